This design comes from an exercise in tuning for small area on the open sky130 flow, not from production work. The RTL was checked by simulation tests, not by an equivalence proof against the original design. The runs stand in the order in which they began. Some may have run side by side, so a run need not build on the results above it, and the first need not be the original design. Not every run is shown, and edits may drop behaviour that the tests do not exercise. The clock cells of runs 8 to 12, 14, 15 and 17 to 20 come from the design's own scripts or RTL, not from TritonCTS. The clock input has no modelled driver; a real chip could not lean on it and would need a root buffer or a full tree. No activity file was given, so power comes from the tool's default toggle rates.

==> flow/design.v <==
module counter_peripheral (
    input  logic        clk,
    input  logic        rst_n,
    input  logic        awvalid,
    output logic        awready,
    input  logic [31:0] awaddr,
    input  logic        wvalid,
    output logic        wready,
    input  logic [31:0] wdata,
    input  logic [3:0]  wstrb,
    output logic        bvalid,
    input  logic        bready,
    output logic [1:0]  bresp,   
    input  logic        arvalid,
    output logic        arready,
    input  logic [31:0] araddr,
    output logic        rvalid,
    input  logic        rready,
    output logic [31:0] rdata,
    output logic [1:0]  rresp    
);
    logic [31:0] ctrl;
    logic [31:0] count;
    logic [31:0] init_val;
    logic        counting;
    logic        ctrl_prev;   
    typedef enum logic [1:0] {
        W_IDLE,
        W_WAIT_DATA,
        W_RESPONSE
    } write_state_t;
    write_state_t wr_state;
    logic [31:0] wr_addr_reg;
    typedef enum logic [1:0] {
        R_IDLE,
        R_RESPONSE
    } read_state_t;
    read_state_t rd_state;
    logic [31:0] rd_addr_reg;
    always_ff @(posedge clk or negedge rst_n) begin
        if (!rst_n) begin
            ctrl <= 32'd0;
            init_val <= 32'd0;
            wr_state <= W_IDLE;
            wr_addr_reg <= 32'd0;
            awready <= 1'b0;
            wready <= 1'b0;
            bvalid <= 1'b0;
            bresp <= 2'b00;
        end else begin
            case (wr_state)
                W_IDLE: begin
                    awready <= 1'b1;
                    wready <= 1'b1;
                    bvalid <= 1'b0;
                    if (awvalid && awready) begin
                        wr_addr_reg <= awaddr;
                        awready <= 1'b0;
                        if (wvalid && wready) begin
                            case (awaddr)
                                32'h00: ctrl <= wdata;
                                32'h08: init_val <= wdata;
                                default: ;
                            endcase
                            wr_state <= W_RESPONSE;
                            wready <= 1'b0;
                            bvalid <= 1'b1;
                            bresp <= 2'b00;  
                        end else begin
                            wr_state <= W_WAIT_DATA;
                        end
                    end else if (wvalid && wready) begin
                        wready <= 1'b0;
                        wr_state <= W_WAIT_DATA;  
                    end
                end
                W_WAIT_DATA: begin
                    if (wvalid && !wready) begin
                        wready <= 1'b1;
                        case (wr_addr_reg)
                            32'h00: ctrl <= wdata;
                            32'h08: init_val <= wdata;
                            default: ;
                        endcase
                        wr_state <= W_RESPONSE;
                        wready <= 1'b0;
                        bvalid <= 1'b1;
                        bresp <= 2'b00;
                    end else if (awvalid && !awready) begin
                        awready <= 1'b1;
                        wr_addr_reg <= awaddr;
                        case (awaddr)
                            32'h00: ctrl <= wdata;
                            32'h08: init_val <= wdata;
                            default: ;
                        endcase
                        wr_state <= W_RESPONSE;
                        awready <= 1'b0;
                        bvalid <= 1'b1;
                        bresp <= 2'b00;
                    end
                end
                W_RESPONSE: begin
                    if (bvalid && bready) begin
                        bvalid <= 1'b0;
                        wr_state <= W_IDLE;
                    end
                end
            endcase
        end
    end
    always_ff @(posedge clk or negedge rst_n) begin
        if (!rst_n) begin
            count <= 32'd0;
            counting <= 1'b0;
            ctrl_prev <= 1'b0;
        end else begin
            ctrl_prev <= ctrl[0];
            if (!ctrl_prev && ctrl[0]) begin
                count <= init_val;
                counting <= 1'b1;
            end else if (ctrl[0] && counting) begin
                count <= count + 1;
            end else if (!ctrl[0]) begin
                counting <= 1'b0;
            end
        end
    end
    always_ff @(posedge clk or negedge rst_n) begin
        if (!rst_n) begin
            rd_state <= R_IDLE;
            rd_addr_reg <= 32'd0;
            arready <= 1'b0;
            rvalid <= 1'b0;
            rdata <= 32'd0;
            rresp <= 2'b00;
        end else begin
            case (rd_state)
                R_IDLE: begin
                    arready <= 1'b1;
                    rvalid <= 1'b0;
                    if (arvalid && arready) begin
                        rd_addr_reg <= araddr;
                        arready <= 1'b0;
                        rvalid <= 1'b1;
                        rresp <= 2'b00;  
                        case (araddr)
                            32'h00: rdata <= ctrl;
                            32'h04: rdata <= count;
                            32'h08: rdata <= init_val;
                            default: begin
                                rdata <= 32'd0;
                                rresp <= 2'b10;  
                            end
                        endcase
                        rd_state <= R_RESPONSE;
                    end
                end
                R_RESPONSE: begin
                    if (rvalid && rready) begin
                        rvalid <= 1'b0;
                        rd_state <= R_IDLE;
                    end
                end
            endcase
        end
    end
endmodule
==> flow/run.sh <==
#!/bin/bash
# synth_recipe.tcl (not shown) runs the flow's synth.tcl, then flattens the netlist and writes it again
# the make line also repeats each setting of config.mk as NAME=value (left out here)
make -C /OpenROAD-flow-scripts/flow DESIGN_CONFIG=/design/flow/config.mk WORK_HOME=/design/flow/orfs CLKGATE_MAP_FILE= SYNTH_SCRIPT=/design/flow/synth_recipe.tcl finish
==> flow/config.mk <==
export PLATFORM = sky130hd
export DESIGN_NAME = counter_peripheral
export DESIGN_NICKNAME = counter_peripheral
export VERILOG_FILES = /design/flow/design.v
export SDC_FILE = /design/flow/constraint.sdc
export NUM_CORES = 4
export LEC_CHECK = 0
export CAP_MARGIN = 20
export CORE_MARGIN = 2
export CORE_UTILIZATION = 40
export SLEW_MARGIN = 20
==> flow/constraint.sdc <==
create_clock -name core_clock -period 4.0 [get_ports {clk}]
set_input_delay 0.8000 -clock core_clock [delete_from_list [all_inputs] [get_ports {clk}]]
set_output_delay 0.8000 -clock core_clock [all_outputs]
set_load 0.01 [all_outputs]
==> results of run 1 <==
worst max-delay path, stage by stage:
cell and delay [ns]:
clkdlybuf4s50_1 0.42, or4_4 0.55, nor4_4 0.41, a32oi_4 0.16
buf_4 0.35, mux2_4 0.38
final cells by class:
class	instances	share of cell area
Sequential cell	171	0.401
Multi-Input combinational cell	522	0.363
Timing Repair Buffer	156	0.143
Clock buffer	17	0.0399
Tap cell	275	0.0323
Clock inverter	15	0.0157
Inverter	11	0.00387
Antenna cell	1	0.000235
cell usage in the layout, fill, tap and decap left out, types with 4 or more instances in the layout:
cell type,instances
clkdlybuf4s50_1,138
mux2_4,60
xor2_1,11
nand2_1,74
a2bb2oi_1,6
nor3_1,8
o21ai_0,53
inv_1,10
nand4_1,17
a31oi_1,4
mux2_2,38
mux2i_1,37
clkbuf_16,17
dfrtp_1,171
a22oi_1,8
a21oi_1,45
nor4_1,24
nand2b_1,5
and2_1,5
o22ai_1,5
or2_2,5
and3_1,7
nor2_1,46
nand3_1,25
inv_6,7
a221o_1,4
buf_4,15
ha_1,4
path summary, 6_finish.rpt:
path                              from            to  slack [ns]  depth (start not counted)
setup / recovery             awaddr[6]  init_val[13]        1.22                          6
max in group asynchronous        rst_n   init_val[6]        2.73                          2
setup reg to reg           wr_state[1]   init_val[0]        1.52                          8
min in group core_clock       rdata[0]      rdata[0]        0.48                          2
hold reg to reg               rdata[0]      rdata[0]        0.48                          2
hold / removal                   rst_n     rdata[14]        0.40                          1
cells by family after synthesis:
group           Yosys count  synth area share
simple gates            229             0.137
flops                   171             0.509
compound gates          138            0.0977
mux                     135             0.202
buf+inv                  59            0.0341
xor+xnor                 13            0.0136
fa+ha+maj                 4           0.00596
other cells               1          0.000446
power by group through the flow:
| stage | Clock (mW) | Sequential [mW] | Combinational [mW] |
|---|---|---|---|
| 2_1_floorplan | 0 | 1.79 | 0.0738 |
| 3_3_place_gp | 0 | 1.79 | 0.269 |
| 3_5_place_dp | 0 | 1.79 | 0.272 |
| 4_1_cts | 1.70 | 1.75 | 0.272 |
| 5_1_grt | 1.78 | 1.75 | 0.292 |
| 6_report | 1.66 | 1.75 | 0.264 |
routing by layer:
layer | GRT usage | up-vias
met5 | 0 | -
met4 | 0.0576 | 0
met3 | 0.0398 | 18
met2 | 0.301 | 160
met1 | 0.268 | 3008
li1 | - | 2965
==> flow_summary.yaml, run 1 <==
timing:
  slew_violations: 0
  setup-tns-final_ns: 0
  setup_violations: 0
  hold_slack_ns: 0.400
  skew_ns: 0.0110
  rsz0062_at_grt: "no"
  tightest_slew_ns: 0.906
  post-route-period-util: 0.695
  worst_slack_ns: 1.22
  finalCriticalPeriod_ns: 2.78
  slew_headroom: 0.390
  max_freq_mhz: 360
  final_hold_viol_count: 0
cells_and_area:
  instances_no_fill: 1168
  regArea_um2: 4280
  fillerInstances: 1878
  postLayoutCellArea_um2: 10700
  layout-drive-gt1-share: 0.182
  final_net_count: 990
  multiInputGateArea_um2: 3870
  final_util: 0.512
  syn_to_final_growth_pct: 26.9
global_routing:
  grt_overflow: 0
  grt_max_degree: 76
  grt_pass1_vias: 6249
  grt_pass1_wl_mm: 33.2
  antenna_found_initial: 1
  grt_usage: 0.192
cts:
  cts_resized: 0
  cts.sinks: 171
  post-cts-setup-buffer-count: 0
  cts.path.max_buffers: 2
  numCtsBuffers: 17
  cts_tree: "yes"
  htree_num_levels: 4
  clock_latency_ns: 0.43
  clk_pin_slew_ns: 0.07
  cts_hold_buffers: 0
  root_buffer: "clkbuf_16"
placed_design:
  gp_congestion: 0.798
  hpwl_mm: 14.1
  post_dp_cell_area_um2: 10100
  dp_cells: 1135
  dpl_worst_slack_ns: 0.755
  portBuffers: 140
yosys:
  synth_area_um2: 8400
  avgSynthCellArea_um2: 11.2
  synthTopCellsByCount: "dfrtp_1 (171), nand2_1 (74), mux2_4 (60), o21ai_0 (53), nor2_1 (47)"
  netlist.area_leader.share: 0.509
  synth_cells: 750
  synth_area_leaders: "dfrtp_1 (51%), mux2_4 (11%), mux2_2 (5.1%)"
  ys_seq_area_frac: 0.509
  ys_seq_elements: 171
  synth_top_area_cell: "dfrtp_1"
  yosysWarningCount: 1
  yosysMostFrequentCell: "dfrtp_1"
  synth_edf_count: 0
  ys.flop_type: "dfrtp_1"
  async_flop_share: 1.00
  synth_cell_types: 53
die:
  dieWidth_um: 149
  num_io_pins: 148
  die-area_um2: 22200
  start_util: 0.403
  die_h_um: 149
  core-area_um2: 20800
  rows: 53
critical_path:
  path_class: "in2reg"
  startpoint_type: "input port"
  crit_required_ns: 4.31
  path_max_fanout: 32
  end_kind: "flop"
  arrival_ns: 3.09
drt:
  drcViolationCount: 0
  dr.pass1.iters: 5
  top_layer: "met4"
  wl_mm: 20.2
  drtAntennaViolNets: 0
  wl_met1_mm: 9.62
  wire_per_inst_um: 17.3
  routed_via_density: 5.27
  met3_length_mm: 1.16
  first_iter_violations: 366
  dr_wl_met2_mm: 9.14
  vias: 6151
power_and_ir_drop:
  clkPwrFrac: 0.452
  max-vdd-ir-drop_mv: 0.292
  p_total_mw: 3.68
  internal-power_mw: 2.76
  power.leakage_nw: 4.97
  seq_power_share: 0.476
  power_density_nw_per_um2: 345
  power_frac_comb: 0.072
  p_switching_uw: 917
  p_sw_frac: 0.249
worst_hold_path:
  min_path_type: "in2async"
status:
  status: "timing/DRC/antenna clean"
flow_run:
  maxCapViolations: 0
==> run 2: changes to the inputs <==
==> flow/design.v (replaced) <==
module counter_peripheral (
    input  logic        clk,
    input  logic        rst_n,
    input  logic        awvalid,
    output logic        awready,
    input  logic [31:0] awaddr,
    input  logic        wvalid,
    output logic        wready,
    input  logic [31:0] wdata,
    input  logic [3:0]  wstrb,
    output logic        bvalid,
    input  logic        bready,
    output logic [1:0]  bresp,
    input  logic        arvalid,
    output logic        arready,
    input  logic [31:0] araddr,
    output logic        rvalid,
    input  logic        rready,
    output logic [31:0] rdata,
    output logic [1:0]  rresp
);
    logic [31:1] ctrl_hi;      
    logic        ctrl0;        
    logic        ctrl_v;       
    logic [31:0] init_val;
    logic        init_v;       
    logic [31:0] count;
    logic        count_v;      
    logic        ctrl_prev;    
    logic        wait_st;
    logic        wa_ctrl, wa_init;    
    logic        rerr;
    wire aw_hi0 = (awaddr[31:4] == 28'd0) && (awaddr[1:0] == 2'd0);
    wire aw_c   = aw_hi0 && (awaddr[3:2] == 2'b00);
    wire aw_i   = aw_hi0 && (awaddr[3:2] == 2'b10);
    wire ar_hi0 = (araddr[31:4] == 28'd0) && (araddr[1:0] == 2'd0);
    wire ar_c   = ar_hi0 && (araddr[3:2] == 2'b00);
    wire ar_n   = ar_hi0 && (araddr[3:2] == 2'b01);
    wire ar_i   = ar_hi0 && (araddr[3:2] == 2'b10);
    wire idle    = !bvalid && !wait_st;
    wire aw_hs   = idle && awvalid && awready;
    wire w_hs    = idle && wvalid && wready;
    wire wr_aw   = wait_st && !awready && awvalid;    
    wire wr_w    = wait_st && !wready && wvalid;      
    wire wr_now  = (aw_hs && w_hs) || wr_aw;          
    wire we_ctrl = (wr_now && aw_c) || (wr_w && wa_ctrl);
    wire we_init = (wr_now && aw_i) || (wr_w && wa_init);
    wire aw_take = aw_hs || wr_aw;
    assign bresp = 2'b00;
    assign rresp = {rerr, 1'b0};
    always_ff @(posedge clk or negedge rst_n) begin
        if (!rst_n) begin
            awready <= 1'b0;
            wready  <= 1'b0;
            bvalid  <= 1'b0;
            wait_st <= 1'b0;
            wa_ctrl <= 1'b1;
            wa_init <= 1'b0;
        end else begin
            if (aw_take) begin
                wa_ctrl <= aw_c;
                wa_init <= aw_i;
            end
            if (bvalid) begin
                if (bready) bvalid <= 1'b0;
            end else if (!wait_st) begin
                if (aw_hs) begin
                    awready <= 1'b0;
                    if (w_hs) begin
                        wready <= 1'b0;
                        bvalid <= 1'b1;
                    end else begin
                        wready  <= 1'b1;
                        wait_st <= 1'b1;
                    end
                end else if (w_hs) begin
                    awready <= 1'b1;
                    wready  <= 1'b0;
                    wait_st <= 1'b1;
                end else begin
                    awready <= 1'b1;
                    wready  <= 1'b1;
                end
            end else if (wr_w) begin
                wready  <= 1'b0;
                bvalid  <= 1'b1;
                wait_st <= 1'b0;
            end else if (wr_aw) begin
                awready <= 1'b0;
                bvalid  <= 1'b1;
                wait_st <= 1'b0;
            end
        end
    end
    always_ff @(posedge clk or negedge rst_n) begin
        if (!rst_n) begin
            ctrl0     <= 1'b0;
            ctrl_v    <= 1'b0;
            init_v    <= 1'b0;
            count_v   <= 1'b0;
            ctrl_prev <= 1'b0;
        end else begin
            ctrl_prev <= ctrl0;
            if (we_ctrl) begin
                ctrl0  <= wdata[0];
                ctrl_v <= 1'b1;
            end
            if (we_init) init_v <= 1'b1;
            if (ctrl0 && !ctrl_prev) count_v <= 1'b1;
        end
    end
    always_ff @(posedge clk) begin
        if (we_ctrl) ctrl_hi <= wdata[31:1];
        if (we_init) init_val <= wdata;
        if (ctrl0) begin
            if (!ctrl_prev) count <= init_v ? init_val : 32'd0;
            else            count <= count + 32'd1;
        end
    end
    always_ff @(posedge clk or negedge rst_n) begin
        if (!rst_n) begin
            arready <= 1'b0;
            rvalid  <= 1'b0;
        end else if (rvalid) begin
            if (rready) rvalid <= 1'b0;
        end else begin
            arready <= 1'b1;
            if (arvalid && arready) begin
                arready <= 1'b0;
                rvalid  <= 1'b1;
            end
        end
    end
    always_ff @(posedge clk) begin
        if (!rvalid) begin
            rerr  <= !(ar_c || ar_n || ar_i);
            rdata <= ({32{ar_c}} & {ctrl_v ? ctrl_hi : 31'd0, ctrl0})
                   | ({32{ar_n && count_v}} & count)
                   | ({32{ar_i && init_v}} & init_val);
        end
    end
endmodule
==> flow_summary.yaml, run 2 <==
power_and_ir_drop:
  power_density_nw_per_um2: 470
  p_total_mw: 3.91
  power.leakage_nw: 2.87
  max-vdd-ir-drop_mv: 0.450
timing:
  final_hold_viol_count: 0
  max_freq_mhz: 381
  setup-tns-final_ns: 0
  skew_ns: 0.00760
  tightest_slew_ns: 1.00
  slew_headroom: 0.330
  slew_violations: 0
  finalCriticalPeriod_ns: 2.62
  rsz0062_at_grt: "no"
  setup_violations: 0
  post-route-period-util: 0.656
  worst_slack_ns: 1.38
  hold_slack_ns: 0.458
yosys:
  yosysWarningCount: 1
  netlist.area_leader.share: 0.631
  ys.flop_type: "edfxtp_1"
  synthTopCellsByCount: "edfxtp_1 (128), nand2_1 (49), nor2_1 (43), a222oi_1 (31), o21ai_0 (28)"
  synth_area_um2: 6090
  synth_cell_types: 40
  synth_area_leaders: "edfxtp_1 (63%), a222oi_1 (5.1%), dfrtp_1 (4.9%)"
  avgSynthCellArea_um2: 13.4
  async_flop_share: 0.0922
  synth_top_area_cell: "edfxtp_1"
  synth_cells: 453
  yosysMostFrequentCell: "edfxtp_1"
  ys_seq_elements: 141
  synth_edf_count: 128
  ys_seq_area_frac: 0.685
cells_and_area:
  antennaDiodeCount: 0
  layout-drive-gt1-share: 0.0911
  syn_to_final_growth_pct: 36.7
  final_util: 0.553
  final_cell_mix: "clkdlybuf4s50_1 (140), edfxtp_1 (128), nand2_1 (49)"
  postLayoutCellArea_um2: 8320
  instances_no_fill: 803
  final_net_count: 711
  reg.largest.list: "count (32), init_val (32), rdata (32)"
  layout_commonest_cell: "clkdlybuf4s50_1"
die:
  core-area_um2: 15000
  num_io_pins: 148
  die-area_um2: 16200
  rows: 45
  start_util: 0.405
  die_h_um: 127
  dieWidth_um: 127
drt:
  first_iter_violations: 516
  drtAntennaViolNets: 0
  drcViolationCount: 0
  routed_via_density: 5.51
  wl_mm: 14.8
  vias: 4423
  wire_per_inst_um: 18.5
  dr.pass1.iters: 9
cts:
  post-cts-setup-buffer-count: 0
  clk_pin_slew_ns: 0.06
  cts_hold_buffers: 0
  htree_num_levels: 4
  cts.path.max_buffers: 2
  cts.sinks: 141
  numCtsBuffers: 17
  cts_tree: "yes"
  cts_resized: 0
  root_buffer: "clkbuf_16"
  clock_latency_ns: 0.43
global_routing:
  grt_pass1_vias: 4507
  grt_pass1_wl_mm: 23.4
  grt_overflow: 0
  antenna_found_initial: 0
  grt_max_degree: 35
  grt_usage: 0.190
flow_run:
  maxCapViolations: 0
status:
  status: "timing/DRC/antenna clean"
critical_path:
  end_kind: "flop"
  crit_required_ns: 4.06
  path_class: "in2reg"
  startpoint_type: "input port"
  path_max_fanout: 32
  arrival_ns: 2.69
placed_design:
  portBuffers: 140
  post_dp_cell_area_um2: 7720
  dp_cells: 771
  hpwl_mm: 9.74
  dpl_worst_slack_ns: 0.955
  gp_congestion: 0.836
worst_hold_path:
  min_path_type: "reg2reg"
==> run 2: changes by cell type in the layout (fill, tap and decap cells not counted), moves of 31 or more <==
cell,change
edfxtp_1,+128
mux2i_1,-35
a21oi_1,-40
mux2_2,-37
mux2_4,-59
a222oi_1,+31
dfrtp_1,-159
==> run 2: final timing paths <==
kind / startpoint / to / slack, ns / depth (start not counted)
max reg2reg: wait_st / init_val[18] / 1.75 / 7
min reg2reg: ctrl_v / ctrl_v / 0.46 / 1
min in group asynchronous: rst_n / arready / 0.75 / 1
max in group asynchronous: rst_n / ctrl_v / 2.88 / 1
min: ctrl_v / ctrl_v / 0.46 / 1
max: awaddr[13] / init_val[18] / 1.38 / 7
==> run 2: final cells by class <==
cell class,count,area (um2)
Fill cell,1281,6710
Tap cell,188,235
Sequential cell,141,4170
Timing Repair Buffer,152,1490
Multi-Input combinational cell,286,1810
Clock buffer,17,425
Clock inverter,15,173
Inverter,4,15.0
==> run 2: worst max-delay path: stages <==
cell             delay [ns]
clkdlybuf4s50_1        0.41
nor4_1                 0.29
nand2_1                0.14
nor4_4                 0.38
nand3_1                0.15
nand2_1                0.08
buf_4                  0.42
==> run 2: cells by family (layout without fill, tap and decap cells) <==
logic type | Yosys count | in the layout | share of synthesized area
and+or+nand+nor | 171 | 171 | 0.145
other | 1 | 3 | 0.000616
adders and majority gates | 2 | 2 | 0.00411
xor gates and xnor gates | 30 | 30 | 0.0432
muxes | 4 | 4 | 0.00760
DFF | 141 | 141 | 0.685
buffers and inverters | 28 | 188 | 0.0208
AOI/OAI and AO/OA | 76 | 76 | 0.0933
==> run 2: per-layer routing <==
| metal | GRT usage | vias up | wire (um) |
|---|---|---|---|
| met1 | 0.244 | 2164 | 6450 |
| met3 | 0.0452 | 27 | 814 |
| met2 | 0.314 | 158 | 7290 |
| li1 | - | 2074 | - |
| met5 | 0 | - | 0 |
| met4 | 0.0750 | 0 | 269 |
==> run 2: where the power goes <==
part | total [mW] | leakage, nW | switching (mW) | internal (mW)
Clock | 1.58 | 0.290 | 0.605 | 0.977
Sequential | 1.79 | 1.30 | 0.0494 | 1.74
Combinational | 0.534 | 1.28 | 0.225 | 0.308
Total | 3.91 | 2.87 | 0.879 | 3.03
==> run 3: changes to the inputs <==
==> flow/flow/run.sh (new file) <==
#!/bin/bash
# Standard layout, but ports are buffered with the smallest buffer (buf_1).
set -euo pipefail
export BUFFER_PORTS_ARGS="-buffer_cell sky130_fd_sc_hd__buf_1"
bash standard.sh > standard_flow.log 2>&1
==> flow/standard.sh (new file) <==
#!/bin/bash
# synth_recipe.tcl (not shown) runs the flow's synth.tcl, then flattens the netlist and writes it again
# the make line also repeats each setting of config.mk as NAME=value (left out here)
make -C /OpenROAD-flow-scripts/flow DESIGN_CONFIG=/design/flow/config.mk WORK_HOME=/design/flow/orfs CLKGATE_MAP_FILE= SYNTH_SCRIPT=/design/flow/synth_recipe.tcl "${@:-finish}"
--- a/flow/config.mk
+++ b/flow/config.mk
@@ -8,4 +8,5 @@
 export CAP_MARGIN = 20
 export CORE_MARGIN = 2
 export CORE_UTILIZATION = 40
+export CTS_BUF_LIST = sky130_fd_sc_hd__clkbuf_2 sky130_fd_sc_hd__clkbuf_4
 export SLEW_MARGIN = 20
removed: flow/run.sh
==> flow_summary.yaml, run 3 <==
placed_design:
  dp_cells: 768
  gp_congestion: 0.819
  hpwl_mm: 9.25
  portBuffers: 140
  post_dp_cell_area_um2: 6840
drt:
  first_iter_violations: 411
  drtAntennaViolNets: 0
  wire_per_inst_um: 17.6
  wl_mm: 14.1
  routed_via_density: 5.39
  dr.pass1.iters: 8
  drcViolationCount: 0
  vias: 4309
timing:
  tightest_slew_ns: 0.818
  setup_violations: 0
  rsz0062_at_grt: "no"
  skew_ns: 0.0161
  slew_headroom: 0.454
  setup-tns-final_ns: 0
  post-route-period-util: 0.603
  finalCriticalPeriod_ns: 2.41
  slew_violations: 0
  final_hold_viol_count: 0
  max_freq_mhz: 415
power_and_ir_drop:
  internal-power_mw: 2.41
  p_total_mw: 3.18
  p_switching_uw: 773
  power_density_nw_per_um2: 443
  max-vdd-ir-drop_mv: 0.255
  p_sw_frac: 0.243
  power_frac_comb: 0.103
  clkPwrFrac: 0.334
  seq_power_share: 0.563
  power.leakage_nw: 2.36
cts:
  clk_pin_slew_ns: 0.12
  cts_tree: "yes"
  numCtsBuffers: 17
  root_buffer: "clkbuf_4"
  cts_hold_buffers: 0
  clock_latency_ns: 0.53
  cts.path.max_buffers: 2
  cts.sinks: 141
  htree_num_levels: 4
  post-cts-setup-buffer-count: 0
  cts_resized: 0
critical_path:
  r2r_start: "wait_st"
  crit_slowest_cell: "dfrtp_1"
  arrival_ns: 2.65
  cp_top_family: "buffers and inverters"
  startpoint_type: "flop"
  cp_cell_sequence: "nor2_1, and3_1, ha_1, a21o_1, a31oi_2, inv_1, buf_12"
  r2r_end: "ctrl_hi[4]"
  rr_worst_depth: 7
  path_buf_inv: 2
  path_max_fanout: 21
  cpPeakStageDelay_ns: 0.45
  crit_required_ns: 4.24
  end_kind: "flop"
  path_class: "reg2reg"
  ff2ff_setup_slack_ns: 1.59
status:
  status: "timing/DRC/antenna clean"
global_routing:
  grt_pass1_vias: 4394
  grt_pass1_wl_mm: 22.6
  grt_max_degree: 34
  grt_usage: 0.182
  antenna_found_initial: 1
  grt_overflow: 0
yosys:
  synth_area_um2: 6090
  ys_seq_elements: 141
  ys.flop_type: "edfxtp_1"
  synth_cell_types: 40
  netlist.area_leader.share: 0.631
  async_flop_share: 0.0922
  synth_area_leaders: "edfxtp_1 (63%), a222oi_1 (5.1%), dfrtp_1 (4.9%)"
  yosysWarningCount: 1
  synth_top_area_cell: "edfxtp_1"
  synthTopCellsByCount: "edfxtp_1 (128), nand2_1 (49), nor2_1 (43), a222oi_1 (31), o21ai_0 (28)"
  yosysMostFrequentCell: "edfxtp_1"
  avgSynthCellArea_um2: 13.4
  synth_cells: 453
  ys_seq_area_frac: 0.685
  synth_edf_count: 128
die:
  start_util: 0.405
  dieWidth_um: 127
  die-area_um2: 16200
  num_io_pins: 148
  core-area_um2: 15000
  die_h_um: 127
  rows: 45
cells_and_area:
  reg.largest.list: "count (32), init_val (32), rdata (32)"
  postLayoutCellArea_um2: 7170
  instances_no_fill: 800
  layout-drive-gt1-share: 0.0833
  final_cell_mix: "buf_1 (140), edfxtp_1 (128), nand2_1 (49)"
  final_net_count: 708
  syn_to_final_growth_pct: 17.8
  layout_commonest_cell: "buf_1"
  antennaDiodeCount: 0
worst_hold_path:
  min_path_type: "in2async"
flow_run:
  maxCapViolations: 0
[run 3: kinds of logic (layout without fill, tap and decap cells)]
kind of cell    after synthesis  in the layout  share of synthesized area
mux                           4              4                    0.00760
compound gates               76             76                     0.0933
other cells                   1              3                   0.000616
simple gates                171            171                      0.145
fa+ha+maj                     2              2                    0.00411
buf+inv                      28            185                     0.0208
xor+xnor                     30             30                     0.0432
flops                       141            141                      0.685
[run 3: power groups by stage]
stage / Clock [mW] / Sequential (mW) / Combinational (mW)
after floorplan: 0 / 1.88 / 0.114
after global placement: 0 / 1.82 / 0.326
after detailed placement: 0 / 1.82 / 0.337
after CTS: 1.09 / 1.79 / 0.338
after global routing: 1.15 / 1.80 / 0.365
final: 1.06 / 1.79 / 0.329
[run 3: routing by layer]
metal | global-route usage | wire, um | vias to the layer above
li1 | - | - | 2051
met1 | 0.238 | 6230 | 2099
met2 | 0.295 | 6810 | 140
met3 | 0.0448 | 794 | 17
met4 | 0.0672 | 208 | 2
met5 | 0 | 11 | -
[run 3: worst max path at each step]
stage / from / to / slack (ns) / cells past startpoint
2_1_floorplan: awaddr[14] / init_val[0] / 1.25 / 5
3_3_place_gp: awaddr[14] / ctrl_hi[16] / 1.15 / 7
3_5_place_dp: awaddr[13] / ctrl_hi[15] / 1.07 / 7
4_1_cts: wait_st / ctrl_hi[15] / 1.55 / 7
5_1_grt: wait_st / ctrl_hi[5] / 1.41 / 7
6_report: wait_st / ctrl_hi[4] / 1.59 / 7
[run 3: stage by stage]
step	utilization	hold slack [ns]	setup slack, ns
6_report	0.477	0.277	1.59
5_1_grt	0.477	0.290	1.41
4_1_cts	0.477	0.239	1.55
3_5_place_dp	0.455	0.453	1.07
3_3_place_gp	0.455	0.442	1.15
2_1_floorplan	-	0.425	1.25
[run 3: cell type report]
class	count	area [um2]
Fill cell	1364	7860
Clock buffer	18	135
Tap cell	188	235
Sequential cell	141	4170
Multi-Input combinational cell	286	1810
Timing Repair Buffer	149	606
Inverter	4	15.0
Clock inverter	14	199
==> run 4: changes to the inputs <==
==> flow/flow/run.sh (replaced) <==
#!/bin/bash
# Standard layout with the smallest port buffers (buf_1) and a clock tree without dummy loads.
set -euo pipefail
export BUFFER_PORTS_ARGS="-buffer_cell sky130_fd_sc_hd__buf_1"
export CTS_ARGS='-sink_clustering_enable -repair_clock_nets -dont_use_dummy_load -buf_list "sky130_fd_sc_hd__clkbuf_4 sky130_fd_sc_hd__clkbuf_8"'
bash standard.sh > standard_flow.log 2>&1
--- a/flow/config.mk
+++ b/flow/config.mk
@@ -8,5 +8,4 @@
 export CAP_MARGIN = 20
 export CORE_MARGIN = 2
 export CORE_UTILIZATION = 40
-export CTS_BUF_LIST = sky130_fd_sc_hd__clkbuf_2 sky130_fd_sc_hd__clkbuf_4
 export SLEW_MARGIN = 20
==> flow_summary.yaml, run 4 <==
placed_design:
  portBuffers: 140
  gp_congestion: 0.819
  hpwl_mm: 9.25
worst_hold_path:
  min_path_type: "in2async"
yosys:
  synth_edf_count: 128
  synthTopCellsByCount: "edfxtp_1 (128), nand2_1 (49), nor2_1 (43), a222oi_1 (31), o21ai_0 (28)"
  synth_compound_area_frac: 0.0933
  synthAdderAreaFrac: 0.00411
  synth_cells: 453
  synth_cell_types: 40
  async_flop_share: 0.0922
  synthMuxAreaShare: 0.00761
  ys.flop_type: "edfxtp_1"
  synth_top_family_by_area: "simple AND/OR/NAND/NOR gates"
  netlist.area_leader.share: 0.631
  synth_xor_area_frac: 0.0432
  avgSynthCellArea_um2: 13.4
  ys_seq_elements: 141
  synth_area_um2: 6090
  yosysMostFrequentCell: "edfxtp_1"
  yosysWarningCount: 1
  ys_seq_area_frac: 0.685
  synth_area_leaders: "edfxtp_1 (63%), a222oi_1 (5.1%), dfrtp_1 (4.9%)"
  synth_top_area_cell: "edfxtp_1"
  synth-simple-area-share: 0.145
cells_and_area:
  antennaDiodeCount: 0
  layout-drive-gt1-share: 0.0653
  fillerInstances: 1372
  final_net_count: 708
  layout_commonest_cell: "buf_1"
  syn_to_final_growth_pct: 16.2
  final_util: 0.470
  reg.largest.list: "count (32), init_val (32), rdata (32)"
  final_cell_mix: "buf_1 (140), edfxtp_1 (128), nand2_1 (49)"
flow_run:
  maxCapViolations: 0
timing:
  slew_violations: 0
  post-route-period-util: 0.616
  finalCriticalPeriod_ns: 2.46
  rsz0062_at_grt: "no"
  tightest_slew_ns: 0.825
  final_hold_viol_count: 0
  setup_violations: 0
  skew_ns: 0.0188
  max_freq_mhz: 406
  slew_headroom: 0.449
  setup-tns-final_ns: 0
cts:
  root_buffer: "clkbuf_8"
  cts_tree: "yes"
  post-cts-setup-buffer-count: 0
  cts_hold_buffers: 0
  numCtsBuffers: 17
  htree_num_levels: 4
  cts.path.max_buffers: 2
  clk_pin_slew_ns: 0.07
  clock_latency_ns: 0.45
  cts_resized: 0
  cts.sinks: 141
die:
  start_util: 0.405
  die_h_um: 127
  dieWidth_um: 127
  die-area_um2: 16200
  rows: 45
  core-area_um2: 15000
  num_io_pins: 148
critical_path:
  startpoint_type: "input port"
  cp_cell_sequence: "buf_1, nor4_1, nand2_1, nor4_4, a31oi_2, inv_1, buf_12"
  crit_slowest_cell: "inv_1"
  end_kind: "flop"
  crit_required_ns: 4.13
  arrival_ns: 2.60
  cpPeakStageDelay_ns: 0.43
  path_max_fanout: 21
  path_class: "in2reg"
drt:
  routed_via_density: 5.47
  vias: 4292
  first_iter_violations: 490
  dr.pass1.iters: 9
  drtAntennaViolNets: 0
  drcViolationCount: 0
  wire_per_inst_um: 17.7
  wl_mm: 13.9
power_and_ir_drop:
  power_density_nw_per_um2: 417
  max-vdd-ir-drop_mv: 0.290
  power.leakage_nw: 2.31
global_routing:
  grt_pass1_vias: 4356
  grt_overflow: 0
  antenna_found_initial: 1
  grt_pass1_wl_mm: 22.5
  grt_max_degree: 34
  grt_usage: 0.181
status:
  status: "timing/DRC/antenna clean"
==> run 4: cell counts after synthesis <==
Identical to the previous run, type by type.
==> run 4: worst paths after layout <==
check / startpoint / endpoint / slack (ns) / cells after the start
setup / recovery: awaddr[13] / ctrl_hi[4] / 1.54 / 7
hold / removal: rst_n / init_v / 0.38 / 1
setup reg to reg: wait_st / ctrl_hi[4] / 1.60 / 7
hold reg to reg: ctrl_v / ctrl_v / 0.47 / 1
max in group asynchronous: rst_n / arready / 3.16 / 1
min in group core_clock: ctrl_v / ctrl_v / 0.47 / 1
==> run 4: stage by stage <==
stage | worst slack [ns] | power (mW) | hold slack (ns) | instances | area (um2)
2_1_floorplan | 1.25 | 2.00 | 0.425 | 455 | 6090
3_3_place_gp | 1.15 | 2.14 | 0.442 | 768 | 6840
3_5_place_dp | 1.07 | 2.16 | 0.453 | 768 | 6840
4_1_cts | 1.54 | 2.99 | 0.375 | 785 | 7070
5_1_grt | 1.32 | 3.08 | 0.425 | 785 | 7070
6_report | 1.54 | 2.95 | 0.384 | 785 | 7070
==> run 4: kinds of logic (layout without fill, tap and decap cells) <==
logic type | Yosys count | in the layout
multiplexers | 4 | 4
AO/OA/AOI/OAI | 76 | 76
AND/OR/NAND/NOR | 171 | 171
buffers and inverters | 28 | 170
XOR/XNOR | 30 | 30
flip-flops | 141 | 141
other | 1 | 3
adder cells (fa/ha/maj) | 2 | 2
==> run 4: power breakdown <==
group / internal, mW / switching, mW
clock: 0.374 / 0.453
sequential: 1.74 / 0.0490
combinational: 0.110 / 0.219
==> run 4: cell type report <==
| type | count | area [um2] | share of cell area |
|---|---|---|---|
| flip-flops and latches | 141 | 4170 | 0.590 |
| multi-input cells | 286 | 1810 | 0.256 |
| repair buffers | 149 | 606 | 0.0856 |
| well taps | 188 | 235 | 0.0333 |
| clock buffers | 17 | 234 | 0.0331 |
| inverters | 4 | 15.0 | 0.00212 |
==> run 4: routing by layer <==
metal  global-route usage  share of wire  up-vias
met1                0.237           0.44     2073
met4               0.0621          0.019        2
met2                0.293           0.48      160
met5                    0        0.00079        -
met3               0.0486          0.065       21
li1                     -              -     2036
==> run 4: worst max-delay path: cells and delay by family <==
family	cells	cell delay [ns]
compound gates	1	0.18
buf+inv	3	0.76
simple gates	3	0.84
==> run 5: changes to the inputs <==
--- a/flow/design.v
+++ b/flow/design.v
@@ -92,6 +92,8 @@
             end
         end
     end
+    wire load = ctrl0 && !ctrl_prev;    
+    wire inc  = ctrl0 && ctrl_prev;     
     always_ff @(posedge clk or negedge rst_n) begin
         if (!rst_n) begin
             ctrl0     <= 1'b0;
@@ -106,16 +108,14 @@
                 ctrl_v <= 1'b1;
             end
             if (we_init) init_v <= 1'b1;
-            if (ctrl0 && !ctrl_prev) count_v <= 1'b1;
+            if (load) count_v <= 1'b1;
         end
     end
+    wire [31:0] cnt_inc = count + {31'd0, inc};    
     always_ff @(posedge clk) begin
-        if (we_ctrl) ctrl_hi <= wdata[31:1];
-        if (we_init) init_val <= wdata;
-        if (ctrl0) begin
-            if (!ctrl_prev) count <= init_v ? init_val : 32'd0;
-            else            count <= count + 32'd1;
-        end
+        ctrl_hi  <= ({31{we_ctrl}} & wdata[31:1]) | ({31{!we_ctrl}} & ctrl_hi);
+        init_val <= ({32{we_init}} & wdata) | ({32{!we_init}} & init_val);
+        count    <= ({32{load && init_v}} & init_val) | ({32{!load}} & cnt_inc);
     end
     always_ff @(posedge clk or negedge rst_n) begin
         if (!rst_n) begin
@@ -132,11 +132,10 @@
         end
     end
     always_ff @(posedge clk) begin
-        if (!rvalid) begin
-            rerr  <= !(ar_c || ar_n || ar_i);
-            rdata <= ({32{ar_c}} & {ctrl_v ? ctrl_hi : 31'd0, ctrl0})
-                   | ({32{ar_n && count_v}} & count)
-                   | ({32{ar_i && init_v}} & init_val);
-        end
+        rerr  <= (rvalid && rerr) || (!rvalid && !(ar_c || ar_n || ar_i));
+        rdata <= ({32{rvalid}} & rdata)
+               | ({32{!rvalid && ar_c}} & {ctrl_v ? ctrl_hi : 31'd0, ctrl0})
+               | ({32{!rvalid && ar_n && count_v}} & count)
+               | ({32{!rvalid && ar_i && init_v}} & init_val);
     end
 endmodule
==> flow/flow/run.sh (replaced) <==
#!/bin/bash
# Standard layout with the smallest port buffers (buf_1) and a clock tree without dummy loads.
set -euo pipefail
export BUFFER_PORTS_ARGS="-buffer_cell sky130_fd_sc_hd__buf_1"
export CTS_ARGS='-sink_clustering_enable -repair_clock_nets -dont_use_dummy_load -buf_list "sky130_fd_sc_hd__clkbuf_2 sky130_fd_sc_hd__clkbuf_4" -sink_clustering_size 20'
bash standard.sh > standard_flow.log 2>&1
==> flow_summary.yaml, run 5 <==
cts:
  cts.path.max_buffers: 2
  root_buffer: "clkbuf_4"
  clk_pin_slew_ns: 0.10
  post-cts-setup-buffer-count: 0
  cts_tree: "yes"
  cts_hold_buffers: 0
  clock_latency_ns: 0.55
  numCtsBuffers: 17
  htree_num_levels: 4
  cts_resized: 0
  cts.sinks: 141
critical_path:
  arrival_ns: 2.84
  end_kind: "flop"
  path_max_fanout: 10
  crit_required_ns: 4.41
  cp_cell_sequence: "and2_1, ha_1, ha_1, nand4_1, nor2_1, nand3_1, xor2_1, a21oi_1"
  startpoint_type: "flop"
  cpPeakStageDelay_ns: 0.51
  rr_worst_depth: 8
  cp_common_cell: "ha_1"
  crit_slowest_cell: "nor2_1"
  path_class: "reg2reg"
drt:
  first_iter_violations: 247
  drtAntennaViolNets: 0
  dr.pass1.iters: 5
  wire_per_inst_um: 16.9
  wl_mm: 13.8
  vias: 4447
  drcViolationCount: 0
  routed_via_density: 5.42
yosys:
  synthAdderAreaFrac: 0.00649
  synthTopCellsByCount: "dfxtp_1 (64), edfxtp_1 (64), a21oi_1 (61), nor2_1 (45)"
  ys.flop_type: "edfxtp_1"
  synth_edf_count: 64
  synth_compound_area_frac: 0.162
  synth_cell_types: 46
  synth_cells: 503
  synth_top_family_by_area: "compound AO/OA/AOI/OAI gates"
  synth_top_area_cell: "edfxtp_1"
  ys_seq_area_frac: 0.610
  synth_area_leaders: "edfxtp_1 (33%), dfxtp_1 (22%), a221o_1 (5.4%)"
  async_flop_share: 0.0922
  avgSynthCellArea_um2: 11.5
  synth-simple-area-share: 0.135
  synth_xor_area_frac: 0.0454
  netlist.area_leader.share: 0.332
  yosysWarningCount: 1
  ys_seq_elements: 141
  synth_area_um2: 5790
  synthMuxAreaShare: 0.00757
timing:
  rsz0062_at_grt: "no"
  max_freq_mhz: 411
  post-route-period-util: 0.608
  setup_violations: 0
  final_hold_viol_count: 0
  tightest_slew_ns: 0.741
  finalCriticalPeriod_ns: 2.43
  skew_ns: 0.0436
  slew_violations: 0
  slew_headroom: 0.506
  hold_slack_ns: 0.292
  setup-tns-final_ns: 0
die:
  start_util: 0.414
  num_io_pins: 148
  core-area_um2: 14000
  dieWidth_um: 124
  die-area_um2: 15400
  rows: 43
  die_h_um: 124
cells_and_area:
  layout-drive-gt1-share: 0.0642
  postLayoutCellArea_um2: 6600
  final_cell_mix: "buf_1 (140), edfxtp_1 (64), dfxtp_1 (64)"
  fillerInstances: 1313
  final_net_count: 751
  syn_to_final_growth_pct: 14.1
  regArea_um2: 3530
  layout_commonest_cell: "buf_1"
  multiInputGateArea_um2: 2090
global_routing:
  grt_overflow: 0
  grt_pass1_vias: 4504
  grt_pass1_wl_mm: 22.8
  antenna_found_initial: 1
  grt_max_degree: 47
  grt_usage: 0.185
power_and_ir_drop:
  seq_power_share: 0.662
  max-vdd-ir-drop_mv: 0.138
  p_switching_uw: 587
  power.leakage_nw: 2.17
  clkPwrFrac: 0.252
  p_sw_frac: 0.245
  power_frac_comb: 0.086
  internal-power_mw: 1.81
  power_density_nw_per_um2: 363
flow_run:
  maxCapViolations: 0
placed_design:
  portBuffers: 140
  gp_congestion: 0.798
  hpwl_mm: 9.00
  post_dp_cell_area_um2: 6470
status:
  status: "timing/DRC/antenna clean"
worst_hold_path:
  min_path_type: "in2async"
-- run 5: cell count changes in the layout (fill, tap and decap cells not counted), sizes merged, moves of 6 or more --
cell and change:
dfxtp +64, edfxtp -64, a21oi +56, a221o +31
a222oi -31, a22oi +31, o21ai -25, nand2 -19
xnor2 +11, xor2 -11, nor4 +6
-- run 5: metal layers --
layer / routed length (um) / GRT usage / up-vias
li1: - / - / 2166
met1: 6070 / 0.232 / 2124
met2: 6720 / 0.308 / 140
met3: 814 / 0.0490 / 17
met4: 222 / 0.0668 / 0
met5: 0 / 0 / -
-- run 5: layout make-up --
type / count / area share
multi-input cells: 323 / 0.316
clock buffers: 17 / 0.0193
flip-flops and latches: 141 / 0.535
diodes: 1 / 0.000379
repair buffers: 150 / 0.0910
well taps: 180 / 0.0341
inverters: 8 / 0.00455
-- run 5: worst paths after layout --
path                            from   endpoint  slack, ns
hold reg to reg               ctrl_v     ctrl_v       0.47
max in group asynchronous      rst_n     ctrl_v       3.22
hold / removal                 rst_n     init_v       0.29
min in group core_clock    wdata[11]       flop       0.44
setup / recovery               ctrl0  count[14]       1.57
setup reg to reg               ctrl0  count[14]       1.57
-- run 5: cells by family after synthesis --
kind of cell,Yosys count
AO/OA/AOI/OAI,136
XOR/XNOR,30
adder cells (fa/ha/maj),3
buffers and inverters,41
flip-flops,141
multiplexers,4
other,1
AND/OR/NAND/NOR,147
-- run 5: through the flow --
step           cells  setup WS [ns]  power, mW  utilization
2_1_floorplan    505           1.14       1.72            -
3_3_place_gp     802           1.16       1.82        0.463
3_5_place_dp     802           1.14       1.83        0.463
4_1_cts          819           1.55       2.43        0.472
5_1_grt          820           1.28       2.52        0.472
6_report         820           1.57       2.39        0.472
-- run 5: power by group through the flow --
stage                     Combinational, mW  Clock (mW)  Sequential [mW]
after floorplan                       0.124           0             1.60
after global placement                0.200           0             1.62
after detailed placement              0.208           0             1.62
after CTS                             0.209       0.631             1.59
after global routing                  0.233       0.692             1.59
final                                 0.207       0.603             1.58
-- run 5: critical path, delay by kind of cell, from the launching register on --
kind	cells	cell delay, ns
adders and majority gates	2	0.36
and+or+nand+nor	4	1.30
AOI/OAI and AO/OA	1	0.08
DFF	1	0.42
xor gates and xnor gates	1	0.15
==> run 6: changes to the inputs <==
==> flow/flow/run.sh (replaced) <==
#!/bin/bash
# The standard layout with three changes that only affect area:
#  - after the standard synthesis, its combinational cells are re-mapped by ABC
#    with an area-oriented script (registers are left exactly as synthesized);
#  - ports are buffered with the smallest buffer, buf_1;
#  - the clock tree uses small clock buffers and no dummy loads.
set -euo pipefail
HERE=$(pwd)
RES=$HERE/orfs/results/$FLOW_PLATFORM/counter_peripheral/base
export BUFFER_PORTS_ARGS="-buffer_cell sky130_fd_sc_hd__buf_1"
export CTS_ARGS='-sink_clustering_enable -repair_clock_nets -dont_use_dummy_load -buf_list "sky130_fd_sc_hd__clkbuf_4 sky130_fd_sc_hd__clkbuf_8"'

bash standard.sh synth > standard_synth.log 2>&1

# Re-map the logic of the standard netlist.
cp $RES/1_2_yosys.v $HERE/standard_netlist.v
printf 'set_driving_cell sky130_fd_sc_hd__buf_1\nset_load 5\n' > $HERE/abc.constr
YOSYS=$FLOW_HOME/../tools/install/yosys/bin/yosys
[[ -x $YOSYS ]] || YOSYS=yosys
LIB=$FLOW_HOME/platforms/$FLOW_PLATFORM/lib/sky130_fd_sc_hd__tt_025C_1v80.lib \
NETLIST_IN=$HERE/standard_netlist.v NETLIST_OUT=$HERE/remapped_netlist.v \
ABC_SCRIPT=$HERE/flow/area.abc ABC_CONSTR=$HERE/abc.constr \
  $YOSYS -c $HERE/flow/remap.ys > remap_yosys.log 2>&1
cp $HERE/remapped_netlist.v $RES/1_2_yosys.v
rm -f $RES/1_synth.odb $RES/1_synth.sdc

bash standard.sh > standard_flow.log 2>&1
==> flow/flow/area.abc (new file) <==
strash
ifraig
scorr
dc2
strash
&get -n
&dch -f
&nf -R 1000
&put
stime -c
==> flow/flow/remap.ys (new file) <==
# Re-map the combinational cells of the standard synthesis netlist for area.
# Flip-flops (and tie cells) are kept as black boxes, so the registers keep
# their instance names, cell types and output nets.
yosys read_liberty -ignore_miss_func $::env(LIB)
yosys read_verilog $::env(NETLIST_IN)
yosys hierarchy -top $::env(FLOW_TOP)
yosys blackbox sky130_fd_sc_hd__df* sky130_fd_sc_hd__edf* sky130_fd_sc_hd__sdf* sky130_fd_sc_hd__conb_1
yosys flatten
yosys rename -hide w:*.*
yosys opt_clean
yosys stat -liberty $::env(LIB)
yosys abc -script $::env(ABC_SCRIPT) -liberty $::env(LIB) -dont_use sky130_fd_sc_hd__lpflow_bleeder_1 -dont_use sky130_fd_sc_hd__lpflow_clkbufkapwr_1 -dont_use sky130_fd_sc_hd__lpflow_clkbufkapwr_16 -dont_use sky130_fd_sc_hd__lpflow_clkbufkapwr_2 -dont_use sky130_fd_sc_hd__lpflow_clkbufkapwr_4 -dont_use sky130_fd_sc_hd__lpflow_clkbufkapwr_8 -dont_use sky130_fd_sc_hd__lpflow_clkinvkapwr_1 -dont_use sky130_fd_sc_hd__lpflow_clkinvkapwr_16 -dont_use sky130_fd_sc_hd__lpflow_clkinvkapwr_2 -dont_use sky130_fd_sc_hd__lpflow_clkinvkapwr_4 -dont_use sky130_fd_sc_hd__lpflow_clkinvkapwr_8 -dont_use sky130_fd_sc_hd__lpflow_decapkapwr_12 -dont_use sky130_fd_sc_hd__lpflow_decapkapwr_3 -dont_use sky130_fd_sc_hd__lpflow_decapkapwr_4 -dont_use sky130_fd_sc_hd__lpflow_decapkapwr_6 -dont_use sky130_fd_sc_hd__lpflow_decapkapwr_8 -dont_use sky130_fd_sc_hd__lpflow_inputiso0n_1 -dont_use sky130_fd_sc_hd__lpflow_inputiso0p_1 -dont_use sky130_fd_sc_hd__lpflow_inputiso1n_1 -dont_use sky130_fd_sc_hd__lpflow_inputiso1p_1 -dont_use sky130_fd_sc_hd__lpflow_inputisolatch_1 -dont_use sky130_fd_sc_hd__lpflow_isobufsrc_1 -dont_use sky130_fd_sc_hd__lpflow_isobufsrc_16 -dont_use sky130_fd_sc_hd__lpflow_isobufsrc_2 -dont_use sky130_fd_sc_hd__lpflow_isobufsrc_4 -dont_use sky130_fd_sc_hd__lpflow_isobufsrc_8 -dont_use sky130_fd_sc_hd__lpflow_isobufsrckapwr_16 -dont_use sky130_fd_sc_hd__lpflow_lsbuf_lh_hl_isowell_tap_1 -dont_use sky130_fd_sc_hd__lpflow_lsbuf_lh_hl_isowell_tap_2 -dont_use sky130_fd_sc_hd__lpflow_lsbuf_lh_hl_isowell_tap_4 -dont_use sky130_fd_sc_hd__lpflow_lsbuf_lh_isowell_4 -dont_use sky130_fd_sc_hd__lpflow_lsbuf_lh_isowell_tap_1 -dont_use sky130_fd_sc_hd__lpflow_lsbuf_lh_isowell_tap_2 -dont_use sky130_fd_sc_hd__lpflow_lsbuf_lh_isowell_tap_4 -dont_use sky130_fd_sc_hd__probe_p_8 -dont_use sky130_fd_sc_hd__probec_p_8  -constr $::env(ABC_CONSTR) -D 4000
yosys opt_clean -purge
yosys stat -liberty $::env(LIB)
yosys write_verilog -noattr -nohex -nodec $::env(NETLIST_OUT)
==> flow_summary.yaml, run 6 <==
cts:
  cts.sinks: 141
  htree_num_levels: 4
  post-cts-setup-buffer-count: 0
  cts.path.max_buffers: 2
  clock_latency_ns: 0.43
  clk_pin_slew_ns: 0.07
  cts_tree: "yes"
  numCtsBuffers: 17
  root_buffer: "clkbuf_8"
die:
  rows: 41
  num_io_pins: 148
  start_util: 0.414
  core-area_um2: 12800
  die_h_um: 119
  dieWidth_um: 119
  die-area_um2: 14100
power_and_ir_drop:
  max-vdd-ir-drop_mv: 0.266
  p_switching_uw: 604
  power_density_nw_per_um2: 405
  p_total_mw: 2.59
  internal-power_mw: 1.99
  power_frac_comb: 0.085
  p_sw_frac: 0.233
  power.leakage_nw: 2.06
  clkPwrFrac: 0.313
  seq_power_share: 0.602
cells_and_area:
  final_util: 0.501
  fillerInstances: 1174
  syn_to_final_growth_pct: 21.0
  postLayoutCellArea_um2: 6390
  final_net_count: 714
  antennaDiodeCount: 0
  final_cell_mix: "buf_1 (140), edfxtp_1 (64), dfxtp_1 (64)"
  instances_no_fill: 777
  layout-drive-gt1-share: 0.0595
  layout_commonest_cell: "buf_1"
critical_path:
  path_class: "reg2reg"
  crit_slowest_cell: "dfrtp_1"
  path_buf_inv: 1
  cp_cell_sequence: "nand4_1, nor2_2, nand3_1, nor2_1, and3_1, and2_0, nand3_1, nor4_1, buf_4, and2_0, and3_1, nand3_1, o21ai_1, o21ai_0"
  rr_worst_depth: 14
  cp_top_family: "simple AND/OR/NAND/NOR gates"
  end_kind: "flop"
  startpoint_type: "flop"
  cp_num_cells: 14
  arrival_ns: 3.86
  crit_required_ns: 4.31
  cpPeakStageDelay_ns: 0.48
  cp_common_cell: "nand3_1"
  path_max_fanout: 8
global_routing:
  grt_max_degree: 34
  grt_overflow: 0
  grt_pass1_vias: 4261
  grt_pass1_wl_mm: 21.0
  antenna_found_initial: 0
  grt_usage: 0.192
timing:
  max_freq_mhz: 281
  hold_slack_ns: 0.387
  tightest_slew_ns: 0.746
  slew_headroom: 0.503
  post-route-period-util: 0.890
  worst_slack_ns: 0.441
  setup_violations: 0
  slew_violations: 0
  final_hold_viol_count: 0
  finalCriticalPeriod_ns: 3.56
  rsz0062_at_grt: "no"
  skew_ns: 0.0174
  setup-tns-final_ns: 0
yosys:
  synth_cells: 433
  synth_area_um2: 5280
  yosysWarningCount: 1
  avgSynthCellArea_um2: 12.2
drt:
  wl_mm: 13.2
  wire_per_inst_um: 16.9
  drtAntennaViolNets: 0
  vias: 4186
  dr.pass1.iters: 5
  first_iter_violations: 282
  routed_via_density: 5.39
  drcViolationCount: 0
placed_design:
  hpwl_mm: 8.73
  post_dp_cell_area_um2: 6160
  dp_cells: 760
  dpl_worst_slack_ns: 0.315
  portBuffers: 140
  gp_congestion: 0.777
status:
  status: "timing/DRC/antenna clean"
worst_hold_path:
  min_path_type: "in2async"
flow_run:
  maxCapViolations: 0
run 6: path summary, 6_finish.rpt:
kind	start	slack, ns	to
hold / removal	rst_n	0.39	rvalid
min in group core_clock	flop	0.47	count[18]
hold reg to reg	flop	0.47	count[18]
max in group asynchronous	rst_n	3.17	init_v
setup / recovery	ctrl0	0.44	count[29]
setup reg to reg	ctrl0	0.44	count[29]
run 6: timing repair:
action                                  4_1_cts  5_1_grt
hold buffers                                  0        0
resized for setup                             0        2
endpoints found under the setup margin        0        2
run 6: worst register-to-register path, cell delays in order, from the launching register on:
cell and delay [ns]:
dfrtp_1 0.48, nand4_1 0.23, nor2_2 0.25, nand3_1 0.17, nor2_1 0.22, and3_1 0.23, and2_0 0.26, nand3_1 0.19
nor4_1 0.34, buf_4 0.18, and2_0 0.23, and3_1 0.21, nand3_1 0.15, o21ai_1 0.21, o21ai_0 0.10
run 6: layer usage:
layer / up-vias / share of wire / track usage
met5: - / 0 / 0
met4: 0 / 0.0043 / 0.0677
met3: 4 / 0.083 / 0.0589
met2: 153 / 0.49 / 0.315
met1: 2000 / 0.42 / 0.241
li1: 2029 / - / -
run 6: cell type report:
cell class                 instances  area, um2  share of cell area
clock buffer                      17        234              0.0366
inverter                           7       26.3             0.00411
multi-input combinational        287       1750               0.274
sequential                       141       3530               0.552
tap                              172        215              0.0337
timing repair buffer             153        636              0.0994
run 6: power by group through the flow:
stage / Combinational [mW] / Sequential, mW / Clock (mW)
5_1_grt: 0.245 / 1.56 / 0.896
3_3_place_gp: 0.213 / 1.59 / 0
3_5_place_dp: 0.221 / 1.59 / 0
2_1_floorplan: 0.0718 / 1.62 / 0
4_1_cts: 0.221 / 1.56 / 0.840
6_report: 0.219 / 1.56 / 0.811
==> run 7: changes to the inputs <==
--- a/flow/flow/run.sh
+++ b/flow/flow/run.sh
@@ -8,7 +8,7 @@
 HERE=$(pwd)
 RES=$HERE/orfs/results/$FLOW_PLATFORM/counter_peripheral/base
 export BUFFER_PORTS_ARGS="-buffer_cell sky130_fd_sc_hd__buf_1"
-export CTS_ARGS='-sink_clustering_enable -repair_clock_nets -dont_use_dummy_load -buf_list "sky130_fd_sc_hd__clkbuf_4 sky130_fd_sc_hd__clkbuf_8"'
+export CTS_ARGS='-sink_clustering_enable -repair_clock_nets -dont_use_dummy_load -buf_list "sky130_fd_sc_hd__clkbuf_4"'
 
 bash standard.sh synth > standard_synth.log 2>&1
 
--- a/flow/config.mk
+++ b/flow/config.mk
@@ -7,5 +7,5 @@
 export LEC_CHECK = 0
 export CAP_MARGIN = 20
 export CORE_MARGIN = 2
-export CORE_UTILIZATION = 40
+export CORE_UTILIZATION = 60
 export SLEW_MARGIN = 20
==> flow_summary.yaml, run 7 <==
status:
  status: "timing/DRC/antenna clean"
placed_design:
  hpwl_mm: 8.14
  portBuffers: 140
  dp_cells: 694
  gp_congestion: 0.854
timing:
  rsz0062_at_grt: "no"
  hold_slack_ns: 0.301
  max_freq_mhz: 281
  skew_ns: 0.0437
  post-route-period-util: 0.891
  final_hold_viol_count: 0
  setup_violations: 0
  slew_violations: 0
  tightest_slew_ns: 0.862
  setup-tns-final_ns: 0
  finalCriticalPeriod_ns: 3.56
  slew_headroom: 0.425
global_routing:
  grt_overflow: 0
  antenna_found_initial: 0
  grt_max_degree: 34
  grt_pass1_vias: 4218
  grt_pass1_wl_mm: 19.7
  grt_usage: 0.263
cts:
  clk_pin_slew_ns: 0.10
  cts.sinks: 141
  cts.path.max_buffers: 2
  post-cts-setup-buffer-count: 0
  cts_hold_buffers: 0
  cts_tree: "yes"
  numCtsBuffers: 17
  cts_resized: 0
  clock_latency_ns: 0.51
  htree_num_levels: 4
  root_buffer: "clkbuf_4"
critical_path:
  crit_required_ns: 4.38
  arrival_ns: 3.95
  startpoint_type: "flop"
  end_kind: "flop"
  path_max_fanout: 8
  rr_worst_depth: 13
  r2r_end: "count[29]"
  path_class: "reg2reg"
  ff2ff_setup_slack_ns: 0.44
  r2r_start: "ctrl0"
die:
  num_io_pins: 148
  dieWidth_um: 97.8
  rows: 34
  die-area_um2: 9570
  die_h_um: 97.8
  core-area_um2: 8640
  start_util: 0.612
drt:
  wl_mm: 12.4
  vias: 4248
  dr.pass1.iters: 6
  drcViolationCount: 0
  wire_per_inst_um: 17.5
  first_iter_violations: 205
  routed_via_density: 5.97
  drtAntennaViolNets: 0
cells_and_area:
  fillerInstances: 667
  layout_commonest_cell: "buf_1"
  final_cell_mix: "buf_1 (140), edfxtp_1 (64), dfxtp_1 (64)"
  final_net_count: 712
  instances_no_fill: 711
  antennaDiodeCount: 0
  syn_to_final_growth_pct: 17.5
  layout-drive-gt1-share: 0.0564
power_and_ir_drop:
  p_total_mw: 2.37
  power_density_nw_per_um2: 382
  power.leakage_nw: 2.02
  max-vdd-ir-drop_mv: 0.307
yosys:
  yosysWarningCount: 1
  avgSynthCellArea_um2: 12.2
  synth_area_um2: 5280
  synth_cells: 433
worst_hold_path:
  min_path_type: "in2async"
flow_run:
  maxCapViolations: 0
## run 7: report_power, final
part	switching (mW)	internal [mW]	total [mW]	leakage (nW)
clock network	0.403	0.195	0.598	0.0782
logic	0.115	0.0742	0.189	0.694
registers	0.0541	1.53	1.59	1.25
total	0.572	1.80	2.37	2.02
## run 7: worst max-delay path, cell delays in order (launching register included)
cell	delay (ns)
dfrtp_1	0.47
nand4_1	0.20
nor2_1	0.24
nand3_1	0.19
nor2_1	0.22
and3_1	0.23
and2_0	0.27
nand3_1	0.24
nor4_4	0.41
and2_1	0.25
and3_1	0.30
nand3_1	0.16
o21ai_1	0.18
o21ai_0	0.09
## run 7: layout make-up
type / instances / area (um2) / area share
timing repair buffer: 151 / 621 / 0.100
multi-input combinational: 287 / 1770 / 0.285
tap: 108 / 135 / 0.0218
inverter: 7 / 26.3 / 0.00423
clock buffer: 17 / 128 / 0.0206
sequential: 141 / 3530 / 0.569
## run 7: worst max-delay path by stage
stage	startpoint	slack [ns]	end	cells past startpoint
global placement	ctrl0	0.41	count[30]	14
finish	ctrl0	0.44	count[29]	13
CTS	ctrl0	0.20	count[29]	13
floorplan	rvalid	0.04	rdata[11]	4
detailed placement	ctrl0	0.26	count[29]	13
global route	ctrl0	0.04	count[29]	13
## run 7: through the flow
step / instance area, um2 / utilization / worst slack, ns
after floorplan: 5290 / - / 0.0419
after global placement: 6060 / 0.702 / 0.414
after detailed placement: 6060 / 0.702 / 0.258
after CTS: 6190 / 0.717 / 0.197
after global routing: 6210 / 0.719 / 0.0387
final: 6210 / 0.719 / 0.438
## run 7: metal layers
metal / up-vias / global-route usage / routed length [um] / share of wire
met5: - / 0 / 0 / 0
met4: 0 / 0.0694 / 49 / 0.0039
met3: 9 / 0.0823 / 966 / 0.078
met2: 185 / 0.457 / 6430 / 0.52
met1: 2025 / 0.319 / 4990 / 0.40
li1: 2029 / - / - / -
==> run 8: changes to the inputs <==
--- a/flow/design.v
+++ b/flow/design.v
@@ -111,7 +111,12 @@
             if (load) count_v <= 1'b1;
         end
     end
-    wire [31:0] cnt_inc = count + {31'd0, inc};    
+    logic [31:0] ones;                              
+    assign ones[0] = 1'b1;
+    for (genvar i = 1; i < 32; i++) begin : g_ones
+        assign ones[i] = ones[i-1] & count[i-1];
+    end
+    wire [31:0] cnt_inc = count ^ ({32{inc}} & ones);    
     always_ff @(posedge clk) begin
         ctrl_hi  <= ({31{we_ctrl}} & wdata[31:1]) | ({31{!we_ctrl}} & ctrl_hi);
         init_val <= ({32{we_init}} & wdata) | ({32{!we_init}} & init_val);
--- a/flow/flow/run.sh
+++ b/flow/flow/run.sh
@@ -1,14 +1,20 @@
 #!/bin/bash
-# The standard layout with three changes that only affect area:
+# The standard layout with changes that only affect area:
 #  - after the standard synthesis, its combinational cells are re-mapped by ABC
 #    with an area-oriented script (registers are left exactly as synthesized);
 #  - ports are buffered with the smallest buffer, buf_1;
-#  - the clock tree uses small clock buffers and no dummy loads.
+#  - the clock tree is a small balanced two-level tree (flow/manual_cts.tcl):
+#    clock port -> one root buffer -> a few leaf buffers -> the flip-flops.
 set -euo pipefail
 HERE=$(pwd)
 RES=$HERE/orfs/results/$FLOW_PLATFORM/counter_peripheral/base
 export BUFFER_PORTS_ARGS="-buffer_cell sky130_fd_sc_hd__buf_1"
-export CTS_ARGS='-sink_clustering_enable -repair_clock_nets -dont_use_dummy_load -buf_list "sky130_fd_sc_hd__clkbuf_4"'
+export PRE_CTS_TCL=$HERE/flow/pre_cts.tcl
+export MCTS_DIR=$HERE/flow
+export MCTS_CLOCK_PORT=clk
+export MCTS_LEAF=sky130_fd_sc_hd__buf_12
+export MCTS_ROOT=sky130_fd_sc_hd__buf_8
+export MCTS_MAX_SINKS=24
 
 bash standard.sh synth > standard_synth.log 2>&1
 
==> flow/flow/manual_cts.tcl (new file) <==
# A small balanced clock tree: the clock port drives one root buffer, which
# drives a few leaf buffers; each leaf buffer drives one cluster of the
# clock sinks (clusters of nearly equal size, found by k-means on the sink
# locations). Every sink is two buffers from the port.
proc manual_cts_build { leaf_master root_master max_sinks } {
  set db [ord::get_db]
  set block [ord::get_db_block]
  set clk_net [$block findNet $::env(MCTS_CLOCK_PORT)]
  set sinks {}
  foreach it [$clk_net getITerms] {
    set inst [$it getInst]
    lappend sinks [list $it {*}[$inst getLocation]]
  }
  set n [llength $sinks]
  set k [expr {int(ceil(double($n) / $max_sinks))}]
  if { $k < 1 } { set k 1 }
  # k-means with capacity: seed centres along the x-sorted list
  set sorted [lsort -real -index 1 $sinks]
  set centres {}
  for {set c 0} {$c < $k} {incr c} {
    set lo [expr {$c * $n / $k}]
    set hi [expr {($c + 1) * $n / $k - 1}]
    set tx 0.0; set ty 0.0
    for {set i $lo} {$i <= $hi} {incr i} {
      set s [lindex $sorted $i]
      set tx [expr {$tx + [lindex $s 1]}]; set ty [expr {$ty + [lindex $s 2]}]
    }
    set m [expr {$hi - $lo + 1}]
    lappend centres [list [expr {$tx / $m}] [expr {$ty / $m}]]
  }
  set cap [expr {int(ceil(double($n) / $k))}]
  for {set iter 0} {$iter < 30} {incr iter} {
    # all (sink, centre) distances, assign greedily by distance with capacity
    set pairs {}
    set i 0
    foreach s $sinks {
      set c 0
      foreach ctr $centres {
        set d [expr {abs([lindex $s 1] - [lindex $ctr 0]) + abs([lindex $s 2] - [lindex $ctr 1])}]
        lappend pairs [list $d $i $c]
        incr c
      }
      incr i
    }
    set pairs [lsort -real -index 0 $pairs]
    array unset assign
    array unset count
    for {set c 0} {$c < $k} {incr c} { set count($c) 0 }
    foreach p $pairs {
      lassign $p d i c
      if { [info exists assign($i)] } { continue }
      if { $count($c) >= $cap } { continue }
      set assign($i) $c
      incr count($c)
    }
    set new {}
    array unset sx
    array unset sy
    for {set c 0} {$c < $k} {incr c} { set sx($c) 0.0; set sy($c) 0.0 }
    for {set i 0} {$i < $n} {incr i} {
      set c $assign($i)
      set s [lindex $sinks $i]
      set sx($c) [expr {$sx($c) + [lindex $s 1]}]; set sy($c) [expr {$sy($c) + [lindex $s 2]}]
    }
    for {set c 0} {$c < $k} {incr c} {
      lappend new [list [expr {$sx($c) / max(1, $count($c))}] [expr {$sy($c) / max(1, $count($c))}]]
    }
    set centres $new
  }
  set lm [$db findMaster $leaf_master]
  set rm [$db findMaster $root_master]
  # root buffer at the centre of the leaf buffers
  set rx 0.0; set ry 0.0
  foreach ctr $centres { set rx [expr {$rx + [lindex $ctr 0]}]; set ry [expr {$ry + [lindex $ctr 1]}] }
  set rx [expr {int($rx / $k)}]; set ry [expr {int($ry / $k)}]
  set root [odb::dbInst_create $block $rm clkbuf_root]
  $root setLocation $rx $ry
  $root setPlacementStatus PLACED
  set root_net [odb::dbNet_create $block clknet_root]
  $root_net setSigType CLOCK
  [$root findITerm X] connect $root_net
  set leaves {}
  for {set c 0} {$c < $k} {incr c} {
    set leaf [odb::dbInst_create $block $lm clkbuf_leaf_$c]
    $leaf setLocation [expr {int([lindex $centres $c 0])}] [expr {int([lindex $centres $c 1])}]
    $leaf setPlacementStatus PLACED
    set net [odb::dbNet_create $block clknet_leaf_$c]
    $net setSigType CLOCK
    [$leaf findITerm X] connect $net
    [$leaf findITerm A] connect $root_net
    lappend leaves $net
  }
  for {set i 0} {$i < $n} {incr i} {
    set it [lindex $sinks $i 0]
    $it disconnect
    $it connect [lindex $leaves $assign($i)]
  }
  [$root findITerm A] connect $clk_net
  $clk_net setSigType CLOCK
  puts "manual CTS: $n sinks, $k leaf buffers ($leaf_master), root $root_master, cluster sizes [lmap c [lsort -integer [array names count]] {set count($c)}]"
}
==> flow/flow/pre_cts.tcl (new file) <==
# Sourced by ORFS's CTS step before clock_tree_synthesis: replace TritonCTS
# by the small balanced tree of manual_cts.tcl. The rest of the CTS step
# (legalisation, timing repair) runs as usual.
source [file join $::env(MCTS_DIR) manual_cts.tcl]
rename clock_tree_synthesis __tritoncts_unused
proc clock_tree_synthesis { args } {
  manual_cts_build $::env(MCTS_LEAF) $::env(MCTS_ROOT) $::env(MCTS_MAX_SINKS)
  set_propagated_clock [all_clocks]
}
--- a/flow/config.mk
+++ b/flow/config.mk
@@ -8,4 +8,5 @@
 export CAP_MARGIN = 20
 export CORE_MARGIN = 2
 export CORE_UTILIZATION = 60
+export GPL_TIMING_DRIVEN = 0
 export SLEW_MARGIN = 20
==> flow_summary.yaml, run 8 <==
status:
  status: "timing/DRC/antenna clean"
die:
  num_io_pins: 148
  dieWidth_um: 97.7
  start_util: 0.612
  die-area_um2: 9540
  die_h_um: 97.7
  core-area_um2: 8590
  rows: 34
power_and_ir_drop:
  p_switching_uw: 579
  clkPwrFrac: 0.277
  seq_power_share: 0.658
  max-vdd-ir-drop_mv: 0.527
  power_frac_comb: 0.065
  internal-power_mw: 1.87
  p_sw_frac: 0.237
  power_density_nw_per_um2: 392
  power.leakage_nw: 2.02
global_routing:
  antenna_found_initial: 0
  grt_pass1_wl_mm: 20.7
  grt_usage: 0.262
  grt_overflow: 0
  grt_pass1_vias: 4223
  grt_max_degree: 38
worst_hold_path:
  min_path_type: "reg2reg"
  min_to: "rdata[15]"
  min_from: "rdata[15]"
  hold-path-cell-count: 2
placed_design:
  gp_congestion: 0.783
  dp_cells: 696
  post_dp_cell_area_um2: 6100
  dpl_worst_slack_ns: 0.0665
  portBuffers: 140
  hpwl_mm: 8.48
yosys:
  avgSynthCellArea_um2: 12.1
  synth_cells: 435
  yosysWarningCount: 1
  synth_area_um2: 5260
flow_run:
  maxCapViolations: 0
critical_path:
  r2r_start: "ctrl0"
  ff2ff_setup_slack_ns: 0.34
  path_max_fanout: 11
  path_class: "reg2reg"
  r2r_end: "count[31]"
  end_kind: "flop"
  startpoint_type: "flop"
  rr_worst_depth: 17
  arrival_ns: 3.88
  crit_required_ns: 4.22
timing:
  worst_slack_ns: 0.342
  max_freq_mhz: 273
  setup-tns-final_ns: 0
  setup_violations: 0
  post-route-period-util: 0.915
  rsz0062_at_grt: "no"
  skew_ns: 0.0164
  tightest_slew_ns: 1.00
  slew_violations: 0
  slew_headroom: 0.334
  final_hold_viol_count: 0
  finalCriticalPeriod_ns: 3.66
cells_and_area:
  layout-drive-gt1-share: 0.0521
  antennaDiodeCount: 0
  fillerInstances: 646
  syn_to_final_growth_pct: 18.7
  layout_commonest_cell: "buf_1"
  regArea_um2: 3530
  postLayoutCellArea_um2: 6250
  final_cell_mix: "buf_1 (140), edfxtp_1 (64), dfxtp_1 (64)"
  final_net_count: 704
  instances_no_fill: 703
  multiInputGateArea_um2: 1760
cts:
  clk_pin_slew_ns: 0.09
  post-cts-setup-buffer-count: 0
  clock_latency_ns: 0.34
drt:
  wire_per_inst_um: 17.7
  first_iter_violations: 429
  dr.pass1.iters: 9
  vias: 4203
  drtAntennaViolNets: 0
  routed_via_density: 5.98
  drcViolationCount: 0
  wl_mm: 12.4
==> run 8: worst max-delay path by stage <==
stage | start | endpoint | slack [ns] | cells past startpoint
2_1_floorplan | rvalid | rdata[12] | 0.13 | 4
3_3_place_gp | rvalid | rdata[1] | -2.80 | 3
3_5_place_dp | ctrl0 | count[31] | 0.07 | 17
4_1_cts | ctrl0 | count[31] | 0.04 | 17
5_1_grt | ctrl0 | count[31] | 0.02 | 17
6_report | ctrl0 | count[31] | 0.34 | 17
==> run 8: stage by stage <==
stage | power [mW] | hold slack [ns] | util
global route | 2.53 | 0.496 | 0.727
finish | 2.45 | 0.461 | 0.727
CTS | 2.46 | 0.470 | 0.726
floorplan | 1.70 | 0.425 | -
global placement | 1.78 | 0.437 | 0.690
detailed placement | 1.80 | 0.444 | 0.710
==> run 8: layout make-up <==
cell class / count / share of cell area
Buffer: 7 / 0.0216
Inverter: 5 / 0.00300
Multi-Input combinational cell: 291 / 0.282
Sequential cell: 141 / 0.565
Tap cell: 108 / 0.0216
Timing Repair Buffer: 151 / 0.107
==> run 8: routing by layer <==
layer	wire length (um)	share of wire	GRT usage
met1	5330	0.43	0.369
met2	6190	0.50	0.455
met3	737	0.059	0.0201
met4	172	0.014	0.0502
met5	0	0	0
==> run 8: power groups by stage <==
stage               Combinational (mW)  Sequential [mW]  Clock, mW
floorplan                       0.0727             1.62          0
global placement                 0.149             1.64          0
detailed placement               0.158             1.64          0
CTS                              0.158             1.61      0.697
global route                     0.178             1.62      0.732
finish                           0.158             1.61      0.679
==> run 8: timing repair <==
action / 4_1_cts / 5_1_grt
hold buffers: 0 / 0
gates resized for setup: 0 / 5
endpoints found under the setup margin: 0 / 5
==> run 8: critical path: stages (launching register included) <==
cell	delay [ns]
dfrtp_2	0.49
nand4_1	0.11
nor2_1	0.11
and4_1	0.27
nand4_1	0.12
nor2_1	0.22
nand2_1	0.17
nor2_2	0.19
and3_1	0.25
nand2_1	0.15
nor2_4	0.18
and3_1	0.23
and2_0	0.27
nand3_1	0.15
clkinv_1	0.11
nand4_1	0.17
a32oi_1	0.22
o21ai_0	0.12
==> run 9: changes to the inputs <==
--- a/flow/config.mk
+++ b/flow/config.mk
@@ -5,8 +5,7 @@
 export SDC_FILE = /design/flow/constraint.sdc
 export NUM_CORES = 4
 export LEC_CHECK = 0
-export CAP_MARGIN = 20
+export CAP_MARGIN = 0
 export CORE_MARGIN = 2
 export CORE_UTILIZATION = 60
-export GPL_TIMING_DRIVEN = 0
-export SLEW_MARGIN = 20
+export SLEW_MARGIN = 0
==> flow_summary.yaml, run 9 <==
die:
  core-area_um2: 8590
  num_io_pins: 148
  die-area_um2: 9540
  dieWidth_um: 97.7
  die_h_um: 97.7
  rows: 34
  start_util: 0.612
critical_path:
  path_max_fanout: 8
  cpPeakStageDelay_ns: 0.47
  startpoint_type: "flop"
  cp_common_cell: "nor2_1"
  cp_top_family: "simple AND/OR/NAND/NOR gates"
  crit_required_ns: 4.23
  crit_slowest_cell: "dfrtp_1"
  path_buf_inv: 1
  arrival_ns: 3.84
  path_class: "reg2reg"
  end_kind: "flop"
  cp_cell_sequence: "nand4_1, nor2_1, and4_1, nand4_1, nor2_1, nand2_1, nor2_1, and3_1, nand2_1, nor2_1, and3_1, and2_0, nand3_1, clkinv_1, nand4_1, a32oi_1, o21ai_0"
yosys:
  avgSynthCellArea_um2: 12.1
  yosysWarningCount: 1
  synth_cells: 435
  synth_area_um2: 5260
drt:
  wl_met1_mm: 4.99
  vias: 4277
  dr.pass1.iters: 6
  first_iter_violations: 294
  routed_via_density: 6.06
  wire_per_inst_um: 17.6
  wl_mm: 12.4
  drcViolationCount: 0
  met3_length_um: 842
  top_layer: "met4"
  drtAntennaViolNets: 0
  dr_wl_met2_mm: 6.42
timing:
  hold_slack_ns: 0.462
  setup_violations: 0
  final_hold_viol_count: 0
  setup-tns-final_ns: 0
  skew_ns: 0.0127
  rsz0062_at_grt: "no"
  max_freq_mhz: 277
  finalCriticalPeriod_ns: 3.61
  slew_violations: 0
  tightest_slew_ns: 0.750
  slew_headroom: 0.500
  post-route-period-util: 0.903
cells_and_area:
  layout-drive-gt1-share: 0.0401
  instances_no_fill: 706
  final_net_count: 707
  syn_to_final_growth_pct: 17.9
  final_cell_mix: "buf_1 (140), edfxtp_1 (64), dfxtp_1 (64)"
  layout_commonest_cell: "buf_1"
  antennaDiodeCount: 0
  fillerInstances: 625
  postLayoutCellArea_um2: 6200
cts:
  cts_hold_buffers: 0
  cts_resized: 0
  clk_pin_slew_ns: 0.10
  post-cts-setup-buffer-count: 0
  clock_latency_ns: 0.34
placed_design:
  portBuffers: 140
  hpwl_mm: 8.22
  gp_congestion: 0.825
  post_dp_cell_area_um2: 6070
  dp_cells: 699
power_and_ir_drop:
  power_density_nw_per_um2: 395
  p_total_mw: 2.45
  power.leakage_nw: 2.02
  max-vdd-ir-drop_mv: 0.369
global_routing:
  antenna_found_initial: 0
  grt_pass1_vias: 4272
  grt_max_degree: 37
  grt_usage: 0.260
  grt_pass1_wl_mm: 20.5
  grt_overflow: 0
status:
  status: "timing/DRC/antenna clean"
worst_hold_path:
  min_path_type: "reg2reg"
flow_run:
  maxCapViolations: 0
-- run 9: report_power, final --
part / internal [mW] / total (mW) / switching, mW / leakage [nW]
logic: 0.0754 / 0.215 / 0.139 / 0.704
clock network: 0.263 / 0.674 / 0.411 / 0.0638
registers: 1.53 / 1.56 / 0.0269 / 1.25
total: 1.87 / 2.45 / 0.577 / 2.02
-- run 9: area by class of cell --
class | instances | area (um2) | share of cell area
Inverter | 5 | 18.8 | 0.00302
Timing Repair Buffer | 154 | 643 | 0.104
Sequential cell | 141 | 3530 | 0.569
Multi-Input combinational cell | 291 | 1740 | 0.281
Tap cell | 108 | 135 | 0.0218
Buffer | 7 | 135 | 0.0218
-- run 9: metal layers --
metal  up-vias  track usage
li1       2030            -
met4         0       0.0438
met2       172        0.472
met3        15       0.0266
met5         -            0
met1      2060        0.346
-- run 9: through the flow --
stage          worst slack [ns]   util
2_1_floorplan             0.133      -
3_3_place_gp              0.602  0.706
3_5_place_dp              0.439  0.706
4_1_cts                   0.429  0.722
5_1_grt                  0.0637  0.722
6_report                  0.386  0.722
-- run 9: worst paths after layout --
kind | cells after the start | startpoint | slack (ns) | end
worst max-delay path | 17 | ctrl_prev | 0.39 | count[31]
worst min-delay path | 2 | rdata[26] | 0.46 | rdata[26]
worst max register to register | 17 | ctrl_prev | 0.39 | count[31]
worst min register to register | 2 | rdata[26] | 0.46 | rdata[26]
max in group asynchronous | 1 | rst_n | 3.06 | wa_init
min in group asynchronous | 1 | rst_n | 0.48 | rvalid
-- run 9: worst register-to-register path, stage by stage, from the launching register on --
cell      delay [ns]
dfrtp_1         0.47
nand4_1         0.13
nor2_1          0.12
and4_1          0.26
nand4_1         0.11
nor2_1          0.13
nand2_1         0.13
nor2_1          0.26
and3_1          0.27
nand2_1         0.13
nor2_1          0.21
and3_1          0.25
and2_0          0.27
nand3_1         0.16
clkinv_1        0.11
nand4_1         0.16
a32oi_1         0.22
o21ai_0         0.10
==> run 10: changes to the inputs <==
--- a/flow/config.mk
+++ b/flow/config.mk
@@ -5,7 +5,7 @@
 export SDC_FILE = /design/flow/constraint.sdc
 export NUM_CORES = 4
 export LEC_CHECK = 0
-export CAP_MARGIN = 0
+export CAP_MARGIN = 20
 export CORE_MARGIN = 2
 export CORE_UTILIZATION = 60
-export SLEW_MARGIN = 0
+export SLEW_MARGIN = 20
==> flow_summary.yaml, run 10 <==
die:
  die_h_um: 97.7
  num_io_pins: 148
  dieWidth_um: 97.7
  die-area_um2: 9540
  start_util: 0.612
  core-area_um2: 8590
  rows: 34
drt:
  drtAntennaViolNets: 0
  wire_per_inst_um: 17.6
  dr.pass1.iters: 6
  routed_via_density: 6.06
  vias: 4277
  drcViolationCount: 0
  first_iter_violations: 294
  wl_mm: 12.4
cells_and_area:
  multiInputGateArea_um2: 1740
  final_cell_mix: "buf_1 (140), edfxtp_1 (64), dfxtp_1 (64)"
  regArea_um2: 3530
  final_util: 0.722
  layout_commonest_cell: "buf_1"
  antennaDiodeCount: 0
  syn_to_final_growth_pct: 17.9
  fillerInstances: 625
  layout-drive-gt1-share: 0.0401
  final_net_count: 707
critical_path:
  crit_required_ns: 4.23
  arrival_ns: 3.84
  path_class: "reg2reg"
  end_kind: "flop"
  r2r_end: "count[31]"
  rr_worst_depth: 17
  startpoint_type: "flop"
  path_max_fanout: 8
  r2r_start: "ctrl_prev"
  ff2ff_setup_slack_ns: 0.39
global_routing:
  grt_usage: 0.260
  grt_pass1_wl_mm: 20.5
  grt_pass1_vias: 4272
  grt_overflow: 0
  antenna_found_initial: 0
  grt_max_degree: 37
cts:
  cts_resized: 0
  clk_pin_slew_ns: 0.10
  post-cts-setup-buffer-count: 0
  clock_latency_ns: 0.34
  cts_hold_buffers: 0
yosys:
  synth_area_um2: 5260
  synth_cells: 435
  avgSynthCellArea_um2: 12.1
  yosysWarningCount: 1
power_and_ir_drop:
  power.leakage_nw: 2.02
  max-vdd-ir-drop_mv: 0.369
  power_density_nw_per_um2: 395
  p_total_mw: 2.45
status:
  status: "timing/DRC/antenna clean"
worst_hold_path:
  hold-path-cell-count: 2
  min_from: "rdata[26]"
  min_path_type: "reg2reg"
  min_to: "rdata[26]"
timing:
  setup_violations: 0
  max_freq_mhz: 277
  slew_violations: 0
  rsz0062_at_grt: "no"
  skew_ns: 0.0127
  final_hold_viol_count: 0
  slew_headroom: 0.500
  setup-tns-final_ns: 0
  finalCriticalPeriod_ns: 3.61
  post-route-period-util: 0.903
  tightest_slew_ns: 0.750
placed_design:
  portBuffers: 140
  hpwl_mm: 8.22
  gp_congestion: 0.825
flow_run:
  maxCapViolations: 0
-- run 10: per-layer routing --
layer,vias up,routed length [um],track usage
met5,-,0,0
met4,0,157,0.0438
met3,15,842,0.0266
met2,172,6420,0.472
met1,2060,4990,0.346
li1,2030,-,-
-- run 10: cell type report --
class	instances	share of cell area
flip-flops and latches	141	0.569
inverters	5	0.00302
well taps	108	0.0218
plain buffers	7	0.0218
multi-input cells	291	0.281
repair buffers	154	0.104
-- run 10: power breakdown --
part | total, mW | switching [mW] | leakage, nW | internal [mW]
logic | 0.215 | 0.139 | 0.704 | 0.0754
clock network | 0.674 | 0.411 | 0.0638 | 0.263
registers | 1.56 | 0.0269 | 1.25 | 1.53
total | 2.45 | 0.577 | 2.02 | 1.87
-- run 10: per-stage QoR --
step | std cells | setup slack (ns) | hold slack, ns | instance area, um2
4_1_cts | 706 | 0.429 | 0.467 | 6200
5_1_grt | 706 | 0.0637 | 0.489 | 6200
2_1_floorplan | 437 | 0.133 | 0.425 | 5270
6_report | 706 | 0.386 | 0.462 | 6200
3_5_place_dp | 699 | 0.439 | 0.443 | 6070
3_3_place_gp | 699 | 0.602 | 0.437 | 6070
-- run 10: worst max path at each step --
stage	cells past startpoint	endpoint	startpoint
final	17	count[31]	ctrl_prev
after global routing	17	count[31]	count[0]
after CTS	17	count[31]	ctrl_prev
after detailed placement	17	count[31]	count[0]
after global placement	17	count[31]	ctrl_prev
after floorplan	4	rdata[12]	rvalid
-- run 10: worst max-delay path, stage by stage, from the launching register on --
cell and delay, ns:
dfrtp_1 0.47, nand4_1 0.13, nor2_1 0.12, and4_1 0.26, nand4_1 0.11, nor2_1 0.13, nand2_1 0.13, nor2_1 0.26
and3_1 0.27, nand2_1 0.13, nor2_1 0.21, and3_1 0.25, and2_0 0.27, nand3_1 0.16, clkinv_1 0.11, nand4_1 0.16
a32oi_1 0.22, o21ai_0 0.10
==> run 11: changes to the inputs <==
--- a/flow/flow/run.sh
+++ b/flow/flow/run.sh
@@ -14,7 +14,7 @@
 export MCTS_CLOCK_PORT=clk
 export MCTS_LEAF=sky130_fd_sc_hd__buf_12
 export MCTS_ROOT=sky130_fd_sc_hd__buf_8
-export MCTS_MAX_SINKS=24
+export MCTS_MAX_SINKS=29
 
 bash standard.sh synth > standard_synth.log 2>&1
 
==> flow_summary.yaml, run 11 <==
cells_and_area:
  layout-drive-gt1-share: 0.0385
  antennaDiodeCount: 0
  syn_to_final_growth_pct: 17.5
  final_cell_mix: "buf_1 (140), edfxtp_1 (64), dfxtp_1 (64)"
  postLayoutCellArea_um2: 6180
  fillerInstances: 631
  layout_commonest_cell: "buf_1"
  final_net_count: 706
critical_path:
  cp_cell_sequence: "nand3_1, nor2_1, and4_1, nand4_1, nor2_1, nand2_1, nor2_1, and3_1, nand2_1, nor2_1, and3_1, and2_0, nand3_1, clkinv_1, nand4_1, a32oi_1, o21ai_0"
  startpoint_type: "flop"
  r2r_end: "count[31]"
  r2r_start: "count[0]"
  cp_common_cell: "nor2_1"
  path_max_fanout: 7
  arrival_ns: 3.87
  crit_slowest_cell: "dfxtp_1"
  cp-endpoint: "count[31]"
  crit_start: "count[0]"
  end_kind: "flop"
  ff2ff_setup_slack_ns: 0.35
  rr_worst_depth: 17
  cp_top_family: "simple AND/OR/NAND/NOR gates"
  crit_required_ns: 4.22
  path_buf_inv: 1
  cp_num_cells: 17
  path_class: "reg2reg"
  cpPeakStageDelay_ns: 0.48
global_routing:
  grt_max_degree: 37
  grt_usage: 0.260
  grt_pass1_vias: 4264
  grt_overflow: 0
  antenna_found_initial: 0
  grt_pass1_wl_mm: 20.5
drt:
  dr.pass1.iters: 8
  drtAntennaViolNets: 0
  vias: 4272
  first_iter_violations: 305
  wl_mm: 12.4
  wire_per_inst_um: 17.6
  routed_via_density: 6.06
  drcViolationCount: 0
die:
  die_h_um: 97.7
  num_io_pins: 148
  rows: 34
  die-area_um2: 9540
  core-area_um2: 8590
  dieWidth_um: 97.7
  start_util: 0.612
timing:
  finalCriticalPeriod_ns: 3.65
  post-route-period-util: 0.912
  final_hold_viol_count: 0
  tightest_slew_ns: 0.747
  slew_headroom: 0.502
  rsz0062_at_grt: "no"
  setup-tns-final_ns: 0
  slew_violations: 0
  max_freq_mhz: 274
  setup_violations: 0
  skew_ns: 0.0102
flow_run:
  maxCapViolations: 0
cts:
  cts_resized: 0
  clock_latency_ns: 0.34
  cts_hold_buffers: 0
  clk_pin_slew_ns: 0.11
  post-cts-setup-buffer-count: 0
placed_design:
  gp_congestion: 0.825
  portBuffers: 140
  hpwl_mm: 8.22
  post_dp_cell_area_um2: 6070
yosys:
  synth_cells: 435
  yosysWarningCount: 1
  avgSynthCellArea_um2: 12.1
  synth_area_um2: 5260
worst_hold_path:
  hold-path-cell-count: 2
  min_path_type: "reg2reg"
power_and_ir_drop:
  power_density_nw_per_um2: 391
  max-vdd-ir-drop_mv: 0.395
  power.leakage_nw: 2.01
status:
  status: "timing/DRC/antenna clean"
[run 11: worst min-delay path by stage]
| stage | end | start |
|---|---|---|
| after floorplan | count_v | count_v |
| after global placement | rdata[18] | rdata[18] |
| after detailed placement | rdata[18] | rdata[18] |
| after CTS | rdata[18] | rdata[18] |
| after global routing | rdata[14] | rdata[14] |
| final | rdata[18] | rdata[18] |
[run 11: worst min-delay path, delay by kind of cell (launching register included)]
family           cells  cell delay, ns
AO/OA/AOI/OAI        1            0.05
flip-flops           1            0.34
AND/OR/NAND/NOR      1            0.05
[run 11: layout make-up]
type	instances	area (um2)	share of cell area
Inverter	5	18.8	0.00303
Buffer	6	115	0.0186
Sequential cell	141	3530	0.571
Multi-Input combinational cell	291	1740	0.282
Tap cell	108	135	0.0218
Timing Repair Buffer	154	643	0.104
[run 11: per-layer routing]
metal  routed length [um]  GRT usage
met2                 6440      0.476
met4                  129     0.0491
met1                 4960      0.340
met3                  901     0.0252
met5                    0          0
[run 11: power by group]
part	internal (mW)	leakage [nW]	switching (mW)
Clock	0.226	0.0544	0.416
Sequential	1.53	1.25	0.0262
Combinational	0.0754	0.704	0.140
Total	1.83	2.01	0.582
[run 11: metrics by stage]
step,util,hold slack [ns],cells,power [mW],setup WS [ns]
6_report,0.720,0.465,705,2.42,0.352
5_1_grt,0.720,0.493,705,2.49,0.0452
4_1_cts,0.720,0.471,705,2.43,0.405
3_5_place_dp,0.706,0.443,699,1.81,0.439
3_3_place_gp,0.706,0.437,699,1.79,0.602
2_1_floorplan,-,0.425,437,1.70,0.133
==> run 12: changes to the inputs <==
--- a/flow/flow/run.sh
+++ b/flow/flow/run.sh
@@ -14,7 +14,7 @@
 export MCTS_CLOCK_PORT=clk
 export MCTS_LEAF=sky130_fd_sc_hd__buf_12
 export MCTS_ROOT=sky130_fd_sc_hd__buf_8
-export MCTS_MAX_SINKS=29
+export MCTS_MAX_SINKS=24
 
 bash standard.sh synth > standard_synth.log 2>&1
 
--- a/flow/config.mk
+++ b/flow/config.mk
@@ -7,5 +7,5 @@
 export LEC_CHECK = 0
 export CAP_MARGIN = 20
 export CORE_MARGIN = 2
-export CORE_UTILIZATION = 60
+export CORE_UTILIZATION = 75
 export SLEW_MARGIN = 20
==> flow_summary.yaml, run 12 <==
status:
  status: "timing/DRC/antenna clean"
yosys:
  yosysWarningCount: 1
  synth_area_um2: 5260
  synth_cells: 435
  avgSynthCellArea_um2: 12.1
critical_path:
  crit_required_ns: 4.23
  cp_common_cell: "nor2_1"
  path_buf_inv: 1
  arrival_ns: 3.86
  cpPeakStageDelay_ns: 0.47
  crit_slowest_cell: "dfxtp_1"
  cp_top_family: "simple AND/OR/NAND/NOR gates"
  r2r_start: "count[0]"
  cp_cell_sequence: "nand3_1, nor2_1, and4_1, nand4_1, nor2_1, nand2_1, nor2_2, and3_1, nand2_1, nor2_1, and3_1, and2_0, nand3_1, clkinv_1, nand4_1, a32oi_1, o21ai_0"
  path_max_fanout: 7
  crit_start: "count[0]"
  end_kind: "flop"
  path_class: "reg2reg"
  startpoint_type: "flop"
die:
  dieWidth_um: 87.8
  num_io_pins: 148
  die-area_um2: 7700
  start_util: 0.775
  die_h_um: 87.8
  rows: 30
  core-area_um2: 6790
timing:
  final_hold_viol_count: 0
  skew_ns: 0.00705
  worst_slack_ns: 0.361
  post-route-period-util: 0.910
  max_freq_mhz: 275
  slew_headroom: 0.385
  slew_violations: 0
  setup-tns-final_ns: 0
  setup_violations: 0
  finalCriticalPeriod_ns: 3.64
  rsz0062_at_grt: "no"
  tightest_slew_ns: 0.921
cells_and_area:
  layout-drive-gt1-share: 0.0403
  postLayoutCellArea_um2: 6180
  multiInputGateArea_um2: 1750
  final_net_count: 705
  fillerInstances: 283
  final_cell_mix: "buf_1 (140), edfxtp_1 (64), dfxtp_1 (64)"
  antennaDiodeCount: 0
  regArea_um2: 3530
  layout_commonest_cell: "buf_1"
  syn_to_final_growth_pct: 17.4
power_and_ir_drop:
  internal-power_mw: 1.87
  p_switching_uw: 589
  power.leakage_nw: 2.00
  seq_power_share: 0.645
  p_sw_frac: 0.239
  p_total_mw: 2.46
  clkPwrFrac: 0.273
  power_density_nw_per_um2: 398
  power_frac_comb: 0.081
  max-vdd-ir-drop_mv: 0.524
drt:
  dr.pass1.iters: 9
  drcViolationCount: 0
  routed_via_density: 6.62
  wire_per_inst_um: 19.7
  first_iter_violations: 533
  wl_mm: 13.6
  vias: 4581
  drtAntennaViolNets: 0
placed_design:
  portBuffers: 140
  post_dp_cell_area_um2: 6040
  dpl_worst_slack_ns: 0.353
  gp_congestion: 0.839
  hpwl_mm: 8.89
global_routing:
  grt_max_degree: 35
  grt_overflow: 0
  grt_pass1_vias: 4536
  grt_usage: 0.350
  grt_pass1_wl_mm: 21.0
  antenna_found_initial: 0
cts:
  post-cts-setup-buffer-count: 0
  clock_latency_ns: 0.34
  clk_pin_slew_ns: 0.09
flow_run:
  maxCapViolations: 0
worst_hold_path:
  min_path_type: "reg2reg"
  min_from: "rdata[18]"
## run 12: worst min-delay path: stages, from the launching register on
cell,delay [ns]
dfxtp_1,0.33
nand2_1,0.05
o21ai_0,0.05
## run 12: through the flow
step | hold WS (ns) | util | cells
after floorplan | 0.425 | - | 437
after global placement | 0.435 | 0.889 | 685
after detailed placement | 0.445 | 0.889 | 685
after CTS | 0.468 | 0.909 | 692
after global routing | 0.499 | 0.909 | 692
final | 0.462 | 0.909 | 692
## run 12: final timing paths
kind | to | slack [ns] | depth (start not counted)
min | rdata[18] | 0.46 | 2
max reg2reg | count[31] | 0.36 | 17
min reg2reg | rdata[18] | 0.46 | 2
min in group asynchronous | rvalid | 0.48 | 1
max in group asynchronous | ctrl0 | 3.03 | 1
max | count[31] | 0.36 | 17
## run 12: what timing repair did
item / 4_1_cts / 5_1_grt
setup endpoints to repair: 0 / 2
gates resized for setup: 0 / 2
hold buffers: 0 / 0
## run 12: layout make-up
class                   count  share of cell area
well taps                  96              0.0194
multi-input cells         291               0.283
inverters                   5             0.00304
repair buffers            152               0.102
plain buffers               7              0.0219
flip-flops and latches    141               0.571
## run 12: routing by layer
metal,GRT usage,routed length (um),up-vias
met2,0.625,6940,343
li1,-,-,2032
met1,0.428,4840,2145
met3,0.0509,1390,61
met4,0.144,457,0
met5,0,0,-
## run 12: power by group through the flow
stage | registers, mW | clock network [mW] | logic [mW]
finish | 1.59 | 0.673 | 0.200
global route | 1.59 | 0.716 | 0.217
CTS | 1.59 | 0.671 | 0.197
detailed placement | 1.62 | 0 | 0.193
global placement | 1.61 | 0 | 0.177
floorplan | 1.62 | 0 | 0.0727
==> run 13: changes to the inputs <==
--- a/flow/config.mk
+++ b/flow/config.mk
@@ -7,5 +7,5 @@
 export LEC_CHECK = 0
 export CAP_MARGIN = 20
 export CORE_MARGIN = 2
-export CORE_UTILIZATION = 75
+export CORE_UTILIZATION = 85
 export SLEW_MARGIN = 20
==> flow_summary.yaml, run 13 <==
die:
  rows: 28
  start_util: 0.884
  num_io_pins: 148
  dieWidth_um: 82.7
  die_h_um: 82.7
yosys:
  synth_cells: 435
  synth_area_um2: 5260
  avgSynthCellArea_um2: 12.1
  yosysWarningCount: 1
placed_design:
  portBuffers: 140
status:
  status: "stopped before the end"
  error_line: "[ERROR GPL-0301] Utilization 105.017 % exceeds 100%."
  haltStage: "global placement (3_3_place_gp)"
==> run 14: changes to the inputs <==
--- a/flow/flow/run.sh
+++ b/flow/flow/run.sh
@@ -14,7 +14,7 @@
 export MCTS_CLOCK_PORT=clk
 export MCTS_LEAF=sky130_fd_sc_hd__buf_12
 export MCTS_ROOT=sky130_fd_sc_hd__buf_8
-export MCTS_MAX_SINKS=24
+export MCTS_MAX_SINKS=29
 
 bash standard.sh synth > standard_synth.log 2>&1
 
--- a/flow/config.mk
+++ b/flow/config.mk
@@ -7,5 +7,5 @@
 export LEC_CHECK = 0
 export CAP_MARGIN = 20
 export CORE_MARGIN = 2
-export CORE_UTILIZATION = 85
+export CORE_UTILIZATION = 75
 export SLEW_MARGIN = 20
==> flow_summary.yaml, run 14 <==
critical_path:
  cp_top_family: "simple AND/OR/NAND/NOR gates"
  cp_cell_sequence: "nand4_1, nor2_1, and4_1, nand4_1, nor2_1, nand2_1, nor2_2, and3_1, nand2_1, nor2_1, and3_1, and2_0, nand3_1, clkinv_1, nand4_1, a32oi_1, o21ai_0"
  crit_slowest_cell: "dfrtp_2"
  path_buf_inv: 1
  cpPeakStageDelay_ns: 0.49
  crit_required_ns: 4.21
  arrival_ns: 3.84
  r2r_start: "ctrl0"
  end_kind: "flop"
  rr_worst_depth: 17
  ff2ff_setup_slack_ns: 0.38
  path_class: "reg2reg"
  startpoint_type: "flop"
  r2r_end: "count[31]"
  path_max_fanout: 11
drt:
  first_iter_violations: 534
  dr.pass1.iters: 8
  wire_per_inst_um: 20.2
  wl_mm: 13.9
  drcViolationCount: 0
  routed_via_density: 6.65
  drtAntennaViolNets: 0
  vias: 4594
die:
  die_h_um: 87.8
  num_io_pins: 148
  die-area_um2: 7700
  core-area_um2: 6790
  dieWidth_um: 87.8
  rows: 30
  start_util: 0.775
status:
  status: "timing/DRC/antenna clean"
timing:
  skew_ns: 0.00781
  rsz0062_at_grt: "no"
  tightest_slew_ns: 0.952
  max_freq_mhz: 276
  setup-tns-final_ns: 0
  final_hold_viol_count: 0
  finalCriticalPeriod_ns: 3.62
  post-route-period-util: 0.906
  slew_violations: 0
  slew_headroom: 0.365
  setup_violations: 0
cells_and_area:
  final_util: 0.907
  layout_commonest_cell: "buf_1"
  antennaDiodeCount: 0
  multiInputGateArea_um2: 1750
  syn_to_final_growth_pct: 17.0
  final_cell_mix: "buf_1 (140), edfxtp_1 (64), dfxtp_1 (63)"
  fillerInstances: 294
  layout-drive-gt1-share: 0.0403
  regArea_um2: 3530
  final_net_count: 704
placed_design:
  portBuffers: 140
  gp_congestion: 0.839
  hpwl_mm: 8.89
global_routing:
  grt_pass1_vias: 4611
  antenna_found_initial: 0
  grt_pass1_wl_mm: 22.0
  grt_overflow: 0
  grt_usage: 0.369
  grt_max_degree: 35
power_and_ir_drop:
  power_density_nw_per_um2: 390
  max-vdd-ir-drop_mv: 0.335
  power.leakage_nw: 2.00
yosys:
  yosysWarningCount: 1
  synth_area_um2: 5260
  avgSynthCellArea_um2: 12.1
  synth_cells: 435
cts:
  clock_latency_ns: 0.33
  clk_pin_slew_ns: 0.11
  post-cts-setup-buffer-count: 0
  cts_hold_buffers: 0
  cts_resized: 0
flow_run:
  maxCapViolations: 0
worst_hold_path:
  min_path_type: "in2async"
==> run 14: per-stage QoR <==
step | setup slack [ns] | area [um2] | instances | hold WS (ns) | power, mW
2_1_floorplan | 0.133 | 5270 | 437 | 0.425 | 1.70
3_3_place_gp | 0.540 | 6040 | 685 | 0.435 | 1.79
3_5_place_dp | 0.353 | 6040 | 685 | 0.445 | 1.81
4_1_cts | 0.293 | 6150 | 691 | 0.471 | 2.40
5_1_grt | 0.0315 | 6160 | 691 | 0.503 | 2.47
6_report | 0.375 | 6160 | 691 | 0.468 | 2.40
==> run 14: cell type report <==
type,instances,area share
tap,96,0.0195
inverter,5,0.00305
multi-input combinational,291,0.283
timing repair buffer,152,0.102
sequential,141,0.573
buffer,6,0.0187
==> run 14: worst reg2reg max path, stage by stage (launching register included) <==
cell      delay (ns)
dfrtp_2         0.49
nand4_1         0.11
nor2_1          0.11
and4_1          0.25
nand4_1         0.12
nor2_1          0.22
nand2_1         0.18
nor2_2          0.20
and3_1          0.25
nand2_1         0.13
nor2_1          0.19
and3_1          0.24
and2_0          0.28
nand3_1         0.14
clkinv_1        0.12
nand4_1         0.16
a32oi_1         0.21
o21ai_0         0.11
==> run 14: how the worst max path moves through the flow <==
stage / startpoint / end / slack (ns) / cells after the start
finish: ctrl0 / count[31] / 0.38 / 17
global route: ctrl0 / count[31] / 0.03 / 17
CTS: ctrl0 / count[31] / 0.29 / 17
detailed placement: ctrl0 / count[31] / 0.35 / 17
global placement: ctrl0 / count[31] / 0.54 / 17
floorplan: rvalid / rdata[12] / 0.13 / 4
==> run 14: metal layers <==
metal / vias to the layer above / GRT usage / routed length [um]
li1: 2029 / - / -
met1: 2112 / 0.451 / 4780
met2: 375 / 0.654 / 7020
met3: 78 / 0.0462 / 1430
met4: 0 / 0.175 / 725
met5: - / 0 / 0
==> run 14: power by group <==
group          total [mW]  internal [mW]  switching, mW
clock network       0.623          0.226          0.397
registers            1.58           1.53         0.0512
logic               0.197         0.0752          0.122
total                2.40           1.83          0.570
==> run 15: changes to the inputs <==
--- a/flow/flow/run.sh
+++ b/flow/flow/run.sh
@@ -14,7 +14,7 @@
 export MCTS_CLOCK_PORT=clk
 export MCTS_LEAF=sky130_fd_sc_hd__buf_12
 export MCTS_ROOT=sky130_fd_sc_hd__buf_8
-export MCTS_MAX_SINKS=29
+export MCTS_MAX_SINKS=24
 
 bash standard.sh synth > standard_synth.log 2>&1
 
==> flow/flow/area.abc (replaced) <==
strash
ifraig
scorr
dc2
strash
&get -n
&dc2
&dch -f
&nf -R 1000
&put
stime -c
==> flow_summary.yaml, run 15 <==
status:
  status: "timing/DRC/antenna clean"
placed_design:
  gp_congestion: 0.817
  post_dp_cell_area_um2: 5930
  dp_cells: 671
  portBuffers: 140
  dpl_worst_slack_ns: 0.0298
  hpwl_mm: 8.79
die:
  num_io_pins: 148
  core-area_um2: 6760
  die_h_um: 87.4
  die-area_um2: 7630
  rows: 30
  dieWidth_um: 87.4
  start_util: 0.771
critical_path:
  path_max_fanout: 6
  rr_worst_depth: 16
  crit_slowest_cell: "dfxtp_1"
  arrival_ns: 3.97
  end_kind: "flop"
  cpPeakStageDelay_ns: 0.45
  path_class: "reg2reg"
  crit_required_ns: 4.22
  startpoint_type: "flop"
  cp_cell_sequence: "nand4_1, nor2_1, and2_1, and3_2, and3_1, and2_1, and3_1, and3_2, and4_1, and3_2, nand3_1, nor2_2, and3_1, nand2_1, nand3_1, o211ai_1"
drt:
  drcViolationCount: 0
  dr.pass1.iters: 8
  wire_per_inst_um: 18.9
  wl_mm: 12.8
  drtAntennaViolNets: 0
  routed_via_density: 6.51
  first_iter_violations: 575
  vias: 4414
cells_and_area:
  instances_no_fill: 678
  syn_to_final_growth_pct: 16.6
  antennaDiodeCount: 0
  layout-drive-gt1-share: 0.0452
  final_net_count: 707
  final_cell_mix: "buf_1 (140), nand2_1 (80), edfxtp_1 (64)"
  layout_commonest_cell: "buf_1"
  postLayoutCellArea_um2: 6080
  final_util: 0.900
  fillerInstances: 309
power_and_ir_drop:
  p_total_mw: 2.43
  seq_power_share: 0.643
  power_frac_comb: 0.088
  max-vdd-ir-drop_mv: 0.446
  power.leakage_nw: 2.01
  power_density_nw_per_um2: 401
  internal-power_mw: 1.87
  p_switching_uw: 564
  p_sw_frac: 0.232
  clkPwrFrac: 0.270
timing:
  final_hold_viol_count: 0
  worst_slack_ns: 0.244
  slew_violations: 0
  rsz0062_at_grt: "no"
  skew_ns: 0.00839
  tightest_slew_ns: 0.865
  finalCriticalPeriod_ns: 3.76
  setup_violations: 0
  hold_slack_ns: 0.467
  max_freq_mhz: 266
  setup-tns-final_ns: 0
  slew_headroom: 0.423
  post-route-period-util: 0.939
global_routing:
  grt_pass1_wl_mm: 19.9
  grt_usage: 0.332
  grt_max_degree: 36
  antenna_found_initial: 0
  grt_overflow: 0
  grt_pass1_vias: 4258
worst_hold_path:
  hold-path-cell-count: 2
  min_path_type: "reg2reg"
cts:
  clock_latency_ns: 0.33
  post-cts-setup-buffer-count: 0
  clk_pin_slew_ns: 0.09
yosys:
  yosysWarningCount: 1
  avgSynthCellArea_um2: 11.9
  synth_area_um2: 5210
  synth_cells: 438
flow_run:
  maxCapViolations: 0
[run 15: path summary, 6_finish.rpt]
check	start	endpoint	slack, ns
max	count[3]	count[31]	0.24
min	rdata[12]	rdata[12]	0.47
max reg2reg	count[3]	count[31]	0.24
min reg2reg	rdata[12]	rdata[12]	0.47
max in group asynchronous	rst_n	ctrl_prev	3.02
min in group asynchronous	rst_n	rvalid	0.48
[run 15: cell type report]
type,instances,area [um2],area share
plain buffers,7,135,0.0222
inverters,8,30.0,0.00494
multi-input cells,291,1670,0.275
flip-flops and latches,141,3530,0.581
well taps,80,100,0.0165
repair buffers,151,608,0.100
[run 15: power by group through the flow]
stage | combinational (mW) | sequential (mW) | clock, mW
after floorplan | 0.0723 | 1.62 | 0
after global placement | 0.197 | 1.59 | 0
after detailed placement | 0.212 | 1.59 | 0
after CTS | 0.213 | 1.56 | 0.660
after global routing | 0.236 | 1.57 | 0.701
final | 0.213 | 1.56 | 0.657
[run 15: critical path, delay by kind of cell (launching register included)]
family	cells	cell delay [ns]
compound gates	1	0.09
simple gates	15	3.08
flops	1	0.45
[run 15: what timing repair did]
item,4_1_cts,5_1_grt
setup endpoints to repair,0,7
hold buffers,0,0
gates resized for setup,0,9
[run 15: metal layers]
| layer | global-route usage | wire length, um | up-vias |
|---|---|---|---|
| met5 | 0 | 0 | - |
| met4 | 0.0937 | 281 | 0 |
| met3 | 0.0332 | 1140 | 34 |
| met2 | 0.614 | 6830 | 282 |
| met1 | 0.415 | 4580 | 2079 |
| li1 | - | - | 2019 |
==> run 16: changes to the inputs <==
--- a/flow/config.mk
+++ b/flow/config.mk
@@ -7,5 +7,5 @@
 export LEC_CHECK = 0
 export CAP_MARGIN = 20
 export CORE_MARGIN = 2
-export CORE_UTILIZATION = 75
+export CORE_UTILIZATION = 80
 export SLEW_MARGIN = 20
==> flow_summary.yaml, run 16 <==
status:
  haltStage: "global routing (5_1_grt)"
  error_line: "[ERROR GRT-0232] Routing congestion too high. Check the congestion heatmap in the GUI."
  status: "stopped before the end"
die:
  start_util: 0.825
  num_io_pins: 148
  die_h_um: 84.7
  rows: 29
  dieWidth_um: 84.7
global_routing:
  grt_usage: 0.870
  grt_max_degree: 35
  grt_overflow: 144
placed_design:
  hpwl_mm: 10.7
  dp_cells: 667
  gp_congestion: 0.821
  portBuffers: 140
  post_dp_cell_area_um2: 5940
yosys:
  synth_area_um2: 5210
  yosysWarningCount: 1
  synth_cells: 438
  avgSynthCellArea_um2: 11.9
timing:
  grt-worst-endpoint: "count[30]$_DFF_P_/D"
  worst-ep-kind: "register data pin"
cts:
  cts_hold_buffers: 0
[run 16: through the flow]
| step | worst slack [ns] | hold WS [ns] |
|---|---|---|
| after floorplan | 0.598 | 0.435 |
| after global placement | 0.322 | 0.436 |
| after detailed placement | -0.189 | 0.447 |
| after CTS | 0.0280 | 0.432 |
[run 16: power groups by stage]
stage | logic [mW] | registers, mW | clock network [mW]
after floorplan | 0.0723 | 1.62 | 0
after global placement | 0.196 | 1.59 | 0
after detailed placement | 0.214 | 1.59 | 0
after CTS | 0.220 | 1.56 | 0.682
[run 16: worst max path at each step]
stage | start | end | depth (start not counted)
floorplan | ctrl0 | count[31] | 16
global placement | ctrl0 | count[31] | 16
detailed placement | ctrl0 | count[31] | 16
CTS | count[3] | count[30] | 16
[run 16: per-layer routing]
metal | track usage | GRT overflow
met1 | 0.871 | 0
met3 | 0.697 | 0
met4 | 0.996 | 80
met2 | 1.01 | 63
met5 | 0.0979 | 1
[run 16: what timing repair did]
| item | in CTS |
|---|---|
| setup buffers | 1 |
| endpoints found under the setup margin | 8 |
| gates resized for setup | 13 |
| hold endpoints to repair | 0 |
==> run 17: changes to the inputs <==
--- a/flow/config.mk
+++ b/flow/config.mk
@@ -7,5 +7,5 @@
 export LEC_CHECK = 0
 export CAP_MARGIN = 20
 export CORE_MARGIN = 2
-export CORE_UTILIZATION = 80
+export CORE_UTILIZATION = 70
 export SLEW_MARGIN = 20
==> flow_summary.yaml, run 17 <==
status:
  status: "timing/DRC/antenna clean"
cts:
  cts_hold_buffers: 0
  cts_resized: 0
  clk_pin_slew_ns: 0.09
  clock_latency_ns: 0.33
  post-cts-setup-buffer-count: 0
die:
  num_io_pins: 148
  die_h_um: 90.3
  die-area_um2: 8150
  start_util: 0.722
  rows: 31
  core-area_um2: 7210
  dieWidth_um: 90.3
power_and_ir_drop:
  p_total_mw: 2.43
  max-vdd-ir-drop_mv: 0.421
  power.leakage_nw: 2.02
  power_density_nw_per_um2: 397
yosys:
  synth_area_um2: 5210
  yosysWarningCount: 1
  avgSynthCellArea_um2: 11.9
  synth_cells: 438
timing:
  slew_headroom: 0.519
  skew_ns: 0.0109
  finalCriticalPeriod_ns: 3.69
  rsz0062_at_grt: "no"
  final_hold_viol_count: 0
  worst_slack_ns: 0.309
  post-route-period-util: 0.923
  slew_violations: 0
  setup-tns-final_ns: 0
  tightest_slew_ns: 0.722
  setup_violations: 0
  max_freq_mhz: 271
cells_and_area:
  postLayoutCellArea_um2: 6120
  layout_commonest_cell: "buf_1"
  antennaDiodeCount: 0
  layout-drive-gt1-share: 0.0434
  final_util: 0.848
  final_cell_mix: "buf_1 (140), nand2_1 (80), edfxtp_1 (64)"
  final_net_count: 708
  syn_to_final_growth_pct: 17.4
global_routing:
  grt_max_degree: 37
  grt_pass1_wl_mm: 19.6
  grt_usage: 0.291
  antenna_found_initial: 0
  grt_pass1_vias: 4253
  grt_overflow: 0
drt:
  first_iter_violations: 369
  wire_per_inst_um: 17.1
  dr_wl_met2_mm: 6.25
  drtAntennaViolNets: 0
  routed_via_density: 6.14
  met3_length_um: 868
  wl_mm: 11.9
  dr.pass1.iters: 7
  drcViolationCount: 0
  wl_met1_mm: 4.57
  vias: 4289
  top_layer: "met4"
placed_design:
  hpwl_mm: 8.02
  portBuffers: 140
  dpl_worst_slack_ns: 0.145
  gp_congestion: 0.893
  post_dp_cell_area_um2: 5980
critical_path:
  path_max_fanout: 6
  crit_required_ns: 4.21
  end_kind: "flop"
  startpoint_type: "flop"
  arrival_ns: 3.90
  path_class: "reg2reg"
flow_run:
  maxCapViolations: 0
worst_hold_path:
  min_path_type: "reg2reg"
run 17: final cells by class:
type                            count  area, um2
Buffer                              7        135
Multi-Input combinational cell    291       1670
Inverter                            8       30.0
Timing Repair Buffer              152        628
Tap cell                           99        124
Fill cell                         440       1090
Sequential cell                   141       3530
run 17: stage by stage:
stage | std cells | hold slack [ns]
finish | 698 | 0.464
global route | 698 | 0.483
CTS | 698 | 0.469
detailed placement | 691 | 0.447
global placement | 691 | 0.436
floorplan | 440 | 0.435
run 17: worst max-delay path, stage by stage, from the launching register on:
cell and delay (ns):
dfrtp_1 0.44, nand4_1 0.12, nor2_1 0.16, and2_0 0.19, and3_1 0.25, and3_1 0.23, and2_1 0.22, and3_1 0.26
and3_2 0.26, and4_1 0.28, and3_2 0.26, nand3_1 0.18, nor2_2 0.18, and3_1 0.24, nand2_1 0.11, nand3_1 0.10
o211ai_1 0.10
run 17: per-layer routing:
| layer | GRT usage | vias up |
|---|---|---|
| li1 | - | 2022 |
| met1 | 0.352 | 2036 |
| met2 | 0.546 | 207 |
| met3 | 0.0359 | 24 |
| met4 | 0.0897 | 0 |
| met5 | 0 | - |
run 17: worst paths after layout:
path                       startpoint   endpoint  slack [ns]  cells after the start
setup / recovery            ctrl_prev  count[31]        0.31                     16
hold reg to reg             rdata[19]  rdata[19]        0.46                      2
setup reg to reg            ctrl_prev  count[31]        0.31                     16
min in group asynchronous       rst_n     ctrl_v        0.49                      1
hold / removal              rdata[19]  rdata[19]        0.46                      2
max in group asynchronous       rst_n    arready        3.05                      1
run 17: report_power, final:
part	internal, mW	switching, mW	total, mW
Combinational	0.0736	0.136	0.210
Clock	0.263	0.396	0.659
Sequential	1.53	0.0267	1.56
Total	1.87	0.559	2.43
==> run 18: changes to the inputs <==
--- a/flow/config.mk
+++ b/flow/config.mk
@@ -7,5 +7,6 @@
 export LEC_CHECK = 0
 export CAP_MARGIN = 20
 export CORE_MARGIN = 2
-export CORE_UTILIZATION = 70
+export CORE_UTILIZATION = 75
+export GPL_ROUTABILITY_DRIVEN = 0
 export SLEW_MARGIN = 20
==> flow_summary.yaml, run 18 <==
timing:
  post-route-period-util: 0.939
  finalCriticalPeriod_ns: 3.76
  hold_slack_ns: 0.467
  skew_ns: 0.00839
  final_hold_viol_count: 0
  max_freq_mhz: 266
  rsz0062_at_grt: "no"
  slew_violations: 0
  setup-tns-final_ns: 0
  slew_headroom: 0.423
  setup_violations: 0
  tightest_slew_ns: 0.865
global_routing:
  grt_overflow: 0
  antenna_found_initial: 0
  grt_pass1_vias: 4258
  grt_max_degree: 36
  grt_usage: 0.332
  grt_pass1_wl_mm: 19.9
yosys:
  synth_area_um2: 5210
  avgSynthCellArea_um2: 11.9
  synth_cells: 438
  yosysWarningCount: 1
cts:
  clock_latency_ns: 0.33
  cts_hold_buffers: 0
  clk_pin_slew_ns: 0.09
worst_hold_path:
  min_to: "rdata[12]"
  min_from: "rdata[12]"
  hold-path-cell-count: 2
  min_path_type: "reg2reg"
drt:
  routed_via_density: 6.51
  wire_per_inst_um: 18.9
  wl_mm: 12.8
  drcViolationCount: 0
  dr.pass1.iters: 8
  vias: 4414
  first_iter_violations: 575
  drtAntennaViolNets: 0
die:
  start_util: 0.771
  die_h_um: 87.4
  rows: 30
  die-area_um2: 7630
  dieWidth_um: 87.4
  core-area_um2: 6760
  num_io_pins: 148
cells_and_area:
  final_util: 0.900
  instances_no_fill: 678
  layout_commonest_cell: "buf_1"
  final_net_count: 707
  postLayoutCellArea_um2: 6080
  antennaDiodeCount: 0
  layout-drive-gt1-share: 0.0452
  final_cell_mix: "buf_1 (140), nand2_1 (80), edfxtp_1 (64)"
  syn_to_final_growth_pct: 16.6
power_and_ir_drop:
  max-vdd-ir-drop_mv: 0.446
  power_density_nw_per_um2: 401
  power.leakage_nw: 2.01
critical_path:
  path_max_fanout: 6
  rr_worst_depth: 16
  r2r_start: "count[3]"
  arrival_ns: 3.97
  crit_slowest_cell: "dfxtp_1"
  startpoint_type: "flop"
  cpPeakStageDelay_ns: 0.45
  r2r_end: "count[31]"
  cp_cell_sequence: "nand4_1, nor2_1, and2_1, and3_2, and3_1, and2_1, and3_1, and3_2, and4_1, and3_2, nand3_1, nor2_2, and3_1, nand2_1, nand3_1, o211ai_1"
  path_class: "reg2reg"
  end_kind: "flop"
  ff2ff_setup_slack_ns: 0.24
  crit_required_ns: 4.22
placed_design:
  portBuffers: 140
  hpwl_mm: 8.79
  post_dp_cell_area_um2: 5930
  dp_cells: 671
status:
  status: "timing/DRC/antenna clean"
flow_run:
  maxCapViolations: 0
run 18: power by group:
group	internal, mW	leakage (nW)	switching (mW)	total, mW
Combinational	0.0736	0.697	0.140	0.213
Clock	0.263	0.0638	0.394	0.657
Sequential	1.53	1.25	0.0302	1.56
Total	1.87	2.01	0.564	2.43
run 18: worst max path at each step:
stage               startpoint   endpoint  depth (start not counted)
global placement      count[0]  count[31]                         16
CTS                   count[0]  count[31]                         16
global route          count[1]  count[31]                         16
finish                count[3]  count[31]                         16
detailed placement    count[0]  count[31]                         16
floorplan                ctrl0  count[31]                         16
run 18: through the flow:
step | setup slack [ns] | power, mW
3_5_place_dp | 0.0298 | 1.80
3_3_place_gp | 0.318 | 1.79
6_report | 0.244 | 2.43
2_1_floorplan | 0.598 | 1.69
5_1_grt | 0.0125 | 2.50
4_1_cts | 0.0118 | 2.44
run 18: area by class of cell:
class	count	area, um2
well taps	80	100
multi-input cells	291	1670
plain buffers	7	135
fillers	309	678
repair buffers	151	608
flip-flops and latches	141	3530
inverters	8	30.0
run 18: per-layer routing:
layer  up-vias  wire, um  part of all wire  global-route usage
li1       2019         -                 -                   -
met1      2079      4580              0.36               0.415
met2       282      6830              0.53               0.614
met3        34      1140             0.089              0.0332
met4         0       281             0.022              0.0937
met5         -         0                 0                   0
run 18: critical path, delay by kind of cell, from the launching register on:
kind	cells	cell delay, ns
simple gates	15	3.08
compound gates	1	0.09
flops	1	0.45
run 18: repair_timing:
action	CTS	global route
resized for setup	0	9
setup buffers	0	0
endpoints found under the setup margin	0	7
==> run 19: changes to the inputs <==
--- a/flow/config.mk
+++ b/flow/config.mk
@@ -8,5 +8,5 @@
 export CAP_MARGIN = 20
 export CORE_MARGIN = 2
 export CORE_UTILIZATION = 75
-export GPL_ROUTABILITY_DRIVEN = 0
+export PLACE_DENSITY = 0.92
 export SLEW_MARGIN = 20
==> flow_summary.yaml, run 19 <==
critical_path:
  crit_required_ns: 4.22
  cp_cell_sequence: "nand4_1, nor2_1, and2_0, and3_1, and3_1, and2_1, and3_2, and3_2, and4_2, and3_2, nand3_2, nor2_2, and3_1, nand2_1, nand3_1, o211ai_1"
  path_class: "reg2reg"
  startpoint_type: "flop"
  crit_slowest_cell: "dfxtp_1"
  path_max_fanout: 6
  rr_worst_depth: 16
  end_kind: "flop"
  cp_top_family: "simple AND/OR/NAND/NOR gates"
  r2r_end: "count[31]"
  cpPeakStageDelay_ns: 0.41
  arrival_ns: 4.02
  path_buf_inv: 0
  ff2ff_setup_slack_ns: 0.20
  r2r_start: "count[2]"
cells_and_area:
  layout_commonest_cell: "buf_1"
  layout-drive-gt1-share: 0.0517
  antennaDiodeCount: 0
  final_net_count: 709
  final_cell_mix: "buf_1 (140), nand2_1 (80), edfxtp_1 (64)"
  fillerInstances: 299
  syn_to_final_growth_pct: 17.3
  instances_no_fill: 680
timing:
  finalCriticalPeriod_ns: 3.80
  post-route-period-util: 0.951
  tightest_slew_ns: 0.878
  hold_slack_ns: 0.464
  max_freq_mhz: 263
  final_hold_viol_count: 0
  rsz0062_at_grt: "no"
  setup_violations: 0
  setup-tns-final_ns: 0
  slew_headroom: 0.414
  skew_ns: 0.0129
  slew_violations: 0
placed_design:
  gp_congestion: 0.911
  portBuffers: 140
  hpwl_mm: 9.06
  dp_cells: 670
drt:
  drcViolationCount: 0
  wl_mm: 14.0
  routed_via_density: 6.66
  dr.pass1.iters: 7
  vias: 4530
  first_iter_violations: 469
  wire_per_inst_um: 20.6
  drtAntennaViolNets: 0
power_and_ir_drop:
  p_switching_uw: 584
  power_density_nw_per_um2: 401
  p_sw_frac: 0.238
  seq_power_share: 0.649
  power.leakage_nw: 2.02
  power_frac_comb: 0.077
  max-vdd-ir-drop_mv: 0.432
  internal-power_mw: 1.87
  clkPwrFrac: 0.274
cts:
  cts_hold_buffers: 0
  clock_latency_ns: 0.34
  clk_pin_slew_ns: 0.09
global_routing:
  antenna_found_initial: 0
  use_met2: 0.648
  top_usage_layer: "met2"
  grt_usage: 0.366
  grt_pass1_vias: 4665
  globalRouteMet3Util: 0.0445
  grt_overflow: 0
  gr-usage-met1: 0.443
  grt_pass1_wl_mm: 21.7
  grt_max_degree: 34
die:
  core-area_um2: 6760
  die-area_um2: 7630
  start_util: 0.771
  num_io_pins: 148
  rows: 30
  dieWidth_um: 87.4
  die_h_um: 87.4
worst_hold_path:
  min_to: "rdata[14]"
  hold-path-cell-count: 2
  min_from: "rdata[14]"
  min_path_type: "reg2reg"
yosys:
  avgSynthCellArea_um2: 11.9
  synth_area_um2: 5210
  yosysWarningCount: 1
  synth_cells: 438
status:
  status: "timing/DRC/antenna clean"
flow_run:
  maxCapViolations: 0
run 19: repair_timing:
action | in CTS | in global routing
setup endpoints to repair | 2 | 4
setup buffers | 0 | 3
hold endpoints to repair | 0 | 0
resized for setup | 4 | 5
run 19: worst register-to-register path: cells and delay by family (launching register included):
| kind | cells | cell delay (ns) |
|---|---|---|
| AOI/OAI and AO/OA | 1 | 0.11 |
| DFF | 1 | 0.41 |
| and+or+nand+nor | 15 | 3.16 |
run 19: worst max-delay path by stage:
stage	startpoint	endpoint	slack [ns]	cells after the start
final	count[2]	count[31]	0.20	16
after global routing	count[2]	count[31]	0.005	16
after CTS	ctrl0	count[31]	0.04	16
after detailed placement	ctrl0	count[31]	0.04	16
after global placement	ctrl0	count[31]	0.32	16
after floorplan	ctrl0	count[31]	0.60	16
run 19: area by class of cell:
| class | count | area, um2 | share of cell area |
|---|---|---|---|
| flip-flops and latches | 141 | 3530 | 0.578 |
| multi-input cells | 291 | 1680 | 0.275 |
| repair buffers | 153 | 636 | 0.104 |
| plain buffers | 7 | 135 | 0.0221 |
| well taps | 80 | 100 | 0.0164 |
| inverters | 8 | 30.0 | 0.00491 |
run 19: power by group through the flow:
stage	combinational [mW]	sequential, mW	clock, mW
finish	0.190	1.59	0.672
global route	0.216	1.60	0.712
CTS	0.188	1.59	0.671
detailed placement	0.188	1.62	0
global placement	0.174	1.61	0
floorplan	0.0723	1.62	0
run 19: metal layers:
| layer | wire length, um | vias up |
|---|---|---|
| met5 | 0 | - |
| met1 | 4820 | 2137 |
| met3 | 1410 | 43 |
| li1 | - | 2019 |
| met2 | 7390 | 331 |
| met4 | 399 | 0 |
run 19: per-stage QoR:
step / utilization / instance area, um2 / total power [mW] / setup slack (ns)
floorplan: - / 5220 / 1.69 / 0.598
global placement: 0.879 / 5940 / 1.79 / 0.315
detailed placement: 0.879 / 5940 / 1.81 / 0.0353
CTS: 0.900 / 6080 / 2.45 / 0.0409
global route: 0.905 / 6110 / 2.52 / 0.00535
finish: 0.905 / 6110 / 2.45 / 0.198
==> run 20: changes to the inputs <==
--- a/flow/flow/run.sh
+++ b/flow/flow/run.sh
@@ -14,7 +14,7 @@
 export MCTS_CLOCK_PORT=clk
 export MCTS_LEAF=sky130_fd_sc_hd__buf_12
 export MCTS_ROOT=sky130_fd_sc_hd__buf_8
-export MCTS_MAX_SINKS=24
+export MCTS_MAX_SINKS=29
 
 bash standard.sh synth > standard_synth.log 2>&1
 
--- a/flow/config.mk
+++ b/flow/config.mk
@@ -8,5 +8,4 @@
 export CAP_MARGIN = 20
 export CORE_MARGIN = 2
 export CORE_UTILIZATION = 75
-export PLACE_DENSITY = 0.92
 export SLEW_MARGIN = 20
==> flow_summary.yaml, run 20 <==
cts:
  post-cts-setup-buffer-count: 0
  cts_hold_buffers: 0
  clock_latency_ns: 0.33
  clk_pin_slew_ns: 0.10
critical_path:
  startpoint_type: "flop"
  r2r_end: "count[31]"
  r2r_start: "ctrl_prev"
  arrival_ns: 3.97
  path_class: "reg2reg"
  crit_start: "ctrl_prev"
  path_max_fanout: 6
  rr_worst_depth: 16
  ff2ff_setup_slack_ns: 0.24
  crit_required_ns: 4.21
  end_kind: "flop"
global_routing:
  grt_usage: 0.329
  grt_pass1_wl_mm: 19.7
  grt_overflow: 0
  antenna_found_initial: 0
  grt_pass1_vias: 4220
  grt_max_degree: 36
cells_and_area:
  regArea_um2: 3530
  layout-drive-gt1-share: 0.0452
  layout_commonest_cell: "buf_1"
  final_net_count: 706
  antennaDiodeCount: 0
  syn_to_final_growth_pct: 16.3
  multiInputGateArea_um2: 1670
  fillerInstances: 317
  final_cell_mix: "buf_1 (140), nand2_1 (80), edfxtp_1 (64)"
placed_design:
  gp_congestion: 0.817
  portBuffers: 140
  hpwl_mm: 8.79
yosys:
  synth_cells: 438
  avgSynthCellArea_um2: 11.9
  synth_area_um2: 5210
  yosysWarningCount: 1
die:
  core-area_um2: 6760
  dieWidth_um: 87.4
  start_util: 0.771
  die_h_um: 87.4
  die-area_um2: 7630
  num_io_pins: 148
  rows: 30
worst_hold_path:
  min_from: "rdata[30]"
  hold-path-cell-count: 2
  min_to: "rdata[30]"
  min_path_type: "reg2reg"
timing:
  finalCriticalPeriod_ns: 3.76
  post-route-period-util: 0.939
  slew_headroom: 0.396
  tightest_slew_ns: 0.906
  max_freq_mhz: 266
  final_hold_viol_count: 0
  rsz0062_at_grt: "no"
  setup_violations: 0
  skew_ns: 0.0220
  slew_violations: 0
  setup-tns-final_ns: 0
drt:
  vias: 4427
  dr.pass1.iters: 6
  routed_via_density: 6.54
  drcViolationCount: 0
  first_iter_violations: 591
  wl_mm: 12.9
  wire_per_inst_um: 19.0
  drtAntennaViolNets: 0
power_and_ir_drop:
  power.leakage_nw: 2.00
  p_total_mw: 2.39
  max-vdd-ir-drop_mv: 0.467
  power_density_nw_per_um2: 394
status:
  status: "timing/DRC/antenna clean"
flow_run:
  maxCapViolations: 0
run 20: repair_timing:
action                                  4_1_cts  5_1_grt
gates resized for setup                       1        9
gates cloned                                  0        0
endpoints found under the setup margin        2        7
run 20: worst max-delay path, cell delays in order, from the launching register on:
cell      delay (ns)
dfrtp_2         0.44
nand4_1         0.12
nor2_1          0.19
and2_1          0.24
and3_2          0.26
and3_1          0.22
and2_1          0.23
and3_2          0.26
and3_2          0.25
and4_1          0.30
and3_1          0.26
nand3_1         0.18
nor2_2          0.18
and3_1          0.23
nand2_1         0.11
nand3_1         0.10
o211ai_1        0.09
run 20: power breakdown:
part	switching, mW	leakage [nW]	internal, mW	total, mW
Sequential	0.0283	1.25	1.53	1.56
Clock	0.390	0.0544	0.226	0.615
Combinational	0.138	0.697	0.0737	0.211
run 20: how the worst max path moves through the flow:
stage	to	slack, ns	cells past startpoint
2_1_floorplan	count[31]	0.60	16
3_3_place_gp	count[31]	0.32	16
3_5_place_dp	count[31]	0.03	16
4_1_cts	count[31]	0.02	16
5_1_grt	count[31]	0.01	16
6_report	count[31]	0.24	16
run 20: layout make-up:
cell class | instances | area share
multi-input combinational | 291 | 0.276
sequential | 141 | 0.583
inverter | 8 | 0.00496
tap | 80 | 0.0165
buffer | 6 | 0.0190
timing repair buffer | 151 | 0.100
run 20: metal layers:
layer,share of wire,wire [um],vias to the layer above,global-route usage
li1,-,-,2011,-
met4,0.020,262,0,0.0951
met2,0.53,6780,309,0.599
met3,0.10,1280,36,0.0351
met1,0.35,4530,2071,0.417
met5,0,0,-,0
run 20: metrics by stage:
| step | area [um2] | cells | hold WS, ns | worst slack (ns) | util |
|---|---|---|---|---|---|
| after floorplan | 5220 | 440 | 0.435 | 0.598 | - |
| after global placement | 5930 | 671 | 0.436 | 0.318 | 0.878 |
| after detailed placement | 5930 | 671 | 0.444 | 0.0298 | 0.878 |
| after CTS | 6050 | 677 | 0.471 | 0.0189 | 0.895 |
| after global routing | 6060 | 677 | 0.487 | 0.0116 | 0.897 |
| final | 6060 | 677 | 0.466 | 0.244 | 0.897 |

## port drivers added, routing unchanged
Ports are ideal in the flow. The routed layouts listed here were re-timed in OpenROAD. Step 1 sets driving cells, clkbuf_16 on the clock port and buf_2 on the other inputs (assumed; they add their load-dependent delay and slew). Step 2, shift: input delay + t, output delay - t, t = (earliest + latest rising clock arrival at the registers) / 2. This alone moves slack from input paths to output paths. Three values: no drivers, after step 1, after step 2; two values: the first two.
run | t (ns) | setup slack, ns | worst setup path at the end
run 1 | 0.469 | 1.220 / 1.245 / 0.776 | input to register
run 2 | 0.462 | 1.375 / 1.382 / 0.920 | input to register
run 3 | 0.562 | 1.588 / 1.588 / 1.099 | input to register
run 4 | 0.469 | 1.535 / 1.545 / 1.076 | input to register
run 5 | 0.556 | 1.567 / 1.567 / 1.123 | input to register
run 6 | 0.460 | 0.441 / 0.441 / 0.441 | register to register
run 7 | 0.519 | 0.438 / 0.438 / 0.438 | register to register
run 8 | 0.366 | 0.342 / 0.342 / 0.342 | register to register
run 9 | 0.367 | 0.386 / 0.386 / 0.386 | register to register
run 10 | 0.367 | 0.386 / 0.386 / 0.386 | register to register
run 11 | 0.364 | 0.352 / 0.352 / 0.352 | register to register
run 12 | 0.373 | 0.361 / 0.361 / 0.361 | register to register
run 14 | 0.359 | 0.375 / 0.375 / 0.375 | register to register
run 15 | 0.359 | 0.244 / 0.244 / 0.244 | register to register
run 17 | 0.364 | 0.309 / 0.309 / 0.309 | register to register
run 18 | 0.359 | 0.244 / 0.244 / 0.244 | register to register
run 19 | 0.371 | 0.198 / 0.198 / 0.198 | register to register
run 20 | 0.351 | 0.244 / 0.244 / 0.244 | register to register
After both steps setup and hold are still met in every run listed. For run 3, which loses most, drivers alone change the setup slack by 0.000 ns; drivers and shift together by -0.489 ns.
